This is an optimization exercise on Yosys and OpenROAD, whose aim is small area, not a production implementation. RTL that was checked went through simulation tests only; none was proved equivalent to the original. Runs are listed by start time; runs that overlapped did not see each other's results, and the first one shown may already differ from the original design. The series may have gaps, and a smaller design here may also do less where the tests do not look. Only the layout flow was run in run 1; the RTL was not checked for function there. In runs 7 to 14 the design's own scripts or RTL, not TritonCTS, make the clock network. The flow treats the clock pin as an ideal source. Dropping or thinning the clock tree relies on that and would not hold on a real chip. No activity file was given, so power comes from the tool's default toggle rates.

File: design/flow/run.sh
#!/bin/bash
# synth_recipe.tcl (not shown) runs the flow's synth.tcl, then flattens the netlist and writes it again
# the make line also repeats each setting of config.mk as NAME=value (left out here)
make -C /OpenROAD-flow-scripts/flow DESIGN_CONFIG=/design/flow/config.mk WORK_HOME=/design/flow/orfs CLKGATE_MAP_FILE= SYNTH_SCRIPT=/design/flow/synth_recipe.tcl finish
File: design/flow/config.mk
export PLATFORM = sky130hd
export DESIGN_NAME = uart_bt_8digit
export DESIGN_NICKNAME = uart_bt_8digit
export VERILOG_FILES = /design/flow/design.v
export SDC_FILE = /design/flow/constraint.sdc
export NUM_CORES = 4
export LEC_CHECK = 0
export CAP_MARGIN = 20
export CORE_MARGIN = 2
export CORE_UTILIZATION = 40
export SLEW_MARGIN = 20
File: design/flow/constraint.sdc
create_clock -name core_clock -period 10.0 [get_ports {clk}]
set_input_delay 2.0000 -clock core_clock [delete_from_list [all_inputs] [get_ports {clk}]]
set_output_delay 2.0000 -clock core_clock [all_outputs]
set_load 0.01 [all_outputs]
File: design/flow/design.v
module uart_bt_8digit(
    input  wire       clk,
    input  wire       rst_n,
    input  wire       rx,
    output wire       tx,
    output wire [7:0] seg_dec,
    output wire [3:0] an_dec,
    output wire [7:0] seg_hex,
    output wire [3:0] an_hex,
    output wire [7:0] leds
);
    localparam [3:0] R_IDLE = 4'd0, R_RCVD = 4'd1, R_START = 4'd2,
                     R_D0 = 4'd3, R_D7 = 4'd10, R_STOP = 4'd11;
    reg [3:0] rph;
    reg [9:0] rtk;
    reg [7:0] rsh;
    reg [7:0] rdat;      
    wire rT = (rtk == 10'd0);
    wire ridle = (rph == R_IDLE) || (rph == R_RCVD);
    always @(posedge clk or negedge rst_n) begin
        if (!rst_n) rph <= R_IDLE;
        else if (ridle) rph <= rx ? R_IDLE : R_START;
        else if (rT) rph <= (rph == R_STOP) ? R_RCVD : rph + 4'd1;
    end
    always @(posedge clk) begin
        if (ridle) rtk <= 10'd434;
        else if (rT) rtk <= 10'd867;
        else rtk <= rtk - 10'd1;
    end
    always @(posedge clk)
        if (!ridle && rT && rph >= R_D0 && rph <= R_D7) rsh <= {rx, rsh[7:1]};
    always @(posedge clk or negedge rst_n) begin
        if (!rst_n) rdat <= 8'd0;
        else if (rph == R_RCVD) rdat <= rsh;
    end
    assign leds = (rph == R_RCVD) ? rsh : rdat;
    localparam [3:0] T_IDLE = 4'd0, T_PRE = 4'd1, T_SB = 4'd2,
                     T_B0 = 4'd3, T_B7 = 4'd10, T_STP = 4'd11;
    reg [3:0] tph;
    reg [9:0] ttk;
    wire tT = (ttk == 10'd0);
    always @(posedge clk or negedge rst_n) begin
        if (!rst_n) tph <= T_IDLE;
        else if (tph == T_IDLE) begin
            if (rph == R_RCVD) tph <= T_PRE;
        end else if (tph == T_PRE) tph <= T_SB;
        else if (tT) tph <= (tph == T_STP) ? T_IDLE : tph + 4'd1;
    end
    always @(posedge clk) begin
        if (tph == T_PRE || tT) ttk <= 10'd867;
        else ttk <= ttk - 10'd1;
    end
    wire [2:0] tidx = tph - T_B0;
    assign tx = (tph >= T_B0 && tph <= T_B7) ? rdat[tidx] : (tph != T_SB);
    reg [16:0] dcnt;
    reg [1:0]  sel;
    wire dT = (dcnt == 17'd99999);
    always @(posedge clk or negedge rst_n) begin
        if (!rst_n) begin
            dcnt <= 17'd0;
            sel  <= 2'd0;
        end else begin
            dcnt <= dT ? 17'd0 : dcnt + 17'd1;
            if (dT) sel <= sel + 2'd1;
        end
    end
    wire [3:0] an = ~(4'b0001 << sel);
    assign an_dec = an;
    assign an_hex = an;
    wire [3:0] hnib = sel[1] ? 4'd0 : (sel[0] ? leds[7:4] : leds[3:0]);
    wire [3:0] d_one = rdat % 10;
    wire [3:0] d_ten = (rdat / 10) % 10;
    wire [3:0] d_hun = rdat / 100;
    wire [3:0] dnib = sel[1] ? (sel[0] ? 4'd0 : d_hun) : (sel[0] ? d_ten : d_one);
    function [7:0] seg7;
        input [3:0] d;
        case (d)
            4'h0: seg7 = 8'b1100_0000;
            4'h1: seg7 = 8'b1111_1001;
            4'h2: seg7 = 8'b1010_0100;
            4'h3: seg7 = 8'b1011_0000;
            4'h4: seg7 = 8'b1001_1001;
            4'h5: seg7 = 8'b1001_0010;
            4'h6: seg7 = 8'b1000_0010;
            4'h7: seg7 = 8'b1111_1000;
            4'h8: seg7 = 8'b1000_0000;
            4'h9: seg7 = 8'b1001_0000;
            4'hA: seg7 = 8'b1000_1000;
            4'hB: seg7 = 8'b1000_0011;
            4'hC: seg7 = 8'b1100_0110;
            4'hD: seg7 = 8'b1010_0001;
            4'hE: seg7 = 8'b1000_0110;
            default: seg7 = 8'b1000_1110;
        endcase
    endfunction
    assign seg_hex = seg7(hnib);
    assign seg_dec = seg7(dnib);
endmodule
==> flow_metrics.env, run 1 <==
export IMPL_status="timing/DRC/antenna clean"
export IMPL_cp_arrival_ns=7.24
export IMPL_ctsHoldBuffers=0
export IMPL_synth_top_area_frac=0.157
export IMPL_cts_buffer_depth=2
export IMPL_netlist_top_cells_area="dfrtp_1, ha_1, dfxtp_1"
export IMPL_async_flop_share=0.556
export IMPL_drc_errors=0
export IMPL_worstSetupPathType="reg -> out"
export IMPL_rsz0062_at_grt="no"
export IMPL_firstDrtPassIters=5
export IMPL_synth_edf_count=8
export IMPL_grt_remaining_overflow=0
export IMPL_cts_max_level=3
export IMPL_crit_top_cell="ha_1"
export IMPL_first_global_vias=4695
export IMPL_clkSlewWorstSetupHoldPaths_ns=0.05
export IMPL_final_area_um2=6280
export IMPL_drt_wl_total_um=13400
export IMPL_cts_resized=0
export IMPL_hold_violations=0
export IMPL_hp_class="reg -> reg"
export IMPL_io_pins=36
export IMPL_ys_ff_latch=63
export IMPL_cp_top_family="compound AO/OA/AOI/OAI gates"
export IMPL_maxSlewHeadroom=0.343
export IMPL_drv_slew=0
export IMPL_postSynthAreaPerCell_um2=8.18
export IMPL_crit_buf_inv=4
export IMPL_cts_tree="built"
export IMPL_min_period_ns=9.24
export IMPL_grt_pass1_wl_um=22800
export IMPL_wl_per_cell_um=15.3
export IMPL_die_y_um=122
export IMPL_antenna_found_initial=0
export IMPL_yosysMostFrequentCell="nor2_1"
export IMPL_yosys_most_used_dff="dfrtp_1"
export IMPL_numCtsBuffers=9
export IMPL_fmax_ghz=0.108
export IMPL_dp_hpwl_um=10000
export IMPL_area_delta_synth_final_pct=12.2
export IMPL_coreArea_um2=13800
export IMPL_grt_usage=0.188
export IMPL_crit_chain="buf_4, clkinv_1, ha_1, nand2b_1, a21o_1, ha_1, nor4_4, a211oi_2, o31ai_1, a21oi_1, o2111ai_1, and2_1, inv_1, ha_1, a211o_1, a311o_1, nor3_4, o22ai_1, o21ai_0, ha_1, or4b_1, o311ai_1, clkdlybuf4s50_1"
export IMPL_yosys_top_cells_count="nor2_1, nand2_1, o21ai_0"
export IMPL_via_per_inst=5.74
export IMPL_critPathLaunchType="flip-flop"
export IMPL_final_setup_tns_ns=0
export IMPL_setup_viol=0
export IMPL_cpMaxStageDelayCell="o21ai_0"
export IMPL_end_kind="output port"
export IMPL_drt_antenna_violating_nets=0
export IMPL_clock_latency_ns=0.32
export IMPL_worstMarginPinSlew_ns=0.984
export IMPL_vias=5049
export IMPL_fin_crit_sh=0.924
export IMPL_die_area_um2=15000
export IMPL_cap_viol_max_count=0
export IMPL_initial_core_util=0.406
export IMPL_syn_area_um2=5600
export IMPL_die_x_um=122
export IMPL_cts_setup_buffers=0
export IMPL_rows=43
export IMPL_cts_root_buf="clkbuf_16"
export IMPL_drive_above_1_share=0.0873
export IMPL_yosysWarnings=1
export IMPL_synth_seq_area_share=0.271
export IMPL_grt_max_degree=36
export IMPL_fin_worst_skew_ns=0.00901
export IMPL_yosys_area_top_type="dfrtp_1"
export IMPL_globalplace_congestion=0.904
export IMPL_synth_cells=684
export IMPL_portBuffers=33
export IMPL_placed_cell_area_um2=5990
export IMPL_cts_sinks=63
export IMPL_final_nets=735
export IMPL_ys_types=98
export IMPL_first_iter_violations=307
export IMPL_cpPeakStageDelay_ns=0.58
export IMPL_cp_required_ns=8.00
export IMPL_antennaDiodeCount=0
export IMPL_path_max_fanout=21
==> worst paths after layout <==
check / startpoint / slack, ns / endpoint / cells after the start
max: rdat[3] / 0.76 / seg_dec[0] / 23
min: ttk[0] / 0.40 / ttk[0] / 1
max reg2reg: rtk[4] / 6.83 / rsh[2] / 4
min reg2reg: ttk[0] / 0.40 / ttk[0] / 1
max in group asynchronous: rst_n / 7.58 / tph[2] / 2
min in group asynchronous: rst_n / 2.09 / dcnt[12] / 2
==> routing by layer <==
metal  vias to the layer above  global-route usage  part of all wire
met5                         -                   0                 0
met4                         0              0.0445            0.0094
met3                        14              0.0288             0.036
met2                       119               0.311              0.49
met1                      2432               0.257              0.47
li1                       2484                   -                 -
==> stage by stage <==
stage | worst slack, ns | util | cells | hold WS, ns
2_1_floorplan | 2.19 | - | 685 | 0.371
6_report | 0.758 | 0.456 | 879 | 0.398
4_1_cts | 0.694 | 0.456 | 879 | 0.401
3_3_place_gp | 1.33 | 0.435 | 863 | 0.379
3_5_place_dp | 1.06 | 0.435 | 863 | 0.390
5_1_grt | 0.0703 | 0.456 | 879 | 0.428
==> cell type report <==
class,count,area [um^2]
Timing Repair Buffer,38,368
Multi-Input combinational cell,543,3740
Tap cell,180,225
Clock inverter,4,46.3
Sequential cell,63,1520
Inverter,39,146
Fill cell,1385,7500
Clock buffer,12,236
==> worst reg2reg max path: stages (launching register included) <==
cell     delay, ns
dfxtp_1       0.32
or4_1         0.60
nor4_1        0.52
nor3b_1       0.87
and3_1        0.52
==> flip-flops by register name (all words and copies together) (netlist names) <==
signal  count
rdat        8
tph         4
ttk        10
rsh         8
rtk        10
rph         4
sel         2
dcnt       17
==> logic make-up after synthesis <==
group | count (synthesis) | share of synthesized area
AND/OR/NAND/NOR | 267 | 0.243
flip-flops | 63 | 0.271
multiplexers | 20 | 0.0418
XOR/XNOR | 35 | 0.0575
other | 1 | 0.000670
buffers and inverters | 79 | 0.0619
AO/OA/AOI/OAI | 180 | 0.237
adder cells (fa/ha/maj) | 39 | 0.0868
==> cells in the final DEF, fill, tap and decap left out, types with 7 or more instances in the layout <==
cell	instances
nor4_1	9
o21ai_0	42
nor3_1	19
xnor2_1	24
dfrtp_1	35
dfxtp_1	20
a21oi_1	35
clkdlybuf4s50_1	33
nand4_1	13
o21a_1	8
edfxtp_1	8
and2_1	7
inv_1	37
clkbuf_16	9
nor2b_1	10
a31oi_1	8
a211oi_1	8
nand2_1	61
ha_1	38
nand2b_1	10
and3_1	8
nor2_1	69
xor2_1	9
mux2_2	7
mux2i_1	11
nand3_1	21
Power of run 1 is not shown: the default activity estimate is doubtful for this run.
==> run 2, diff against run 1 <==
==> design/flow/design.v (replaced) <==
module uart_bt_8digit(
    input  wire       clk,
    input  wire       rst_n,
    input  wire       rx,
    output wire       tx,
    output wire [7:0] seg_dec,
    output wire [3:0] an_dec,
    output wire [7:0] seg_hex,
    output wire [3:0] an_hex,
    output wire [7:0] leds
);
    localparam [9:0] K_T  = 10'b0001011100;
    localparam [9:0] K_P  = 10'b1000101101;
    localparam [9:0] K_Q  = 10'b1001011100;
    localparam [3:0] R_IDLE = 4'b0000, R_RCVD = 4'b0001, R_START = 4'b0010,
                     R_STOP = 4'b0011, R_D0 = 4'b1000, R_D7 = 4'b1111;
    reg [3:0] rph;
    reg [9:0] rtk;
    reg [7:0] rsh;
    reg [7:0] rdat;      
    wire rT    = (rtk == K_T);
    wire ridle = !rph[3] && !rph[1];
    wire rrcvd = (rph == R_RCVD);
    always @(posedge clk or negedge rst_n) begin
        if (!rst_n) rph <= R_IDLE;
        else if (ridle) rph <= rx ? R_IDLE : R_START;
        else if (rT) begin
            case (rph)
                R_START: rph <= R_D0;
                R_STOP:  rph <= R_RCVD;
                R_D7:    rph <= R_STOP;
                default: rph <= rph + 4'd1;
            endcase
        end
    end
    always @(posedge clk) begin
        if (ridle) rtk <= K_P;
        else rtk <= {rtk[8:0], rtk[9] ^ rtk[6] ^ rT};
    end
    always @(posedge clk)
        if (rph[3] && rT) rsh <= {rx, rsh[7:1]};
    always @(posedge clk or negedge rst_n) begin
        if (!rst_n) rdat <= 8'd0;
        else if (rrcvd) rdat <= rsh;
    end
    assign leds = rrcvd ? rsh : rdat;
    localparam [3:0] T_IDLE = 4'b0000, T_PRE = 4'b0001, T_SB = 4'b0010,
                     T_STP = 4'b0011, T_B0 = 4'b1000, T_B7 = 4'b1111;
    reg [3:0] tph;
    reg [9:0] ttk;
    wire tT    = (ttk == K_T);
    wire tidle = (tph == T_IDLE);
    always @(posedge clk or negedge rst_n) begin
        if (!rst_n) tph <= T_IDLE;
        else if (tidle) begin
            if (rrcvd) tph <= T_PRE;
        end else if (tph == T_PRE) tph <= T_SB;
        else if (tT) begin
            case (tph)
                T_SB:    tph <= T_B0;
                T_B7:    tph <= T_STP;
                T_STP:   tph <= T_IDLE;
                default: tph <= tph + 4'd1;
            endcase
        end
    end
    always @(posedge clk) begin
        if (tidle) ttk <= K_Q;
        else ttk <= {ttk[8:0], ttk[9] ^ ttk[6] ^ tT};
    end
    assign tx = tph[3] ? rdat[tph[2:0]] : (tph != T_SB);
    localparam [16:0] K_R  = 17'b10011000011010011;    
    localparam [16:0] K_DT = 17'b01001100001101001;    
    reg [16:0] dcnt;
    reg [1:0]  sel;
    wire dT = (dcnt == K_DT);
    always @(posedge clk or negedge rst_n) begin
        if (!rst_n) begin
            dcnt <= K_R;
            sel  <= 2'd0;
        end else begin
            dcnt <= {dcnt[15:0], dcnt[16] ^ dcnt[13] ^ dT};
            if (dT) sel <= sel + 2'd1;
        end
    end
    wire [3:0] an = ~(4'b0001 << sel);
    assign an_dec = an;
    assign an_hex = an;
    function [3:0] add3;
        input [3:0] x;
        case (x)
            4'd5: add3 = 4'd8;
            4'd6: add3 = 4'd9;
            4'd7: add3 = 4'd10;
            4'd8: add3 = 4'd11;
            4'd9: add3 = 4'd12;
            default: add3 = x;
        endcase
    endfunction
    wire [3:0] c1 = add3({1'b0, rdat[7:5]});
    wire [3:0] c2 = add3({c1[2:0], rdat[4]});
    wire [3:0] c3 = add3({c2[2:0], rdat[3]});
    wire [3:0] c4 = add3({c3[2:0], rdat[2]});
    wire [3:0] c5 = add3({1'b0, c1[3], c2[3], c3[3]});
    wire [3:0] c6 = add3({c4[2:0], rdat[1]});
    wire [3:0] c7 = add3({c5[2:0], c4[3]});
    wire [9:0] bcd = {c5[3], c7, c6, rdat[0]};
    wire [3:0] hnib = sel[1] ? 4'd0 : (sel[0] ? leds[7:4] : leds[3:0]);
    wire [3:0] dnib = sel[1] ? (sel[0] ? 4'd0 : {2'b00, bcd[9:8]})
                             : (sel[0] ? bcd[7:4] : bcd[3:0]);
    function [7:0] seg7;
        input [3:0] d;
        case (d)
            4'h0: seg7 = 8'b1100_0000;
            4'h1: seg7 = 8'b1111_1001;
            4'h2: seg7 = 8'b1010_0100;
            4'h3: seg7 = 8'b1011_0000;
            4'h4: seg7 = 8'b1001_1001;
            4'h5: seg7 = 8'b1001_0010;
            4'h6: seg7 = 8'b1000_0010;
            4'h7: seg7 = 8'b1111_1000;
            4'h8: seg7 = 8'b1000_0000;
            4'h9: seg7 = 8'b1001_0000;
            4'hA: seg7 = 8'b1000_1000;
            4'hB: seg7 = 8'b1000_0011;
            4'hC: seg7 = 8'b1100_0110;
            4'hD: seg7 = 8'b1010_0001;
            4'hE: seg7 = 8'b1000_0110;
            default: seg7 = 8'b1000_1110;
        endcase
    endfunction
    assign seg_hex = seg7(hnib);
    assign seg_dec = seg7(dnib);
endmodule
--- a/design/flow/config.mk
+++ b/design/flow/config.mk
@@ -7,5 +7,8 @@
 export LEC_CHECK = 0
+export ABC_AREA = 1
+export ABC_CLOCK_PERIOD_IN_PS = 10000
 export CAP_MARGIN = 20
 export CORE_MARGIN = 2
-export CORE_UTILIZATION = 40
+export CORE_UTILIZATION = 60
+export CTS_BUF_LIST = sky130_fd_sc_hd__clkbuf_2 sky130_fd_sc_hd__clkbuf_4
 export SLEW_MARGIN = 20
==> run 2 against run 1 <==
Via count is 40% lower. Fmax up 62%. Global-route usage increased by 4.5 points. Routed wire length fell by 47%. Still clean on timing, DRC and antenna. Synthesized cell count fell by 33%. Die area is 55% lower. Flip-flop and latch count did not move.
==> flow_metrics.env, run 2 <==
export IMPL_status="timing/DRC/antenna clean"
export IMPL_end_kind="output port"
export IMPL_grt_usage=0.233
export IMPL_drc_errors=0
export IMPL_timing_hold_ws_ns=0.374
export IMPL_power_total_uw=814
export IMPL_yosys_area_top_type="dfrtp_1"
export IMPL_area_delta_synth_final_pct=13.4
export IMPL_rsz0062_at_grt="no"
export IMPL_coreArea_um2=5920
export IMPL_synth_top_family_by_area="simple AND/OR/NAND/NOR gates"
export IMPL_globalplace_congestion=0.870
export IMPL_synth_edf_count=8
export IMPL_netlist_top_cells_area="dfrtp_1, dfxtp_1, nand2_1"
export IMPL_io_pins=36
export IMPL_rows=28
export IMPL_final_nets=519
export IMPL_min_period_ns=5.70
export IMPL_setup_viol=0
export IMPL_fin_cells=573
export IMPL_drv_slew=0
export IMPL_reg_largest_list="dcnt x17, rtk x10, ttk x10"
export IMPL_die_area_um2=6790
export IMPL_cts_sinks=63
export IMPL_grt_max_degree=36
export IMPL_cts_setup_buffers=0
export IMPL_synth_cells=459
export IMPL_drt_wl_total_um=7160
export IMPL_synth_compound_area_share=0.0964
export IMPL_crit_buf_inv=4
export IMPL_ys_types=45
export IMPL_largest_reg_flops=17
export IMPL_synth_top_area_frac=0.183
export IMPL_clockPowerShare=0.206
export IMPL_p_sw_frac=0.374
export IMPL_layout_commonest_cell="nand2_1"
export IMPL_portBuffers=33
export IMPL_power_frac_comb=0.374
export IMPL_firstDrtPassIters=5
export IMPL_mostFrequentLayoutCells="nand2_1, inv_1, nor2_1"
export IMPL_hp_class="reg -> reg"
export IMPL_first_global_vias=2793
export IMPL_crit_chain="inv_1, ha_1, nand2_1, inv_2, o21ai_0, nor2_1, nor3_1, inv_1, ha_1, nand2_1, nand2_1, a21oi_1, or2_1, clkdlybuf4s50_1"
export IMPL_first_iter_violations=187
export IMPL_muxShareOfSynthArea=0.00577
export IMPL_initial_core_util=0.623
export IMPL_via_per_inst=5.31
export IMPL_grt_remaining_overflow=0
export IMPL_numCtsBuffers=9
export IMPL_finish_utilization=0.706
export IMPL_synth_seq_area_share=0.414
export IMPL_cpPeakStageDelay_ns=0.55
export IMPL_cp_arrival_ns=3.70
export IMPL_final_setup_tns_ns=0
export IMPL_clock_latency_ns=0.40
export IMPL_irDropWorstVdd_mv=0.160
export IMPL_crit_top_cell="nand2_1"
export IMPL_cap_viol_max_count=0
export IMPL_powerDensity_nw_per_um2=195
export IMPL_maxSlewHeadroom=0.566
export IMPL_antennaDiodeCount=0
export IMPL_yosysMostFrequentCell="nand2_1"
export IMPL_placed_cells=557
export IMPL_critPathLaunchType="flip-flop"
export IMPL_yosysWarnings=1
export IMPL_fmax_ghz=0.175
export IMPL_cts_max_level=3
export IMPL_drive_above_1_share=0.153
export IMPL_syn_area_um2=3690
export IMPL_synth_simple_area_share=0.294
export IMPL_worstMarginPinSlew_ns=0.647
export IMPL_postSynthAreaPerCell_um2=8.03
export IMPL_ys_ff_latch=63
export IMPL_hold_violations=0
export IMPL_die_x_um=82.4
export IMPL_yosys_most_used_dff="dfrtp_1"
export IMPL_worstSetupPathType="reg -> out"
export IMPL_die_y_um=82.4
export IMPL_cp_required_ns=8.00
export IMPL_ctsHoldBuffers=0
export IMPL_fin_worst_skew_ns=0.0177
export IMPL_cts_resized=0
export IMPL_cts_buffer_depth=2
export IMPL_cp_top_family="simple AND/OR/NAND/NOR gates"
export IMPL_yosys_top_cells_count="nand2_1, inv_1, nor2_1"
export IMPL_synthAdderAreaFrac=0.0780
export IMPL_grt_pass1_wl_um=12000
export IMPL_wl_per_cell_um=12.5
export IMPL_clkSlewWorstSetupHoldPaths_ns=0.11
export IMPL_top_register="dcnt"
export IMPL_fin_crit_sh=0.570
export IMPL_cts_tree="built"
export IMPL_p_seq_frac=0.420
export IMPL_dp_hpwl_um=5540
export IMPL_leakagePower_nw=2.10
export IMPL_cpMaxStageDelayCell="nor3_1"
export IMPL_async_flop_share=0.556
export IMPL_p_switching_uw=304
export IMPL_path_max_fanout=9
export IMPL_vias=3040
export IMPL_intPower_uw=509
export IMPL_synth_xor_area_share=0.0119
export IMPL_cts_root_buf="clkbuf_4"
export IMPL_antenna_found_initial=0
export IMPL_drt_antenna_violating_nets=0
[run 2: cell types whose count changed after synthesis, sizes merged, moves of 18 or more]
cell,previous run,this run
nand2,61,104
inv,37,76
nor2,71,40
xnor2,25,1
clkbuf,21,3
[run 2: path summary, 6_finish.rpt]
check                      slack, ns  cells after the start     from    endpoint
max in group asynchronous       7.67                      2    rst_n     dcnt[1]
hold / removal                  0.37                      0  dcnt[6]     dcnt[7]
setup reg to reg                7.89                      5   rtk[5]      rsh[5]
min in group asynchronous       1.99                      2    rst_n     dcnt[9]
hold reg to reg                 0.37                      0  dcnt[6]     dcnt[7]
setup / recovery                4.30                     14   rph[1]  seg_hex[3]
[run 2: power groups by stage]
stage	Sequential [mW]	Clock, mW	Combinational (mW)
after global routing	0.349	0.182	0.349
final	0.342	0.167	0.304
after global placement	0.346	0	0.300
after CTS	0.342	0.172	0.307
after floorplan	0.334	0	0.224
after detailed placement	0.347	0	0.303
[run 2: through the flow]
step                area [um^2]  worst slack, ns
finish                     4180             4.30
CTS                        4180             4.29
floorplan                  3690             5.38
global placement           4040             4.88
global route               4180             3.85
detailed placement         4040             4.75
[run 2: area by class of cell]
type	instances	area (um^2)
flip-flops and latches	63	1530
clock buffers	10	75.1
repair buffers	34	338
well taps	75	93.8
fillers	477	1740
inverters	76	285
clock inverters	6	62.6
multi-input cells	309	1800
[run 2: kinds of logic after synthesis]
group                    Yosys count
AND/OR/NAND/NOR                  215
flip-flops                        63
XOR/XNOR                           5
AO/OA/AOI/OAI                     62
other                              1
buffers and inverters             88
multiplexers                       2
adder cells (fa/ha/maj)           23
[run 2: metal layers]
metal	vias to the layer above	wire length (um)	global-route usage
met4	0	117	0.0883
met5	-	0	0
met2	66	3540	0.398
li1	1543	-	-
met3	10	333	0.0522
met1	1421	3170	0.287
==> run 3, diff against run 2 <==
==> design/flow/flow/run.sh (new file) <==
#!/bin/bash
# Own layout flow: the standard flow (standard.sh) with
#  - synthesis: no half/full-adder extraction, ABC mapping with an area script
#  - port buffers of the smallest buffer cell (buf_1)
# Each tool's output is in orfs/logs/; make's own output goes to flow_make.log.
set -euo pipefail
WORK=$(pwd)
export AREA_ABC_SCRIPT=$WORK/flow/area.abc
export FLOW_SYNTH_TCL=$WORK/synth_recipe.tcl
export ADDER_MAP_FILE=
export BUFFER_PORTS_ARGS="-buffer_cell sky130_fd_sc_hd__buf_1"
sed "s|SYNTH_SCRIPT=[^ ]*|SYNTH_SCRIPT=$WORK/flow/synth_area.tcl|" standard.sh > own_standard.sh
grep -q "SYNTH_SCRIPT=$WORK/flow/synth_area.tcl" own_standard.sh
bash own_standard.sh finish > flow_make.log 2>&1
==> design/flow/flow/area.abc (new file) <==
strash
&get -n
&deepsyn -T 20
&put
strash
dch -f
map -a
topo
==> design/flow/flow/synth_area.tcl (new file) <==
# The standard synthesis (synth_recipe.tcl), with ABC's technology mapping
# run on an area-oriented script (flow/area.abc) and without a delay target.
proc abc {args} {
  set i [lsearch -exact $args -script]
  if { $i >= 0 } { lset args [expr {$i + 1}] $::env(AREA_ABC_SCRIPT) }
  set j [lsearch -exact $args -D]
  if { $j >= 0 } { set args [lreplace $args $j [expr {$j + 1}]] }
  yosys abc {*}$args
}
source $::env(FLOW_SYNTH_TCL)
==> design/flow/standard.sh (new file) <==
#!/bin/bash
# synth_recipe.tcl (not shown) runs the flow's synth.tcl, then flattens the netlist and writes it again
# the make line also repeats each setting of config.mk as NAME=value (left out here)
make -C /OpenROAD-flow-scripts/flow DESIGN_CONFIG=/design/flow/config.mk WORK_HOME=/design/flow/orfs CLKGATE_MAP_FILE= SYNTH_SCRIPT=/design/flow/synth_recipe.tcl "${@:-finish}"
==> design/flow/config.mk (replaced) <==
export PLATFORM = sky130hd
export DESIGN_NAME = uart_bt_8digit
export DESIGN_NICKNAME = uart_bt_8digit
export VERILOG_FILES = /design/flow/design.v
export SDC_FILE = /design/flow/constraint.sdc
export NUM_CORES = 4
export LEC_CHECK = 0
export CAP_MARGIN = 20
export CORE_MARGIN = 2
export CORE_UTILIZATION = 40
export SLEW_MARGIN = 20
removed: design/flow/run.sh
==> run 3 against run 2 <==
Still clean. Count of clock-buffer cells in the layout did not move. Routed wire length fell by 23%. Sequential power rose by 2%. Flip-flop and latch count did not move. Fmax fell by 13%. Sequential share of layout area rose by 11 points. Combinational power fell by 53%. Non-clock buffer count did not move. Largest power group unchanged. Highest routed layer unchanged.
==> flow_metrics.env, run 3 <==
export IMPL_status="timing/DRC/antenna clean"
export IMPL_cp_required_ns=8.00
export IMPL_final_setup_tns_ns=0
export IMPL_synthAdderAreaFrac=0
export IMPL_drv_slew=0
export IMPL_hold_violations=0
export IMPL_fin_ws_ns=3.46
export IMPL_cap_viol_max_count=0
export IMPL_cpPeakStageDelay_ns=0.46
export IMPL_p_sw_frac=0.312
export IMPL_cpMaxStageDelayCell="o21ai_0"
export IMPL_vias=2272
export IMPL_die_x_um=87.9
export IMPL_muxShareOfSynthArea=0
export IMPL_rsz0062_at_grt="no"
export IMPL_async_flop_share=0.556
export IMPL_rows=30
export IMPL_clock_latency_ns=0.32
export IMPL_min_period_ns=6.54
export IMPL_drt_wl_total_um=5520
export IMPL_first_iter_violations=183
export IMPL_power_frac_comb=0.214
export IMPL_syn_area_um2=2820
export IMPL_path_max_fanout=6
export IMPL_clockPowerShare=0.263
export IMPL_top_register="dcnt"
export IMPL_firstDrtPassIters=4
export IMPL_mostFrequentLayoutCells="clkinv_1, nor2_1, nand2_1"
export IMPL_powerDensity_nw_per_um2=210
export IMPL_initial_core_util=0.415
export IMPL_yosys_top_cells_count="clkinv_1, nand2_1, nor2_1"
export IMPL_irDropWorstVdd_mv=0.150
export IMPL_antennaDiodeCount=0
export IMPL_cts_buffer_depth=2
export IMPL_fin_cells=480
export IMPL_fin_worst_skew_ns=0.00695
export IMPL_synth_xor_area_share=0.0249
export IMPL_ys_ff_latch=63
export IMPL_cts_tree="built"
export IMPL_first_global_vias=2195
export IMPL_numCtsBuffers=9
export IMPL_timing_hold_ws_ns=0.366
export IMPL_drc_errors=0
export IMPL_nFillCells=668
export IMPL_via_per_inst=4.73
export IMPL_grt_max_degree=36
export IMPL_largest_reg_flops=17
export IMPL_reg_largest_list="dcnt x17, rtk x10, ttk x10"
export IMPL_leakagePower_nw=1.32
export IMPL_cts_sinks=63
export IMPL_coreArea_um2=6790
export IMPL_globalplace_congestion=0.933
export IMPL_die_area_um2=7730
export IMPL_p_switching_uw=208
export IMPL_drive_above_1_share=0.0807
export IMPL_final_area_um2=3180
export IMPL_portBuffers=33
export IMPL_crit_top_cell="nand2_1"
export IMPL_grt_usage=0.162
export IMPL_yosysMostFrequentCell="clkinv_1"
export IMPL_yosys_area_top_type="dfrtp_1"
export IMPL_synth_seq_area_share=0.542
export IMPL_ctsHoldBuffers=0
export IMPL_synth_edf_count=8
export IMPL_die_y_um=87.9
export IMPL_cts_max_level=3
export IMPL_synth_cells=339
export IMPL_final_nets=382
export IMPL_netlist_top_cells_area="dfrtp_1, dfxtp_1, edfxtp_1"
export IMPL_pre_cts_slack_ns=3.86
export IMPL_cp_arrival_ns=4.54
export IMPL_grt_remaining_overflow=0
export IMPL_synth_simple_area_share=0.198
export IMPL_end_kind="output port"
export IMPL_area_delta_synth_final_pct=13.0
export IMPL_power_total_uw=668
export IMPL_cts_root_buf="clkbuf_8"
export IMPL_critPathLaunchType="flip-flop"
export IMPL_worstSetupPathType="reg -> out"
export IMPL_antenna_found_initial=0
export IMPL_clkSlewWorstSetupHoldPaths_ns=0.07
export IMPL_yosys_most_used_dff="dfrtp_1"
export IMPL_intPower_uw=460
export IMPL_synth_compound_area_share=0.141
export IMPL_cts_resized=0
export IMPL_placed_cell_area_um2=3030
export IMPL_io_pins=36
export IMPL_layout_commonest_cell="clkinv_1"
export IMPL_hp_class="reg -> reg"
export IMPL_fin_crit_sh=0.654
export IMPL_maxSlewHeadroom=0.438
export IMPL_placed_cells=464
export IMPL_setup_viol=0
export IMPL_drt_antenna_violating_nets=0
export IMPL_grt_pass1_wl_um=9710
export IMPL_yosysWarnings=1
export IMPL_cts_setup_buffers=0
export IMPL_ys_types=27
export IMPL_p_seq_frac=0.524
export IMPL_fmax_ghz=0.153
export IMPL_postSynthAreaPerCell_um2=8.31
export IMPL_worstMarginPinSlew_ns=0.843
export IMPL_wl_per_cell_um=11.5
export IMPL_synth_top_family_by_area="simple AND/OR/NAND/NOR gates"
export IMPL_dp_hpwl_um=4120
export IMPL_finish_utilization=0.469
export IMPL_synth_top_area_frac=0.240
==> run 3: cell count changes after synthesis, moves of 5 or more <==
| cell | change |
|---|---|
| a22oi_1 | +6 |
| clkinv_1 | +58 |
| ha_1 | -23 |
| inv_1 | -64 |
| inv_2 | -12 |
| nand2_1 | -38 |
| nand2_2 | -12 |
| nand3_1 | -16 |
| nand3_2 | -8 |
| nand4_1 | -10 |
| nor2_1 | +15 |
| o21ai_0 | +5 |
==> run 3: cell type report <==
cell class | count | area, um^2 | area share
sequential | 63 | 1530 | 0.479
inverter | 58 | 218 | 0.0684
clock buffer | 10 | 128 | 0.0401
timing repair buffer | 34 | 133 | 0.0417
tap | 96 | 120 | 0.0377
multi-input combinational | 213 | 1030 | 0.324
clock inverter | 6 | 27.5 | 0.00864
==> run 3: kinds of logic after synthesis <==
kind of cell / Yosys count
other cells: 1
flops: 63
xor+xnor: 8
buf+inv: 64
compound gates: 70
simple gates: 133
==> run 3: layer usage <==
metal	GRT usage	routed length (um)
met1	0.226	2770
met3	0.0386	273
met4	0.0685	72
met5	0	0
met2	0.242	2410
==> run 3: path summary, 6_finish.rpt <==
path / start / end / slack, ns / cells past startpoint
min reg2reg: dcnt[12] / dcnt[13] / 0.37 / 0
max: rdat[7] / seg_dec[6] / 3.46 / 28
max reg2reg: rph[3] / tph[3] / 7.28 / 9
max in group asynchronous: rst_n / tph[0] / 7.69 / 1
min: dcnt[12] / dcnt[13] / 0.37 / 0
min in group asynchronous: rst_n / dcnt[10] / 1.77 / 1
==> run 3: power by group through the flow <==
| stage | Combinational, mW | Sequential, mW | Clock, mW |
|---|---|---|---|
| 2_1_floorplan | 0.115 | 0.347 | 0 |
| 3_3_place_gp | 0.141 | 0.355 | 0 |
| 3_5_place_dp | 0.145 | 0.355 | 0 |
| 4_1_cts | 0.145 | 0.351 | 0.184 |
| 5_1_grt | 0.171 | 0.357 | 0.193 |
| 6_report | 0.143 | 0.350 | 0.175 |
==> run 3: worst max-delay path: cells and delay by family (launching register included) <==
kind            cells  cell delay, ns
buf+inv             4            0.47
simple gates       15            1.48
flops               1            0.38
compound gates      7            1.56
xor+xnor            2            0.31
==> run 4, diff against run 3 <==
--- a/design/flow/config.mk
+++ b/design/flow/config.mk
@@ -9,3 +9,6 @@
 export CORE_MARGIN = 2
-export CORE_UTILIZATION = 40
+export CORE_UTILIZATION = 60
+export CTS_BUF_LIST = sky130_fd_sc_hd__clkbuf_2 sky130_fd_sc_hd__clkbuf_4
+export CTS_CLUSTER_DIAMETER = 80
+export CTS_CLUSTER_SIZE = 40
 export SLEW_MARGIN = 20
==> run 4 against run 3 <==
Non-clock buffer count unchanged. Largest cell class unchanged. Cell count decreased by 9.2%. Die area decreased by 32%. Critical path type unchanged. Highest routed layer unchanged. Design area decreased by 3.1%. Utilization increased by 23 points. Still clean on timing, DRC and antenna. Largest power group unchanged.
==> flow_metrics.env, run 4 <==
export IMPL_status="timing/DRC/antenna clean"
export IMPL_layout_commonest_cell="clkinv_1"
export IMPL_vias=2344
export IMPL_dp_hpwl_um=3970
export IMPL_worstSetupPathType="reg -> out"
export IMPL_grt_usage=0.230
export IMPL_fin_worst_skew_ns=0.0159
export IMPL_cts_sinks=63
export IMPL_die_area_um2=5260
export IMPL_endpoint="seg_dec[6]"
export IMPL_hp_class="reg -> reg"
export IMPL_yosys_most_used_dff="dfrtp_1"
export IMPL_antennaDiodeCount=0
export IMPL_drt_wl_total_um=5390
export IMPL_worstMarginPinSlew_ns=0.850
export IMPL_grt_pass1_wl_um=9320
export IMPL_drive_above_1_share=0.0859
export IMPL_fin_crit_sh=0.663
export IMPL_drc_errors=0
export IMPL_antenna_found_initial=0
export IMPL_die_x_um=72.5
export IMPL_cts_resized=0
export IMPL_maxSlewHeadroom=0.433
export IMPL_finish_utilization=0.694
export IMPL_r2r_slack_ns=7.32
export IMPL_syn_area_um2=2820
export IMPL_r2r_end="tph[3]"
export IMPL_area_delta_synth_final_pct=9.50
export IMPL_yosys_top_cells_count="clkinv_1, nand2_1, nor2_1"
export IMPL_initial_core_util=0.634
export IMPL_reg_largest_list="dcnt x17, rtk x10, ttk x10"
export IMPL_firstDrtPassIters=5
export IMPL_synth_cells=339
export IMPL_postSynthAreaPerCell_um2=8.31
export IMPL_drt_antenna_violating_nets=0
export IMPL_cpMaxStageDelayCell="o21ai_0"
export IMPL_io_pins=36
export IMPL_irDropWorstVdd_mv=0.153
export IMPL_yosysWarnings=1
export IMPL_r2r_start="rph[3]"
export IMPL_ys_types=27
export IMPL_wl_per_cell_um=12.4
export IMPL_powerDensity_nw_per_um2=205
export IMPL_cts_buffer_depth=2
export IMPL_cts_root_buf="clkbuf_4"
export IMPL_globalplace_congestion=0.934
export IMPL_rsz0062_at_grt="no"
export IMPL_cts_setup_buffers=0
export IMPL_cp_arrival_ns=4.63
export IMPL_path_max_fanout=6
export IMPL_async_flop_share=0.556
export IMPL_hold_depth=0
export IMPL_ys_ff_latch=63
export IMPL_via_per_inst=5.38
export IMPL_ctsHoldBuffers=0
export IMPL_power_total_uw=633
export IMPL_first_global_vias=2184
export IMPL_yosys_area_top_type="dfrtp_1"
export IMPL_cp_top_family="compound AO/OA/AOI/OAI gates"
export IMPL_synth_top_area_frac=0.240
export IMPL_first_iter_violations=112
export IMPL_min_period_ns=6.63
export IMPL_die_y_um=72.5
export IMPL_cap_viol_max_count=0
export IMPL_mostFrequentLayoutCells="clkinv_1, nor2_1, nand2_1"
export IMPL_reg2reg_depth=9
export IMPL_leakagePower_nw=1.30
export IMPL_portBuffers=33
export IMPL_netlist_top_cells_area="dfrtp_1, dfxtp_1, edfxtp_1"
export IMPL_cp_required_ns=8.00
export IMPL_crit_buf_inv=4
export IMPL_crit_top_cell="nand2_1"
export IMPL_hold_violations=0
export IMPL_cpPeakStageDelay_ns=0.44
export IMPL_fmax_ghz=0.151
export IMPL_yosysMostFrequentCell="clkinv_1"
export IMPL_final_setup_tns_ns=0
export IMPL_grt_max_degree=36
export IMPL_cts_max_level=3
export IMPL_rows=24
export IMPL_final_nets=382
export IMPL_synth_edf_count=8
export IMPL_clock_latency_ns=0.39
export IMPL_coreArea_um2=4440
export IMPL_numCtsBuffers=9
export IMPL_critPathLaunchType="flip-flop"
export IMPL_top_register="dcnt"
export IMPL_setup_viol=0
export IMPL_end_kind="output port"
export IMPL_synth_seq_area_share=0.542
export IMPL_clkSlewWorstSetupHoldPaths_ns=0.10
export IMPL_grt_remaining_overflow=0
export IMPL_cts_tree="built"
export IMPL_cp_num_cells=28
export IMPL_cp_startpoint="rdat[7]"
export IMPL_drv_slew=0
export IMPL_largest_reg_flops=17
run 4: cell counts after synthesis:
Identical to the previous run, type by type.
run 4: worst min-delay path by stage:
stage                         end  slack, ns  startpoint
after detailed placement  dcnt[7]       0.36     dcnt[6]
final                     dcnt[7]       0.37     dcnt[6]
after global placement    dcnt[7]       0.36     dcnt[6]
after floorplan           dcnt[7]       0.35     dcnt[6]
after global routing      dcnt[7]       0.37     dcnt[6]
after CTS                 dcnt[7]       0.37     dcnt[6]
run 4: power by group:
| group | switching, mW | internal (mW) | leakage, nW |
|---|---|---|---|
| combinational | 0.0831 | 0.0583 | 0.547 |
| sequential | 0.0352 | 0.315 | 0.686 |
| clock | 0.0895 | 0.0528 | 0.0641 |
run 4: kinds of logic (layout without fill, tap and decap cells):
family | after synthesis | after routing | share of synthesized area
and+or+nand+nor | 133 | 133 | 0.198
other | 1 | 2 | 0.00133
AOI/OAI and AO/OA | 70 | 70 | 0.141
DFF | 63 | 63 | 0.542
xor gates and xnor gates | 8 | 8 | 0.0249
buffers and inverters | 64 | 108 | 0.0932
run 4: stage by stage:
stage	instance area (um^2)	std cells	hold slack, ns	setup slack [ns]
global route	3090	436	0.370	2.60
finish	3090	436	0.369	3.37
global placement	2970	420	0.356	4.06
CTS	3090	436	0.367	3.42
detailed placement	2970	420	0.358	3.90
floorplan	2820	340	0.354	4.38
run 4: area by class of cell:
| class | count | area, um^2 |
|---|---|---|
| flip-flops and latches | 63 | 1530 |
| fillers | 407 | 1360 |
| multi-input cells | 213 | 1030 |
| inverters | 58 | 218 |
| repair buffers | 34 | 133 |
| clock buffers | 10 | 75.1 |
| well taps | 52 | 65.1 |
| clock inverters | 6 | 36.3 |
run 4: layer usage:
layer	part of all wire	vias up	global-route usage	wire length, um
li1	-	1192	-	-
met1	0.46	1065	0.304	2480
met2	0.47	79	0.365	2530
met3	0.059	8	0.0583	319
met4	0.011	0	0.0947	61
met5	0	-	0	0
==> run 5, diff against run 4 <==
--- a/design/flow/design.v
+++ b/design/flow/design.v
@@ -14,2 +14,3 @@
     localparam [9:0] K_Q  = 10'b1001011100;
+    localparam [9:0] POL  = 10'b0101010101;
     localparam [3:0] R_IDLE = 4'b0000, R_RCVD = 4'b0001, R_START = 4'b0010,
@@ -17,3 +18,4 @@
     reg [3:0] rph;
-    reg [9:0] rtk;
+    reg [9:0] rtz;
+    wire [9:0] rtk = rtz ^ POL;
     reg [7:0] rsh;
@@ -36,4 +38,4 @@
     always @(posedge clk) begin
-        if (ridle) rtk <= K_P;
-        else rtk <= {rtk[8:0], rtk[9] ^ rtk[6] ^ rT};
+        if (ridle) rtz <= K_P ^ POL;
+        else rtz <= {rtk[8:0], rtk[9] ^ rtk[6] ^ rT} ^ POL;
     end
@@ -49,3 +51,4 @@
     reg [3:0] tph;
-    reg [9:0] ttk;
+    reg [9:0] ttz;
+    wire [9:0] ttk = ttz ^ POL;
     wire tT    = (ttk == K_T);
@@ -67,4 +70,4 @@
     always @(posedge clk) begin
-        if (tidle) ttk <= K_Q;
-        else ttk <= {ttk[8:0], ttk[9] ^ ttk[6] ^ tT};
+        if (tidle) ttz <= K_Q ^ POL;
+        else ttz <= {ttk[8:0], ttk[9] ^ ttk[6] ^ tT} ^ POL;
     end
--- a/design/flow/config.mk
+++ b/design/flow/config.mk
@@ -10,5 +10,5 @@
 export CORE_UTILIZATION = 60
-export CTS_BUF_LIST = sky130_fd_sc_hd__clkbuf_2 sky130_fd_sc_hd__clkbuf_4
-export CTS_CLUSTER_DIAMETER = 80
-export CTS_CLUSTER_SIZE = 40
+export CTS_BUF_LIST = sky130_fd_sc_hd__clkbuf_16
+export CTS_CLUSTER_DIAMETER = 300
+export CTS_CLUSTER_SIZE = 64
 export SLEW_MARGIN = 20
==> run 5 against run 4 <==
Synthesized cell count grew 0.59%. Setup slack improved by 0.93 ns. First-iteration DRC count increased by 25%. Count of clock-buffer cells in the layout did not move. Synthesized area is 0.44% higher. Register-to-register slack improved by 0.83 ns.
==> flow_metrics.env, run 5 <==
export IMPL_path_max_fanout=4
export IMPL_yosysMostFrequentCell="nor2_1"
export IMPL_rsz0062_at_grt="no"
export IMPL_fin_crit_sh=0.570
export IMPL_die_area_um2=5280
export IMPL_final_area_um2=3260
export IMPL_synth_xor_area_share=0.0155
export IMPL_drt_wl_total_um=5950
export IMPL_synth_simple_area_share=0.235
export IMPL_critPathLaunchType="flip-flop"
export IMPL_ys_ff_latch=63
export IMPL_coreArea_um2=4440
export IMPL_muxShareOfSynthArea=0.00398
export IMPL_cp_required_ns=8.00
export IMPL_cp_arrival_ns=3.70
export IMPL_synthAdderAreaFrac=0
export IMPL_postSynthAreaPerCell_um2=8.30
export IMPL_antenna_found_initial=0
export IMPL_worstMarginPinSlew_ns=0.827
export IMPL_top_register="dcnt"
export IMPL_netlist_top_cells_area="dfrtp_1, dfxtp_1, nor2_1"
export IMPL_drt_antenna_violating_nets=0
export IMPL_hp_start="dcnt[12]"
export IMPL_clkSlewWorstSetupHoldPaths_ns=0.05
export IMPL_placed_cells=421
export IMPL_placed_cell_area_um2=2980
export IMPL_grt_pass1_wl_um=10200
export IMPL_dp_hpwl_um=4270
export IMPL_via_per_inst=5.51
export IMPL_area_delta_synth_final_pct=15.1
export IMPL_synth_cells=341
export IMPL_layout_commonest_cell="nor2_1"
export IMPL_synth_seq_area_share=0.539
export IMPL_reg2reg_depth=7
export IMPL_first_iter_violations=140
export IMPL_yosys_most_used_dff="dfrtp_1"
export IMPL_cts_setup_buffers=0
export IMPL_globalplace_congestion=0.904
export IMPL_synth_top_area_frac=0.239
export IMPL_portBuffers=33
export IMPL_yosysWarnings=1
export IMPL_maxSlewHeadroom=0.449
export IMPL_fin_worst_skew_ns=0.00538
export IMPL_die_y_um=72.7
export IMPL_vias=2406
export IMPL_cts_max_level=3
export IMPL_first_global_vias=2205
export IMPL_status="timing/DRC/antenna clean"
export IMPL_drc_errors=0
export IMPL_grt_usage=0.257
export IMPL_wl_per_cell_um=13.6
export IMPL_io_pins=36
export IMPL_firstDrtPassIters=4
export IMPL_timing_hold_ws_ns=0.368
export IMPL_grt_max_degree=36
export IMPL_yosys_area_top_type="dfrtp_1"
export IMPL_cts_buffer_depth=2
export IMPL_synth_compound_area_share=0.126
export IMPL_synth_edf_count=8
export IMPL_cts_sinks=63
export IMPL_clock_latency_ns=0.33
export IMPL_numCtsBuffers=9
export IMPL_r2r_end="tph[0]"
export IMPL_yosys_top_cells_count="nor2_1, nand2_1, clkinv_1"
export IMPL_final_nets=383
export IMPL_r2r_slack_ns=8.15
export IMPL_syn_area_um2=2830
export IMPL_largest_reg_flops=17
export IMPL_drv_slew=0
export IMPL_setup_viol=0
export IMPL_synth_top_family_by_area="simple AND/OR/NAND/NOR gates"
export IMPL_worstSetupPathType="reg -> out"
export IMPL_mostFrequentLayoutCells="nor2_1, nand2_1, clkinv_1"
export IMPL_cap_viol_max_count=0
export IMPL_rows=24
export IMPL_ctsHoldBuffers=0
export IMPL_reg_largest_list="dcnt x17, rtz x10, ttz x10"
export IMPL_antennaDiodeCount=0
export IMPL_cts_root_buf="clkbuf_16"
export IMPL_min_period_ns=5.70
export IMPL_end_kind="output port"
export IMPL_final_setup_tns_ns=0
export IMPL_drive_above_1_share=0.0597
export IMPL_initial_core_util=0.637
export IMPL_die_x_um=72.7
export IMPL_fmax_ghz=0.176
export IMPL_ys_types=34
export IMPL_hold_violations=0
export IMPL_fin_cells=437
export IMPL_hold_depth=0
export IMPL_r2r_start="tph[3]"
export IMPL_async_flop_share=0.556
export IMPL_whs_endpoint="dcnt[13]"
export IMPL_cts_tree="built"
export IMPL_hp_class="reg -> reg"
export IMPL_cts_resized=0
export IMPL_grt_remaining_overflow=0
==> run 5: per-stage QoR <==
| stage | utilization | worst slack [ns] |
|---|---|---|
| 6_report | 0.733 | 4.30 |
| 3_3_place_gp | 0.670 | 4.70 |
| 2_1_floorplan | - | 5.18 |
| 4_1_cts | 0.733 | 4.33 |
| 5_1_grt | 0.733 | 3.81 |
| 3_5_place_dp | 0.670 | 4.69 |
==> run 5: worst max-delay path, stage by stage (launching register included) <==
cell and delay (ns):
dfrtp_1 0.41, clkinv_1 0.14, nor2_1 0.18, clkinv_1 0.13
a21oi_1 0.27, clkinv_1 0.16, nor2_1 0.11, clkinv_1 0.08
nor2_1 0.08, o21ai_0 0.07, nand2_1 0.12, nand2_1 0.06
nand2_1 0.08, clkinv_1 0.11, nor2_1 0.12, o21ai_0 0.09
o221ai_1 0.14, a31oi_1 0.11, nor2_1 0.13, clkinv_1 0.12
nor2_1 0.15, nor2_1 0.05, nor2_1 0.10, clkinv_1 0.08
a21oi_1 0.11, buf_1 0.16
==> run 5: layout make-up <==
cell class / instances / area, um^2
Clock inverter: 6 / 27.5
Fill cell: 339 / 1190
Multi-Input combinational cell: 226 / 1090
Clock buffer: 10 / 250
Tap cell: 52 / 65.1
Sequential cell: 63 / 1530
Inverter: 47 / 176
Timing Repair Buffer: 33 / 125
==> run 5: cells by family (layout without fill, tap and decap cells) <==
family,after synthesis,count (layout)
mux,1,1
xor+xnor,5,5
other cells,1,2
compound gates,58,58
flops,63,63
buf+inv,53,96
simple gates,160,160
==> run 5: how the worst max path moves through the flow <==
stage / start / endpoint / slack [ns] / cells after the start
CTS: rdat[6] / seg_dec[5] / 4.33 / 25
global route: rdat[6] / seg_dec[5] / 3.81 / 25
detailed placement: rdat[6] / seg_dec[5] / 4.69 / 25
floorplan: rph[3] / seg_hex[3] / 5.18 / 15
global placement: rdat[6] / seg_dec[5] / 4.70 / 25
finish: rdat[6] / seg_dec[5] / 4.30 / 25
==> run 5: per-layer routing <==
metal  GRT usage  part of all wire
met2       0.415              0.50
met4       0.117             0.012
met3      0.0552             0.044
met5           0                 0
met1       0.332              0.44
Power of run 5 is not shown: the default activity estimate is doubtful for this run.
==> run 6, diff against run 5 <==
--- a/design/flow/config.mk
+++ b/design/flow/config.mk
@@ -10,3 +10,3 @@
 export CORE_UTILIZATION = 60
-export CTS_BUF_LIST = sky130_fd_sc_hd__clkbuf_16
+export CTS_BUF_LIST = sky130_fd_sc_hd__clkbuf_8
 export CTS_CLUSTER_DIAMETER = 300
==> run 6 against run 5 <==
Utilization decreased by 1.5 points. Non-clock buffer count is the same. Routed wire length is 4.8% lower.
==> flow_metrics.env, run 6 <==
export IMPL_maxSlewHeadroom=0.429
export IMPL_synth_compound_area_share=0.126
export IMPL_fmax_ghz=0.176
export IMPL_cts_sinks=63
export IMPL_firstDrtPassIters=4
export IMPL_end_kind="output port"
export IMPL_yosysWarnings=1
export IMPL_path_max_fanout=4
export IMPL_status="timing/DRC/antenna clean"
export IMPL_ys_types=34
export IMPL_setup_viol=0
export IMPL_cts_root_buf="clkbuf_8"
export IMPL_rsz0062_at_grt="no"
export IMPL_critPathLaunchType="flip-flop"
export IMPL_wl_per_cell_um=13.0
export IMPL_synth_edf_count=8
export IMPL_async_flop_share=0.556
export IMPL_synth_top_family_by_area="simple AND/OR/NAND/NOR gates"
export IMPL_fin_worst_skew_ns=0.00780
export IMPL_drt_wl_total_um=5660
export IMPL_syn_area_um2=2830
export IMPL_netlist_top_cells_area="dfrtp_1, dfxtp_1, nor2_1"
export IMPL_cp_arrival_ns=3.67
export IMPL_dp_hpwl_um=4270
export IMPL_synth_top_area_frac=0.239
export IMPL_layout_commonest_cell="nor2_1"
export IMPL_hp_class="reg -> reg"
export IMPL_cp_startpoint="rdat[6]"
export IMPL_wl_met1_um=2670
export IMPL_yosysMostFrequentCell="nor2_1"
export IMPL_muxShareOfSynthArea=0.00398
export IMPL_antennaDiodeCount=0
export IMPL_antenna_found_initial=0
export IMPL_reg_largest_list="dcnt x17, rtz x10, ttz x10"
export IMPL_grt_pass1_wl_um=9870
export IMPL_via_per_inst=5.41
export IMPL_cpMaxStageDelayCell="dfrtp_1"
export IMPL_drv_slew=0
export IMPL_final_setup_tns_ns=0
export IMPL_met3WireLength_um=192
export IMPL_r2r_start="tph[3]"
export IMPL_hold_violations=0
export IMPL_numCtsBuffers=9
export IMPL_mostFrequentLayoutCells="nor2_1, nand2_1, clkinv_1"
export IMPL_worstMarginPinSlew_ns=0.856
export IMPL_r2r_end="tph[0]"
export IMPL_initial_core_util=0.637
export IMPL_io_pins=36
export IMPL_ctsHoldBuffers=0
export IMPL_postSynthAreaPerCell_um2=8.30
export IMPL_first_iter_violations=159
export IMPL_synthAdderAreaFrac=0
export IMPL_fin_ws_ns=4.33
export IMPL_met2_length_um=2730
export IMPL_crit_top_cell="nor2_1"
export IMPL_rows=24
export IMPL_final_nets=383
export IMPL_reg2reg_depth=7
export IMPL_clkSlewWorstSetupHoldPaths_ns=0.06
export IMPL_synth_xor_area_share=0.0155
export IMPL_vias=2364
export IMPL_cp_required_ns=8.00
export IMPL_globalplace_congestion=0.904
export IMPL_drive_above_1_share=0.0675
export IMPL_die_area_um2=5280
export IMPL_cts_buffer_depth=2
export IMPL_yosys_top_cells_count="nor2_1, nand2_1, clkinv_1"
export IMPL_endpoint="seg_dec[6]"
export IMPL_synth_simple_area_share=0.235
export IMPL_die_x_um=72.7
export IMPL_highest_layer="met4"
export IMPL_ys_ff_latch=63
export IMPL_pre_cts_slack_ns=4.69
export IMPL_min_period_ns=5.67
export IMPL_drt_antenna_violating_nets=0
export IMPL_cap_viol_max_count=0
export IMPL_cts_setup_buffers=0
export IMPL_portBuffers=33
export IMPL_clock_latency_ns=0.32
export IMPL_top_register="dcnt"
export IMPL_synth_seq_area_share=0.539
export IMPL_cts_tree="built"
export IMPL_cts_resized=0
export IMPL_grt_usage=0.247
export IMPL_largest_reg_flops=17
export IMPL_synth_cells=341
export IMPL_fin_crit_sh=0.567
export IMPL_die_y_um=72.7
export IMPL_grt_remaining_overflow=0
export IMPL_area_delta_synth_final_pct=12.7
export IMPL_first_global_vias=2186
export IMPL_drc_errors=0
export IMPL_worstSetupPathType="reg -> out"
export IMPL_yosys_area_top_type="dfrtp_1"
export IMPL_grt_max_degree=36
export IMPL_coreArea_um2=4440
export IMPL_yosys_most_used_dff="dfrtp_1"
export IMPL_finish_utilization=0.718
export IMPL_r2r_slack_ns=8.17
export IMPL_cpPeakStageDelay_ns=0.41
export IMPL_cts_max_level=3
run 6: how the worst min path moves through the flow:
| stage | startpoint | cells past startpoint | slack [ns] | end |
|---|---|---|---|---|
| 2_1_floorplan | dcnt[9] | 0 | 0.35 | dcnt[10] |
| 3_3_place_gp | dcnt[9] | 0 | 0.36 | dcnt[10] |
| 3_5_place_dp | dcnt[12] | 0 | 0.36 | dcnt[13] |
| 4_1_cts | dcnt[6] | 0 | 0.37 | dcnt[7] |
| 5_1_grt | dcnt[12] | 0 | 0.37 | dcnt[13] |
| 6_report | dcnt[12] | 0 | 0.37 | dcnt[13] |
run 6: layout make-up:
type	instances	area, um^2
clock buffers	12	165
repair buffers	33	125
flip-flops and latches	63	1530
clock inverters	4	46.3
inverters	47	176
fillers	357	1250
multi-input cells	226	1090
well taps	52	65.1
run 6: per-stage QoR:
stage / cells / area [um^2] / hold WS, ns
after floorplan: 342 / 2830 / 0.345
after global placement: 421 / 2980 / 0.357
after detailed placement: 421 / 2980 / 0.358
after CTS: 437 / 3190 / 0.371
after global routing: 437 / 3190 / 0.373
final: 437 / 3190 / 0.371
run 6: metal layers:
| layer | vias to the layer above | GRT usage |
|---|---|---|
| met5 | - | 0 |
| met4 | 0 | 0.0988 |
| met3 | 7 | 0.0497 |
| met2 | 54 | 0.399 |
| met1 | 1084 | 0.328 |
| li1 | 1219 | - |
run 6: worst max-delay path, delay by kind of cell (launching register included):
kind / cells / cell delay (ns)
compound gates: 6 / 0.80
simple gates: 11 / 1.17
buf+inv: 8 / 0.98
flops: 1 / 0.41
run 6: cell families after synthesis:
group | Yosys count
flip-flops | 63
multiplexers | 1
AND/OR/NAND/NOR | 160
XOR/XNOR | 5
buffers and inverters | 53
other | 1
AO/OA/AOI/OAI | 58
Power of run 6 is not shown: the default activity estimate is doubtful for this run.
==> run 7, diff against run 6 <==
--- a/design/flow/flow/run.sh
+++ b/design/flow/flow/run.sh
@@ -2,4 +2,7 @@
 # Own layout flow: the standard flow (standard.sh) with
-#  - synthesis: no half/full-adder extraction, ABC mapping with an area script
+#  - synthesis: no half/full-adder extraction, ABC mapping with an area
+#    script (flow/area.abc, via flow/synth_area.tcl)
 #  - port buffers of the smallest buffer cell (buf_1)
+#  - clock tree: CLKBUF_COUNT buffers on the clock port, each driving a group
+#    of nearby flip-flops (flow/cts_pre.tcl), instead of an H-tree
 # Each tool's output is in orfs/logs/; make's own output goes to flow_make.log.
@@ -11,2 +14,5 @@
 export BUFFER_PORTS_ARGS="-buffer_cell sky130_fd_sc_hd__buf_1"
+export PRE_CTS_TCL=$WORK/flow/cts_pre.tcl
+export CLKBUF_CELL=sky130_fd_sc_hd__clkbuf_16
+export CLKBUF_COUNT=2
 sed "s|SYNTH_SCRIPT=[^ ]*|SYNTH_SCRIPT=$WORK/flow/synth_area.tcl|" standard.sh > own_standard.sh
==> design/flow/flow/cts_pre.tcl (new file) <==
# PRE_CTS_TCL hook: the clock port drives CLKBUF_COUNT clock buffers
# (CLKBUF_CELL) directly; each drives the flip-flop clock pins of one group
# of nearby flip-flops (k-means on the placed positions). The H-tree that
# clock_tree_synthesis would build is skipped.
set block [ord::get_db_block]
set master [[ord::get_db] findMaster $::env(CLKBUF_CELL)]
set k $::env(CLKBUF_COUNT)
set clknet [[$block findBTerm clk] getNet]
set sinks {}
foreach it [$clknet getITerms] {
  set box [[$it getInst] getBBox]
  lappend sinks [list $it [expr {([$box xMin] + [$box xMax]) / 2.0}] [expr {([$box yMin] + [$box yMax]) / 2.0}]]
}
set n [llength $sinks]
# initial centres: sinks spread along x
set sorted [lsort -real -index 1 $sinks]
set cx {}; set cy {}
for {set j 0} {$j < $k} {incr j} {
  set s [lindex $sorted [expr {int(($j + 0.5) * $n / $k)}]]
  lappend cx [lindex $s 1]; lappend cy [lindex $s 2]
}
# balanced k-means: each group takes at most ceil(n/k) sinks
set cap [expr {($n + $k - 1) / $k}]
for {set iter 0} {$iter < 30} {incr iter} {
  set pairs {}
  foreach s $sinks {
    for {set j 0} {$j < $k} {incr j} {
      set d [expr {abs([lindex $s 1] - [lindex $cx $j]) + abs([lindex $s 2] - [lindex $cy $j])}]
      lappend pairs [list $d [lindex $s 0] $j [lindex $s 1] [lindex $s 2]]
    }
  }
  set pairs [lsort -real -index 0 $pairs]
  array unset grp; array unset cnt
  for {set j 0} {$j < $k} {incr j} { set cnt($j) 0; set sxs($j) 0.0; set sys($j) 0.0 }
  foreach p $pairs {
    lassign $p d it j x y
    if {[info exists grp($it)] || $cnt($j) >= $cap} continue
    set grp($it) $j; incr cnt($j)
    set sxs($j) [expr {$sxs($j) + $x}]; set sys($j) [expr {$sys($j) + $y}]
  }
  set cx {}; set cy {}
  for {set j 0} {$j < $k} {incr j} {
    lappend cx [expr {$sxs($j) / max(1, $cnt($j))}]; lappend cy [expr {$sys($j) / max(1, $cnt($j))}]
  }
}
for {set j 0} {$j < $k} {incr j} {
  set inst($j) [odb::dbInst_create $block $master clkbuf_root_$j]
  set net($j) [odb::dbNet_create $block clk_root_$j]
  $net($j) setSigType CLOCK
  [$inst($j) findITerm A] connect $clknet
  [$inst($j) findITerm X] connect $net($j)
  $inst($j) setLocation [expr {int([lindex $cx $j])}] [expr {int([lindex $cy $j])}]
  $inst($j) setPlacementStatus PLACED
}
foreach s $sinks {
  set it [lindex $s 0]
  $it disconnect
  $it connect $net($grp($it))
}
puts "PRE_CTS_TCL: $k clock buffers ($::env(CLKBUF_CELL)) drive $n clock sinks"
proc clock_tree_synthesis {args} { puts "clock_tree_synthesis skipped: clock buffers inserted by PRE_CTS_TCL" }
--- a/design/flow/config.mk
+++ b/design/flow/config.mk
@@ -10,5 +10,2 @@
 export CORE_UTILIZATION = 60
-export CTS_BUF_LIST = sky130_fd_sc_hd__clkbuf_8
-export CTS_CLUSTER_DIAMETER = 300
-export CTS_CLUSTER_SIZE = 64
 export SLEW_MARGIN = 20
==> run 7 against run 6 <==
Register-to-register slack about the same. Flip-flop and latch count unchanged. Critical path depth did not move. Synthesized area did not move. Sequential share of layout area grew 2.5 points. Worst hold slack improved by 0.0031 ns. Highest routed layer unchanged. Fmax up 2.3%. Critical path type unchanged. Setup slack improved by 0.13 ns.
==> flow_metrics.env, run 7 <==
export IMPL_status="timing/DRC/antenna clean"
export IMPL_antennaDiodeCount=0
export IMPL_fin_crit_sh=0.555
export IMPL_fin_cells=423
export IMPL_netlist_top_cells_area="dfrtp_1, dfxtp_1, nor2_1"
export IMPL_fin_worst_skew_ns=0.00924
export IMPL_hold_depth=0
export IMPL_mostFrequentLayoutCells="nor2_1, nand2_1, clkinv_1"
export IMPL_syn_area_um2=2830
export IMPL_portBuffers=33
export IMPL_grt_max_degree=36
export IMPL_muxShareOfSynthArea=0.00398
export IMPL_yosys_area_top_type="dfrtp_1"
export IMPL_synth_cells=341
export IMPL_reg_largest_list="dcnt x17, rtz x10, ttz x10"
export IMPL_synth_top_family_by_area="simple AND/OR/NAND/NOR gates"
export IMPL_first_global_vias=2118
export IMPL_path_max_fanout=4
export IMPL_clock_latency_ns=0.17
export IMPL_placed_cells=421
export IMPL_first_iter_violations=117
export IMPL_initial_core_util=0.637
export IMPL_top_register="dcnt"
export IMPL_drv_slew=0
export IMPL_die_x_um=72.7
export IMPL_firstDrtPassIters=4
export IMPL_area_delta_synth_final_pct=7.03
export IMPL_synth_edf_count=8
export IMPL_ctsHoldBuffers=0
export IMPL_hp_start="dcnt[6]"
export IMPL_end_kind="output port"
export IMPL_yosysWarnings=1
export IMPL_cp_required_ns=8.00
export IMPL_grt_pass1_wl_um=9500
export IMPL_final_nets=376
export IMPL_hp_class="reg -> reg"
export IMPL_die_y_um=72.7
export IMPL_ys_ff_latch=63
export IMPL_yosys_most_used_dff="dfrtp_1"
export IMPL_rsz0062_at_grt="no"
export IMPL_drc_errors=0
export IMPL_drt_antenna_violating_nets=0
export IMPL_antenna_found_initial=0
export IMPL_setup_viol=0
export IMPL_cp_arrival_ns=3.55
export IMPL_min_period_ns=5.55
export IMPL_hold_violations=0
export IMPL_placed_cell_area_um2=2980
export IMPL_synth_simple_area_share=0.235
export IMPL_rows=24
export IMPL_maxSlewHeadroom=0.436
export IMPL_worstMarginPinSlew_ns=0.846
export IMPL_via_per_inst=5.37
export IMPL_final_setup_tns_ns=0
export IMPL_fmax_ghz=0.180
export IMPL_clkSlewWorstSetupHoldPaths_ns=0.11
export IMPL_ys_types=34
export IMPL_wl_per_cell_um=12.8
export IMPL_r2r_slack_ns=8.17
export IMPL_grt_usage=0.220
export IMPL_largest_reg_flops=17
export IMPL_synth_top_area_frac=0.239
export IMPL_grt_remaining_overflow=0
export IMPL_vias=2273
export IMPL_coreArea_um2=4440
export IMPL_timing_hold_ws_ns=0.374
export IMPL_cap_viol_max_count=0
export IMPL_globalplace_congestion=0.904
export IMPL_async_flop_share=0.556
export IMPL_yosysMostFrequentCell="nor2_1"
export IMPL_drt_wl_total_um=5400
export IMPL_r2r_end="tph[0]"
export IMPL_r2r_start="tph[3]"
export IMPL_cts_setup_buffers=0
export IMPL_postSynthAreaPerCell_um2=8.30
export IMPL_synth_compound_area_share=0.126
export IMPL_dp_hpwl_um=4270
export IMPL_worstSetupPathType="reg -> out"
export IMPL_io_pins=36
export IMPL_die_area_um2=5280
export IMPL_synth_seq_area_share=0.539
export IMPL_layout_commonest_cell="nor2_1"
export IMPL_nFillCells=382
export IMPL_synthAdderAreaFrac=0
export IMPL_cts_resized=0
export IMPL_synth_xor_area_share=0.0155
export IMPL_final_area_um2=3030
export IMPL_whs_endpoint="dcnt[7]"
export IMPL_reg2reg_depth=7
export IMPL_yosys_top_cells_count="nor2_1, nand2_1, clkinv_1"
export IMPL_drive_above_1_share=0.0377
export IMPL_critPathLaunchType="flip-flop"
-- run 7: cell types whose count changed in the layout (fill, tap and decap cells not counted), sizes merged --
cell and change:
clkinv -1, inv -2, clkbuf -10, bufinv -1
-- run 7: cells by family after synthesis --
group                     Yosys count
xor gates and xnor gates            5
buffers and inverters              53
other                               1
DFF                                63
AOI/OAI and AO/OA                  58
and+or+nand+nor                   160
muxes                               1
-- run 7: per-stage QoR --
stage / utilization / worst slack, ns
after floorplan: - / 5.18
after global placement: 0.670 / 4.70
after detailed placement: 0.670 / 4.69
after CTS: 0.682 / 4.67
after global routing: 0.682 / 3.93
final: 0.682 / 4.45
-- run 7: worst max-delay path: stages (launching register included) --
cell and delay (ns):
dfrtp_1 0.43, clkinv_1 0.14, nor2_1 0.16, clkinv_1 0.12, a21oi_1 0.27, clkinv_1 0.16
nor2_1 0.11, clkinv_1 0.08, nor2_1 0.08, o21ai_0 0.07, nand2_1 0.11, nand2_1 0.06
nand2_1 0.08, clkinv_1 0.11, nor2_1 0.13, o21ai_0 0.10, o221ai_1 0.15, a31oi_1 0.11
nor2_1 0.13, clkinv_1 0.12, nor2_1 0.15, nor2_1 0.05, nor2_1 0.10, clkinv_1 0.08
a21oi_1 0.11, buf_1 0.16
-- run 7: area by class of cell --
class	count	area, um^2	area share
plain buffers	2	50.0	0.0165
well taps	52	65.1	0.0215
multi-input cells	226	1090	0.359
flip-flops and latches	63	1530	0.504
repair buffers	33	125	0.0413
inverters	47	176	0.0582
-- run 7: metal layers --
layer,track usage,wire [um]
met1,0.320,2590
met2,0.384,2650
met3,0.00829,124
met4,0.0247,34
met5,0,0
-- run 7: how the worst max path moves through the flow --
stage          startpoint  cells past startpoint  slack [ns]          to
2_1_floorplan      rph[3]                     15        5.18  seg_hex[3]
3_3_place_gp      rdat[6]                     25        4.70  seg_dec[5]
3_5_place_dp      rdat[6]                     25        4.69  seg_dec[5]
4_1_cts           rdat[6]                     25        4.67  seg_dec[5]
5_1_grt           rdat[6]                     25        3.93  seg_dec[5]
6_report          rdat[6]                     25        4.45  seg_dec[5]
Power of run 7 is not shown: the default activity estimate is doubtful for this run.
==> run 8, diff against run 7 <==
--- a/design/flow/flow/run.sh
+++ b/design/flow/flow/run.sh
@@ -15,4 +15,4 @@
 export PRE_CTS_TCL=$WORK/flow/cts_pre.tcl
-export CLKBUF_CELL=sky130_fd_sc_hd__clkbuf_16
-export CLKBUF_COUNT=2
+export CLKBUF_CELL=sky130_fd_sc_hd__clkbuf_8
+export CLKBUF_COUNT=3
 sed "s|SYNTH_SCRIPT=[^ ]*|SYNTH_SCRIPT=$WORK/flow/synth_area.tcl|" standard.sh > own_standard.sh
==> run 8 against run 7 <==
Critical path depth unchanged. Clock skew is 0.0063 ns higher. Setup slack improved by 0.023 ns. Flip-flop and latch count unchanged. Sequential share of layout area up 0.15 points. Design area shrank 0.29%. Synthesized cell count is the same. Routed wire length grew 0.68%. Critical path type unchanged. Largest cell class unchanged.
==> flow_metrics.env, run 8 <==
export IMPL_synth_edf_count=8
export IMPL_cp_startpoint="rdat[6]"
export IMPL_grt_max_degree=36
export IMPL_coreArea_um2=4440
export IMPL_ys_ff_latch=63
export IMPL_drive_above_1_share=0.0403
export IMPL_hold_violations=0
export IMPL_yosys_area_top_type="dfrtp_1"
export IMPL_multi_input_comb_area_um2=1090
export IMPL_first_iter_violations=123
export IMPL_worstSetupPathType="reg -> out"
export IMPL_drv_slew=0
export IMPL_setup_viol=0
export IMPL_antenna_found_initial=0
export IMPL_rows=24
export IMPL_r2r_start="rtz[6]"
export IMPL_layout_commonest_cell="nor2_1"
export IMPL_portBuffers=33
export IMPL_firstDrtPassIters=5
export IMPL_final_nets=377
export IMPL_placed_cell_area_um2=2980
export IMPL_drt_wl_total_um=5440
export IMPL_endpoint="seg_dec[6]"
export IMPL_drt_antenna_violating_nets=0
export IMPL_die_y_um=72.7
export IMPL_rsz0062_at_grt="no"
export IMPL_placed_cells=421
export IMPL_yosys_most_used_dff="dfrtp_1"
export IMPL_min_period_ns=5.52
export IMPL_cp_required_ns=8.00
export IMPL_critPathLaunchType="flip-flop"
export IMPL_vias=2308
export IMPL_nFillCells=380
export IMPL_end_kind="output port"
export IMPL_via_per_inst=5.44
export IMPL_synth_seq_area_share=0.539
export IMPL_hp_class="reg -> reg"
export IMPL_dp_hpwl_um=4270
export IMPL_drc_errors=0
export IMPL_grt_busiest_layer="met2"
export IMPL_die_x_um=72.7
export IMPL_maxSlewHeadroom=0.418
export IMPL_top_register="dcnt"
export IMPL_reg2reg_depth=3
export IMPL_fin_crit_sh=0.552
export IMPL_mostFrequentLayoutCells="nor2_1, nand2_1, clkinv_1"
export IMPL_yosys_top_cells_count="nor2_1, nand2_1, clkinv_1"
export IMPL_cap_viol_max_count=0
export IMPL_r2r_slack_ns=8.15
export IMPL_cp_arrival_ns=3.52
export IMPL_final_setup_tns_ns=0
export IMPL_yosysMostFrequentCell="nor2_1"
export IMPL_fmax_ghz=0.181
export IMPL_initial_core_util=0.637
export IMPL_synth_top_area_frac=0.239
export IMPL_r2r_end="rsh[5]"
export IMPL_clkSlewWorstSetupHoldPaths_ns=0.12
export IMPL_cts_setup_buffers=0
export IMPL_clock_latency_ns=0.17
export IMPL_antennaDiodeCount=0
export IMPL_grtUsageMet3=0.00967
export IMPL_status="timing/DRC/antenna clean"
export IMPL_ctsHoldBuffers=0
export IMPL_yosysWarnings=1
export IMPL_die_area_um2=5280
export IMPL_final_seq_area_um2=1530
export IMPL_io_pins=36
export IMPL_ys_types=34
export IMPL_largest_reg_flops=17
export IMPL_netlist_top_cells_area="dfrtp_1, dfxtp_1, nor2_1"
export IMPL_reg_largest_list="dcnt x17, rtz x10, ttz x10"
export IMPL_final_area_um2=3020
export IMPL_postSynthAreaPerCell_um2=8.30
export IMPL_cts_resized=0
export IMPL_fin_worst_skew_ns=0.0155
export IMPL_syn_area_um2=2830
export IMPL_grt_usage=0.221
export IMPL_path_max_fanout=4
export IMPL_grt_remaining_overflow=0
export IMPL_first_global_vias=2145
export IMPL_fin_cells=424
export IMPL_grt_pass1_wl_um=9540
export IMPL_worstMarginPinSlew_ns=0.873
export IMPL_grt_use_met1=0.314
export IMPL_wl_per_cell_um=12.8
export IMPL_async_flop_share=0.556
export IMPL_area_delta_synth_final_pct=6.72
export IMPL_globalplace_congestion=0.904
export IMPL_globalRouteMet2Util=0.388
export IMPL_synth_cells=341
run 8: worst min path at each step:
stage	from	end	cells past startpoint
floorplan	dcnt[9]	dcnt[10]	0
global placement	dcnt[9]	dcnt[10]	0
detailed placement	dcnt[12]	dcnt[13]	0
CTS	dcnt[6]	dcnt[7]	0
global route	dcnt[12]	dcnt[13]	0
finish	dcnt[6]	dcnt[7]	0
run 8: critical path, cell delays in order (launching register included):
cell and delay, ns:
dfrtp_1 0.43, clkinv_1 0.14, nor2_1 0.16, clkinv_1 0.12, a21oi_1 0.26, clkinv_1 0.15, nor2_1 0.11, clkinv_1 0.08
nor2_1 0.08, o21ai_0 0.07, nand2_1 0.11, nand2_1 0.06, nand2_1 0.09, clkinv_1 0.11, nor2_1 0.13, o21ai_0 0.10
o221ai_1 0.14, a31oi_1 0.11, nor2_1 0.13, clkinv_1 0.12, nor2_1 0.15, nor2_1 0.05, nor2_1 0.10, clkinv_1 0.08
a21oi_1 0.11, buf_1 0.16
run 8: logic make-up after synthesis:
| family | count (synthesis) | share of synthesized area |
|---|---|---|
| buf+inv | 53 | 0.0782 |
| xor+xnor | 5 | 0.0155 |
| flops | 63 | 0.539 |
| simple gates | 160 | 0.235 |
| mux | 1 | 0.00398 |
| other cells | 1 | 0.00132 |
| compound gates | 58 | 0.126 |
run 8: per-layer routing:
| metal | vias up | routed length (um) |
|---|---|---|
| met5 | - | 0 |
| met4 | 0 | 78 |
| met3 | 6 | 222 |
| met2 | 52 | 2610 |
| met1 | 1051 | 2530 |
| li1 | 1199 | - |
run 8: cell type report:
cell class	instances	share of cell area
multi-input combinational	226	0.360
tap	52	0.0215
inverter	47	0.0584
buffer	3	0.0137
sequential	63	0.505
timing repair buffer	33	0.0414
run 8: stage by stage:
step	hold WS, ns	util	worst slack, ns
2_1_floorplan	0.345	-	5.18
3_3_place_gp	0.357	0.670	4.70
3_5_place_dp	0.358	0.670	4.69
4_1_cts	0.361	0.680	4.67
5_1_grt	0.381	0.680	3.93
6_report	0.374	0.680	4.48
Power of run 8 is not shown: the default activity estimate is doubtful for this run.
==> run 9, diff against run 8 <==
--- a/design/flow/flow/run.sh
+++ b/design/flow/flow/run.sh
@@ -2,4 +2,5 @@
 # Own layout flow: the standard flow (standard.sh) with
-#  - synthesis: no half/full-adder extraction, ABC mapping with an area
-#    script (flow/area.abc, via flow/synth_area.tcl)
+#  - synthesis: no half/full-adder extraction; ABC maps the logic with each
+#    area script flow/a*.abc and the smallest result is kept
+#    (flow/synth_area.tcl wraps synth_recipe.tcl)
 #  - port buffers of the smallest buffer cell (buf_1)
@@ -10,3 +11,3 @@
 WORK=$(pwd)
-export AREA_ABC_SCRIPT=$WORK/flow/area.abc
+export AREA_ABC_SCRIPTS="$(ls $WORK/flow/a*.abc | tr '\n' ' ')"
 export FLOW_SYNTH_TCL=$WORK/synth_recipe.tcl
@@ -15,4 +16,4 @@
 export PRE_CTS_TCL=$WORK/flow/cts_pre.tcl
-export CLKBUF_CELL=sky130_fd_sc_hd__clkbuf_8
-export CLKBUF_COUNT=3
+export CLKBUF_CELL=sky130_fd_sc_hd__clkbuf_16
+export CLKBUF_COUNT=2
 sed "s|SYNTH_SCRIPT=[^ ]*|SYNTH_SCRIPT=$WORK/flow/synth_area.tcl|" standard.sh > own_standard.sh
==> design/flow/flow/a1_deep_map.abc (new file) <==
strash
&get -n
&deepsyn -T 20
&put
strash
dch -f
map -a
topo
==> design/flow/flow/a2_deep_amap.abc (new file) <==
strash
&get -n
&deepsyn -T 20
&put
strash
dch -f
amap
topo
==> design/flow/flow/a3_deep_amapm.abc (new file) <==
strash
&get -n
&deepsyn -T 20
&put
strash
dch -f
amap -m
topo
==> design/flow/flow/a4_deep_dc2_amap.abc (new file) <==
strash
&get -n
&deepsyn -T 20
&put
strash
dc2
dch -f
amap
topo
==> design/flow/flow/synth_area.tcl (replaced) <==
# The standard synthesis (synth_recipe.tcl), with ABC's technology mapping
# run on area-oriented scripts (AREA_ABC_SCRIPTS) and without a delay target:
# every script is tried on the same logic and the smallest result is kept.
proc abc {args} {
  set i [lsearch -exact $args -script]
  set j [lsearch -exact $args -D]
  if { $j >= 0 } { set args [lreplace $args $j [expr {$j + 1}]] }
  set lib [lindex $args [expr {[lsearch -exact $args -liberty] + 1}]]
  design -save before_area_abc
  set best ""
  set best_area 1e18
  foreach s $::env(AREA_ABC_SCRIPTS) {
    design -load before_area_abc
    set a $args
    lset a [expr {$i + 1}] $s
    yosys abc {*}$a
    set rpt $::env(OBJECTS_DIR)/area_abc_stat.txt
    tee -q -o $rpt stat -liberty $lib
    set f [open $rpt r]; set txt [read $f]; close $f
    regexp {Chip area for module[^:]*:\s*([0-9.]+)} $txt -> area
    puts "AREA_ABC: $s -> $area"
    if { $area < $best_area } { set best_area $area; set best $s }
  }
  design -load before_area_abc
  set a $args
  lset a [expr {$i + 1}] $best
  puts "AREA_ABC: using $best ($best_area)"
  yosys abc {*}$a
}
source $::env(FLOW_SYNTH_TCL)
removed: design/flow/flow/area.abc
==> run 9 against run 8 <==
Worst hold slack about the same. Setup slack got worse by 0.38 ns. Fmax decreased by 6.5%. First-iteration DRC count increased by 72%. Still clean on timing, DRC and antenna.
==> flow_metrics.env, run 9 <==
export IMPL_status="timing/DRC/antenna clean"
export IMPL_worstMarginPinSlew_ns=0.843
export IMPL_area_delta_synth_final_pct=7.24
export IMPL_ys_ff_latch=63
export IMPL_synth_top_area_frac=0.246
export IMPL_r2r_slack_ns=7.05
export IMPL_yosys_most_used_dff="dfrtp_1"
export IMPL_first_global_vias=1996
export IMPL_yosys_area_top_type="dfrtp_1"
export IMPL_cts_resized=0
export IMPL_synth_edf_count=8
export IMPL_nFillCells=355
export IMPL_clkSlewWorstSetupHoldPaths_ns=0.11
export IMPL_grt_remaining_overflow=0
export IMPL_async_flop_share=0.556
export IMPL_postSynthAreaPerCell_um2=9.07
export IMPL_yosys_top_cells_count="nor2_1, clkinv_1, nand2_1"
export IMPL_critPathLaunchType="flip-flop"
export IMPL_synth_seq_area_share=0.555
export IMPL_drv_slew=0
export IMPL_antenna_found_initial=0
export IMPL_drt_antenna_violating_nets=0
export IMPL_grt_max_degree=36
export IMPL_netlist_top_cells_area="dfrtp_1, dfxtp_1, edfxtp_1"
export IMPL_drive_above_1_share=0.0330
export IMPL_hold_violations=0
export IMPL_mostFrequentLayoutCells="nor2_1, clkinv_1, nand2_1, buf_1, dfrtp_1"
export IMPL_final_nets=338
export IMPL_syn_area_um2=2750
export IMPL_wl_per_cell_um=13.6
export IMPL_hp_class="reg -> reg"
export IMPL_portBuffers=33
export IMPL_cap_viol_max_count=0
export IMPL_clock_latency_ns=0.17
export IMPL_ys_types=46
export IMPL_vias=2255
export IMPL_grt_pass1_wl_um=9000
export IMPL_globalplace_congestion=0.998
export IMPL_multi_input_comb_area_um2=1050
export IMPL_finish_utilization=0.672
export IMPL_drt_wl_total_um=5230
export IMPL_rows=24
export IMPL_rsz0062_at_grt="no"
export IMPL_path_max_fanout=5
export IMPL_cp_arrival_ns=3.91
export IMPL_initial_core_util=0.627
export IMPL_yosysWarnings=1
export IMPL_top_register="dcnt"
export IMPL_end_kind="output port"
export IMPL_yosysMostFrequentCell="nor2_1"
export IMPL_fmax_ghz=0.169
export IMPL_fin_crit_sh=0.591
export IMPL_via_per_inst=5.86
export IMPL_maxSlewHeadroom=0.438
export IMPL_coreArea_um2=4380
export IMPL_ctsHoldBuffers=0
export IMPL_final_setup_tns_ns=0
export IMPL_min_period_ns=5.91
export IMPL_fin_worst_skew_ns=0.00691
export IMPL_hold_depth=0
export IMPL_reg_largest_list="dcnt x17, rtz x10, ttz x10"
export IMPL_io_pins=36
export IMPL_die_y_um=71.7
export IMPL_worstSetupPathType="reg -> out"
export IMPL_die_x_um=71.7
export IMPL_setup_viol=0
export IMPL_synth_cells=303
export IMPL_firstDrtPassIters=5
export IMPL_dp_hpwl_um=3940
export IMPL_reg2reg_depth=7
export IMPL_drc_errors=0
export IMPL_cp_required_ns=8.00
export IMPL_cts_setup_buffers=0
export IMPL_grt_usage=0.211
export IMPL_die_area_um2=5140
export IMPL_largest_reg_flops=17
export IMPL_first_iter_violations=212
export IMPL_layout_commonest_cell="nor2_1"
export IMPL_antennaDiodeCount=0
export IMPL_final_seq_area_um2=1530
==> run 9: cell count changes in the layout (fill, tap and decap cells not counted), sizes merged, moves of 6 or more <==
cell / previous run / this run
a21oi: 18 / 12
nor2: 76 / 57
clkinv: 47 / 36
nand3: 10 / 2
nand2: 53 / 32
o22ai: 4 / 14
==> run 9: metal layers <==
layer | GRT usage | up-vias | part of all wire
li1 | - | 1120 | -
met1 | 0.331 | 1051 | 0.48
met2 | 0.336 | 75 | 0.45
met3 | 0.00563 | 9 | 0.050
met4 | 0.0356 | 0 | 0.016
met5 | 0 | - | 0
==> run 9: worst max-delay path, stage by stage, from the launching register on <==
cell and delay [ns]:
dfrtp_1 0.40, clkinv_1 0.16, nor2_1 0.16, clkinv_1 0.12
a21oi_1 0.29, clkinv_1 0.14, nor2_1 0.14, a211o_1 0.13
nand2_1 0.09, o21ai_0 0.35, a21oi_1 0.11, a21oi_1 0.12
o21ai_0 0.16, a222oi_1 0.57, nor2_1 0.13, nor2_1 0.19
clkinv_1 0.10, nor2_1 0.12, or2_0 0.11, buf_1 0.14
==> run 9: cells by family after synthesis <==
family / count (synthesis) / synth area share
XOR/XNOR: 1 / 0.00319
flip-flops: 63 / 0.555
buffers and inverters: 42 / 0.0655
other: 1 / 0.00136
AND/OR/NAND/NOR: 127 / 0.210
AO/OA/AOI/OAI: 69 / 0.164
==> run 9: worst paths after layout <==
path	end	start
worst max-delay path	seg_dec[3]	rdat[6]
worst min-delay path	dcnt[7]	dcnt[6]
worst max register to register	rph[0]	rtz[1]
worst min register to register	dcnt[7]	dcnt[6]
max in group asynchronous	dcnt[10]	rst_n
min in group asynchronous	rph[0]	rst_n
==> run 9: layout make-up <==
| type | instances | area share |
|---|---|---|
| Tap cell | 52 | 0.0221 |
| Sequential cell | 63 | 0.518 |
| Multi-Input combinational cell | 199 | 0.355 |
| Inverter | 36 | 0.0458 |
| Buffer | 2 | 0.0170 |
| Timing Repair Buffer | 33 | 0.0424 |
==> run 9: per-stage QoR <==
step	cells	area (um^2)	hold WS, ns	setup slack (ns)
floorplan	304	2750	0.345	4.81
global placement	383	2900	0.354	4.57
detailed placement	383	2900	0.359	4.36
CTS	385	2950	0.356	4.34
global route	385	2950	0.382	3.50
finish	385	2950	0.374	4.09
Power of run 9 is not shown: the default activity estimate is doubtful for this run.
==> run 10, diff against run 9 <==
--- a/design/flow/design.v
+++ b/design/flow/design.v
@@ -15,11 +15,11 @@
     localparam [9:0] POL  = 10'b0101010101;
-    localparam [3:0] R_IDLE = 4'b0000, R_RCVD = 4'b0001, R_START = 4'b0010,
-                     R_STOP = 4'b0011, R_D0 = 4'b1000, R_D7 = 4'b1111;
-    reg [3:0] rph;
+    localparam [2:0] R_IDLE = 3'd0, R_RCVD = 3'd1, R_START = 3'd2,
+                     R_STOP = 3'd3, R_DATA = 3'd4;
+    reg [2:0] rph;
     reg [9:0] rtz;
     wire [9:0] rtk = rtz ^ POL;
-    reg [7:0] rsh;
+    reg [7:0] rsh;       
     reg [7:0] rdat;      
     wire rT    = (rtk == K_T);
-    wire ridle = !rph[3] && !rph[1];
+    wire ridle = !rph[2] && !rph[1];
     wire rrcvd = (rph == R_RCVD);
@@ -30,6 +30,6 @@
             case (rph)
-                R_START: rph <= R_D0;
+                R_START: rph <= R_DATA;
+                R_DATA:  if (rsh[0]) rph <= R_STOP;
                 R_STOP:  rph <= R_RCVD;
-                R_D7:    rph <= R_STOP;
-                default: rph <= rph + 4'd1;
+                default: rph <= R_IDLE;
             endcase
@@ -42,3 +42,6 @@
     always @(posedge clk)
-        if (rph[3] && rT) rsh <= {rx, rsh[7:1]};
+        if (rT) begin
+            if (rph == R_START) rsh <= 8'b1000_0000;
+            else if (rph == R_DATA) rsh <= {rx, rsh[7:1]};
+        end
     always @(posedge clk or negedge rst_n) begin
==> run 10 against run 9 <==
Worst hold slack got worse by 0.0012 ns. Flip-flop and latch count fell by 1. Synthesized area fell by 0.64%. Global-route usage fell by 0.28 points. Die area fell by 0.60%. Synthesized cell count fell by 0.66%. Critical path depth rose by 7. Via count fell by 4.6%. Cell count fell by 0.52%. Critical path type unchanged. Largest cell class unchanged. Highest routed layer unchanged.
==> flow_metrics.env, run 10 <==
export IMPL_syn_area_um2=2730
export IMPL_antenna_found_initial=0
export IMPL_clock_latency_ns=0.17
export IMPL_yosysWarnings=1
export IMPL_io_pins=36
export IMPL_die_y_um=71.5
export IMPL_final_seq_area_um2=1500
export IMPL_final_area_um2=2930
export IMPL_reg_largest_list="dcnt x17, rtz x10, ttz x10"
export IMPL_area_delta_synth_final_pct=7.28
export IMPL_critPathLaunchType="flip-flop"
export IMPL_drive_above_1_share=0.0332
export IMPL_min_period_ns=6.96
export IMPL_initial_core_util=0.623
export IMPL_hold_violations=0
export IMPL_grt_usage=0.208
export IMPL_cts_resized=0
export IMPL_yosys_top_cells_count="nor2_1, clkinv_1, dfrtp_1, nand2_1"
export IMPL_top_register="dcnt"
export IMPL_grt_pass1_wl_um=8820
export IMPL_async_flop_share=0.548
export IMPL_die_x_um=71.5
export IMPL_netlist_top_cells_area="dfrtp_1, dfxtp_1, edfxtp_1"
export IMPL_ctsHoldBuffers=0
export IMPL_fin_crit_sh=0.696
export IMPL_synth_cells=301
export IMPL_placed_cell_area_um2=2880
export IMPL_cts_setup_buffers=0
export IMPL_synth_top_area_frac=0.238
export IMPL_first_global_vias=1973
export IMPL_die_area_um2=5110
export IMPL_fin_worst_skew_ns=0.00520
export IMPL_drc_errors=0
export IMPL_mostFrequentLayoutCells="nor2_1, clkinv_1, buf_1"
export IMPL_final_nets=336
export IMPL_worstSetupPathType="reg -> out"
export IMPL_rsz0062_at_grt="no"
export IMPL_wl_per_cell_um=13.2
export IMPL_cp_required_ns=8.00
export IMPL_synth_edf_count=8
export IMPL_grt_remaining_overflow=0
export IMPL_rows=24
export IMPL_drt_wl_total_um=5060
export IMPL_nFillCells=358
export IMPL_postSynthAreaPerCell_um2=9.07
export IMPL_coreArea_um2=4380
export IMPL_yosysMostFrequentCell="nor2_1"
export IMPL_path_max_fanout=6
export IMPL_portBuffers=33
export IMPL_via_per_inst=5.62
export IMPL_dp_hpwl_um=3920
export IMPL_setup_viol=0
export IMPL_maxSlewHeadroom=0.328
export IMPL_status="timing/DRC/antenna clean"
export IMPL_layout_commonest_cell="nor2_1"
export IMPL_drv_slew=0
export IMPL_yosys_most_used_dff="dfrtp_1"
export IMPL_hp_class="reg -> reg"
export IMPL_cp_arrival_ns=4.96
export IMPL_worstMarginPinSlew_ns=1.00
export IMPL_firstDrtPassIters=4
export IMPL_final_setup_tns_ns=0
export IMPL_fmax_ghz=0.144
export IMPL_first_iter_violations=71
export IMPL_clkSlewWorstSetupHoldPaths_ns=0.10
export IMPL_vias=2151
export IMPL_fin_ws_ns=3.04
export IMPL_timing_hold_ws_ns=0.373
export IMPL_pre_cts_slack_ns=3.30
export IMPL_cap_viol_max_count=0
export IMPL_ys_types=41
export IMPL_synth_seq_area_share=0.550
export IMPL_yosys_area_top_type="dfrtp_1"
export IMPL_drt_antenna_violating_nets=0
export IMPL_end_kind="output port"
export IMPL_multi_input_comb_area_um2=1050
export IMPL_grt_max_degree=35
export IMPL_ys_ff_latch=62
export IMPL_globalplace_congestion=0.875
export IMPL_antennaDiodeCount=0
export IMPL_largest_reg_flops=17
run 10: cell types whose count changed after synthesis, sizes merged, moves of 3 or more:
cell,previous run,this run
nor2b,2,9
nand2,32,26
o21a,1,7
o22ai,14,20
a22oi,0,5
nor2,57,54
or3,4,1
or4,5,2
run 10: cell families (layout without fill, tap and decap cells):
family	count (synthesis)	count (layout)	share of synthesized area
other	1	2	0.00137
buffers and inverters	44	73	0.0687
and+or+nand+nor	116	116	0.194
DFF	62	62	0.550
AOI/OAI and AO/OA	77	77	0.183
xor gates and xnor gates	1	1	0.00321
run 10: routing by layer:
metal / track usage / wire length [um] / vias to the layer above / part of all wire
li1: - / - / 1106 / -
met1: 0.317 / 2510 / 1011 / 0.50
met2: 0.348 / 2350 / 27 / 0.46
met3: 0.00563 / 116 / 7 / 0.023
met4: 0.0252 / 79 / 0 / 0.016
met5: 0 / 0 / - / 0
run 10: per-stage QoR:
step                      cells  utilization
after global placement      381        0.657
after floorplan             302            -
final                       383        0.668
after global routing        383        0.668
after CTS                   383        0.668
after detailed placement    381        0.657
run 10: cell type report:
class                   instances  share of cell area
plain buffers                   2              0.0171
inverters                      38              0.0487
multi-input cells             196               0.357
flip-flops and latches         62               0.512
well taps                      52              0.0222
repair buffers                 33              0.0427
run 10: worst paths after layout:
check	cells past startpoint	startpoint	endpoint	slack, ns
max	26	rdat[7]	seg_dec[3]	3.04
min	0	dcnt[12]	dcnt[13]	0.37
max reg2reg	6	rph[2]	rdat[7]	7.23
min reg2reg	0	dcnt[12]	dcnt[13]	0.37
max in group asynchronous	1	rst_n	dcnt[3]	7.56
min in group asynchronous	1	rst_n	rdat[1]	1.91
run 10: critical path: stages (launching register included):
cell and delay [ns]:
dfrtp_1 0.42, clkinv_1 0.10, nor2_1 0.18, clkinv_1 0.13, o211ai_1 0.13, o21ai_0 0.18, o21ai_0 0.24, a21oi_1 0.10
nor2_1 0.17, clkinv_1 0.10, o21ai_0 0.21, nor2_1 0.06, o21ai_0 0.50, clkinv_1 0.23, a22oi_1 0.24, nand2_1 0.12
clkinv_1 0.06, o21a_1 0.14, nor2_1 0.06, o22a_1 0.21, o32ai_1 0.25, clkinv_1 0.24, nor2_1 0.23, o21bai_1 0.11
nor2_1 0.15, a21o_1 0.10, buf_1 0.14
Power of run 10 is not shown: the default activity estimate is doubtful for this run.
==> run 11, diff against run 10 <==
--- a/design/flow/design.v
+++ b/design/flow/design.v
@@ -13,3 +13,2 @@
     localparam [9:0] K_P  = 10'b1000101101;
-    localparam [9:0] K_Q  = 10'b1001011100;
     localparam [9:0] POL  = 10'b0101010101;
@@ -51,4 +50,4 @@
     assign leds = rrcvd ? rsh : rdat;
-    localparam [3:0] T_IDLE = 4'b0000, T_PRE = 4'b0001, T_SB = 4'b0010,
-                     T_STP = 4'b0011, T_B0 = 4'b1000, T_B7 = 4'b1111;
+    localparam [3:0] T_IDLE = 4'b0101, T_PRE = 4'b0110, T_SB = 4'b0111,
+                     T_STP = 4'b0000, T_B0 = 4'b1000, T_B7 = 4'b1111;
     reg [3:0] tph;
@@ -58,14 +57,7 @@
     wire tidle = (tph == T_IDLE);
+    wire tadv = tidle ? rrcvd : tT;
     always @(posedge clk or negedge rst_n) begin
         if (!rst_n) tph <= T_IDLE;
-        else if (tidle) begin
-            if (rrcvd) tph <= T_PRE;
-        end else if (tph == T_PRE) tph <= T_SB;
-        else if (tT) begin
-            case (tph)
-                T_SB:    tph <= T_B0;
-                T_B7:    tph <= T_STP;
-                T_STP:   tph <= T_IDLE;
-                default: tph <= tph + 4'd1;
-            endcase
+        else if (tadv) begin
+            tph <= (tph == T_STP) ? T_IDLE : tph + 4'd1;
         end
@@ -73,3 +65,3 @@
     always @(posedge clk) begin
-        if (tidle) ttz <= K_Q ^ POL;
+        if (tidle) ttz <= K_T ^ POL;
         else ttz <= {ttk[8:0], ttk[9] ^ ttk[6] ^ tT} ^ POL;
==> design/flow/flow/a5_deep2_amap.abc (new file) <==
strash
&get -n
&deepsyn -T 10
&put
strash
dch -f
amap
strash
&get -n
&deepsyn -T 10
&put
strash
dch -f
amap
topo
==> run 11 against run 10 <==
Fmax increased by 24%. Clock skew increased by 0.010 ns. Design area decreased by 1.1%. Setup slack improved by 1.3 ns. Synthesized area decreased by 1.4%. Critical path depth decreased by 10. Cell count unchanged. Synthesized cell count unchanged. Utilization decreased by 0.29 points. Register-to-register slack improved by 0.44 ns. Via count decreased by 1.0%.
==> flow_metrics.env, run 11 <==
export IMPL_via_per_inst=5.56
export IMPL_dp_hpwl_um=3890
export IMPL_first_global_vias=1868
export IMPL_syn_area_um2=2690
export IMPL_cp_arrival_ns=3.61
export IMPL_r2r_slack_ns=7.67
export IMPL_first_iter_violations=118
export IMPL_drt_antenna_violating_nets=0
export IMPL_async_flop_share=0.548
export IMPL_layout_commonest_cell="nor2_1"
export IMPL_netlist_top_cells_area="dfrtp_1, dfxtp_1, dfstp_2"
export IMPL_die_x_um=71.0
export IMPL_largest_reg_flops=17
export IMPL_reg_largest_list="dcnt x17, rtz x10, ttz x10"
export IMPL_crit_buf_inv=2
export IMPL_antennaDiodeCount=0
export IMPL_status="timing/DRC/antenna clean"
export IMPL_r2r_end="rsh[1]"
export IMPL_synth_top_area_frac=0.223
export IMPL_r2r_start="rtz[1]"
export IMPL_firstDrtPassIters=4
export IMPL_cp_required_ns=8.00
export IMPL_coreArea_um2=4350
export IMPL_die_y_um=71.0
export IMPL_fin_worst_skew_ns=0.0153
export IMPL_ys_types=38
export IMPL_cts_resized=0
export IMPL_yosysMostFrequentCell="nor2_1"
export IMPL_clock_latency_ns=0.17
export IMPL_setup_viol=0
export IMPL_cpMaxStageDelayCell="dfrtp_1"
export IMPL_yosysWarnings=1
export IMPL_synth_seq_area_share=0.558
export IMPL_hp_class="reg -> reg"
export IMPL_cts_setup_buffers=0
export IMPL_fin_cells=383
export IMPL_initial_core_util=0.619
export IMPL_placed_cells=381
export IMPL_rows=24
export IMPL_portBuffers=33
export IMPL_maxSlewHeadroom=0.456
export IMPL_hold_depth=0
export IMPL_fmax_ghz=0.178
export IMPL_area_delta_synth_final_pct=7.57
export IMPL_drt_wl_total_um=5150
export IMPL_grt_pass1_wl_um=8590
export IMPL_die_area_um2=5040
export IMPL_ys_ff_latch=62
export IMPL_drc_errors=0
export IMPL_fin_crit_sh=0.561
export IMPL_hp_start="dcnt[0]"
export IMPL_path_max_fanout=8
export IMPL_synth_cells=301
export IMPL_cpPeakStageDelay_ns=0.47
export IMPL_crit_chain="o21ai_0, nand2_1, nand2_1, nor3_1, a311oi_1, clkinv_1, or3_1, nand2_1, o21ai_0, a32oi_1, o21ai_0, nand2_1, o21ai_0, or2_0, o22ai_1, buf_1"
export IMPL_mostFrequentLayoutCells="nor2_1, clkinv_1, buf_1"
export IMPL_final_nets=336
export IMPL_cap_viol_max_count=0
export IMPL_io_pins=36
export IMPL_end_kind="output port"
export IMPL_yosys_area_top_type="dfrtp_1"
export IMPL_antenna_found_initial=0
export IMPL_finish_utilization=0.666
export IMPL_hold_violations=0
export IMPL_clkSlewWorstSetupHoldPaths_ns=0.11
export IMPL_grt_remaining_overflow=0
export IMPL_worstSetupPathType="reg -> out"
export IMPL_grt_usage=0.204
export IMPL_reg2reg_depth=5
export IMPL_globalplace_congestion=0.957
export IMPL_min_period_ns=5.61
export IMPL_critPathLaunchType="flip-flop"
export IMPL_postSynthAreaPerCell_um2=8.95
export IMPL_drive_above_1_share=0.0423
export IMPL_yosys_most_used_dff="dfrtp_1"
export IMPL_nFillCells=366
export IMPL_cp_top_family="compound AO/OA/AOI/OAI gates"
export IMPL_multi_input_comb_area_um2=1000
export IMPL_final_setup_tns_ns=0
export IMPL_rsz0062_at_grt="no"
export IMPL_yosys_top_cells_count="nor2_1, clkinv_1, dfrtp_1"
export IMPL_grt_max_degree=35
export IMPL_whs_endpoint="dcnt[1]"
export IMPL_wl_per_cell_um=13.5
export IMPL_top_register="dcnt"
export IMPL_drv_slew=0
export IMPL_ctsHoldBuffers=0
export IMPL_synth_edf_count=8
export IMPL_timing_hold_ws_ns=0.359
export IMPL_vias=2129
export IMPL_final_seq_area_um2=1500
export IMPL_worstMarginPinSlew_ns=0.816
run 11: cell count changes after synthesis, sizes merged, moves of 3 or more:
| cell | previous run | this run |
|---|---|---|
| nor2 | 54 | 66 |
| nor4 | 1 | 4 |
| nor2b | 9 | 4 |
| nand2 | 26 | 18 |
| nor3 | 9 | 14 |
| nand3 | 4 | 0 |
| o21a | 7 | 2 |
| or2 | 2 | 6 |
run 11: layout make-up:
class / count / area share
flip-flops and latches: 62 / 0.519
plain buffers: 2 / 0.0173
multi-input cells: 194 / 0.346
inverters: 40 / 0.0518
well taps: 52 / 0.0225
repair buffers: 33 / 0.0432
run 11: cells by family (layout without fill, tap and decap cells):
family,after synthesis,after routing,share of synthesized area
other,1,2,0.00139
AOI/OAI and AO/OA,65,65,0.151
xor gates and xnor gates,1,1,0.00325
DFF,62,62,0.558
and+or+nand+nor,126,126,0.214
buffers and inverters,46,75,0.0725
run 11: layer usage:
| metal | track usage | vias to the layer above | share of wire |
|---|---|---|---|
| met5 | 0 | - | 0 |
| met4 | 0.0210 | 0 | 0.015 |
| met3 | 0.00855 | 8 | 0.041 |
| met2 | 0.364 | 46 | 0.48 |
| met1 | 0.290 | 983 | 0.47 |
| li1 | - | 1092 | - |
run 11: metrics by stage:
stage               setup slack, ns  cell area, um^2
global route                   3.96             2900
finish                         4.39             2900
CTS                            4.66             2890
detailed placement             4.66             2840
floorplan                      5.12             2700
global placement               4.82             2840
run 11: worst max path at each step:
stage | startpoint | endpoint | slack, ns | cells past startpoint
3_5_place_dp | rdat[7] | seg_dec[6] | 4.66 | 16
2_1_floorplan | rdat[7] | seg_dec[6] | 5.12 | 16
5_1_grt | rdat[7] | seg_dec[6] | 3.96 | 16
4_1_cts | rdat[7] | seg_dec[6] | 4.66 | 16
6_report | rdat[7] | seg_dec[6] | 4.39 | 16
3_3_place_gp | rdat[7] | seg_dec[6] | 4.82 | 12
Power of run 11 is not shown: the default activity estimate is doubtful for this run.
==> run 12, diff against run 11 <==
--- a/design/flow/design.v
+++ b/design/flow/design.v
@@ -14,4 +14,4 @@
     localparam [9:0] POL  = 10'b0101010101;
-    localparam [2:0] R_IDLE = 3'd0, R_RCVD = 3'd1, R_START = 3'd2,
-                     R_STOP = 3'd3, R_DATA = 3'd4;
+    localparam [2:0] R_IDLE = 3'd0, R_RCVD = 3'd2, R_START = 3'd3,
+                     R_STOP = 3'd4, R_DATA = 3'd5;
     reg [2:0] rph;
@@ -19,6 +19,6 @@
     wire [9:0] rtk = rtz ^ POL;
-    reg [7:0] rsh;       
+    reg [7:0] rsh;
     reg [7:0] rdat;      
     wire rT    = (rtk == K_T);
-    wire ridle = !rph[2] && !rph[1];
+    wire ridle = (rph == R_IDLE) || (rph == R_RCVD);
     wire rrcvd = (rph == R_RCVD);
@@ -41,6 +41,4 @@
     always @(posedge clk)
-        if (rT) begin
-            if (rph == R_START) rsh <= 8'b1000_0000;
-            else if (rph == R_DATA) rsh <= {rx, rsh[7:1]};
-        end
+        if (ridle) rsh <= 8'b1000_0000;
+        else if (rT && rph == R_DATA) rsh <= {rx, rsh[7:1]};
     always @(posedge clk or negedge rst_n) begin
==> run 12 against run 11 <==
Still clean. Design area down 2.0%. Setup slack worse by 0.35 ns. Flip-flop and latch count unchanged. Die area down 1.9%. Register-to-register slack worse by 0.41 ns. Fmax down 5.9%. Synthesized cell count up 1.0%. Sequential share of layout area down 1.7 points. Clock skew down 0.0036 ns. Global-route usage about the same. Utilization down 0.44 points. Critical endpoint is now seg_hex[2].
==> flow_metrics.env, run 12 <==
export IMPL_grt_max_degree=35
export IMPL_first_global_vias=1975
export IMPL_crit_chain="nor2_1, clkinv_1, nor2_1, clkinv_1, o22ai_1, a32oi_1, nand2_1, o21ai_0, nor3_1, a21oi_1, o21ai_0, clkinv_1, o22ai_1, buf_1"
export IMPL_ctsHoldBuffers=0
export IMPL_ys_types=40
export IMPL_setup_viol=0
export IMPL_mostFrequentLayoutCells="nor2_1, clkinv_1, buf_1"
export IMPL_initial_core_util=0.615
export IMPL_grt_remaining_overflow=0
export IMPL_first_iter_violations=80
export IMPL_yosysMostFrequentCell="nor2_1"
export IMPL_cpMaxStageDelayCell="nor2_1"
export IMPL_io_pins=36
export IMPL_worstSetupPathType="reg -> out"
export IMPL_cp_arrival_ns=3.96
export IMPL_coreArea_um2=4290
export IMPL_fin_worst_skew_ns=0.0117
export IMPL_clkSlewWorstSetupHoldPaths_ns=0.10
export IMPL_synth_cells=304
export IMPL_yosys_top_cells_count="nor2_1, clkinv_1, dfxtp_1"
export IMPL_hold_depth=0
export IMPL_drv_slew=0
export IMPL_largest_reg_flops=17
export IMPL_drive_above_1_share=0.0389
export IMPL_critPathLaunchType="flip-flop"
export IMPL_synth_seq_area_share=0.539
export IMPL_clock_latency_ns=0.17
export IMPL_cp_required_ns=8.00
export IMPL_globalplace_congestion=0.993
export IMPL_wl_per_cell_um=12.9
export IMPL_final_setup_tns_ns=0
export IMPL_path_max_fanout=10
export IMPL_yosys_area_top_type="dfrtp_1"
export IMPL_reg_largest_list="dcnt x17, rtz x10, ttz x10"
export IMPL_antenna_found_initial=0
export IMPL_ys_ff_latch=62
export IMPL_via_per_inst=5.64
export IMPL_vias=2178
export IMPL_postSynthAreaPerCell_um2=8.68
export IMPL_hold_violations=0
export IMPL_drt_wl_total_um=4970
export IMPL_rsz0062_at_grt="no"
export IMPL_dp_hpwl_um=3890
export IMPL_antennaDiodeCount=0
export IMPL_rows=24
export IMPL_cts_resized=0
export IMPL_die_y_um=70.3
export IMPL_synth_edf_count=0
export IMPL_layout_commonest_cell="nor2_1"
export IMPL_drc_errors=0
export IMPL_fmax_ghz=0.168
export IMPL_yosysWarnings=1
export IMPL_async_flop_share=0.548
export IMPL_portBuffers=33
export IMPL_yosys_most_used_dff="dfxtp_1"
export IMPL_synth_top_area_frac=0.227
export IMPL_syn_area_um2=2640
export IMPL_maxSlewHeadroom=0.293
export IMPL_fin_crit_sh=0.596
export IMPL_final_nets=339
export IMPL_die_area_um2=4950
export IMPL_worstMarginPinSlew_ns=1.05
export IMPL_cpPeakStageDelay_ns=0.58
export IMPL_finish_utilization=0.661
export IMPL_end_kind="output port"
export IMPL_grt_usage=0.204
export IMPL_hp_class="reg -> reg"
export IMPL_die_x_um=70.3
export IMPL_top_register="dcnt"
export IMPL_min_period_ns=5.96
export IMPL_firstDrtPassIters=4
export IMPL_area_delta_synth_final_pct=7.54
export IMPL_grt_pass1_wl_um=8600
export IMPL_reg2reg_depth=9
export IMPL_status="timing/DRC/antenna clean"
export IMPL_cap_viol_max_count=0
export IMPL_netlist_top_cells_area="dfrtp_1, dfxtp_1, dfstp_2"
export IMPL_cts_setup_buffers=0
export IMPL_crit_top_cell="clkinv_1"
export IMPL_drt_antenna_violating_nets=0
[run 12: path summary, 6_finish.rpt]
check                                   to    start  slack (ns)
worst max-delay path            seg_hex[2]   rph[0]        4.04
worst min-delay path               dcnt[7]  dcnt[6]        0.37
worst max register to register      tph[3]   rph[0]        7.26
worst min register to register     dcnt[7]  dcnt[6]        0.37
max in group asynchronous           sel[1]    rst_n        7.59
min in group asynchronous          rdat[3]    rst_n        1.91
[run 12: cell type report]
| cell class | instances | area, um^2 |
|---|---|---|
| multi-input combinational | 192 | 1010 |
| timing repair buffer | 33 | 125 |
| inverter | 45 | 169 |
| buffer | 2 | 50.0 |
| fill | 363 | 1460 |
| sequential | 62 | 1420 |
| tap | 52 | 65.1 |
[run 12: stage by stage]
step / setup WS (ns) / hold slack (ns) / instance area, um^2 / cells
floorplan: 4.75 / 0.345 / 2640 / 305
global placement: 4.22 / 0.348 / 2790 / 384
detailed placement: 4.28 / 0.357 / 2790 / 384
CTS: 4.26 / 0.352 / 2840 / 386
global route: 3.51 / 0.378 / 2840 / 386
finish: 4.04 / 0.372 / 2840 / 386
[run 12: layer usage]
metal,vias to the layer above,global-route usage,wire (um)
met5,-,0,0
met4,0,0.0321,55
met3,6,0.00866,158
met2,44,0.352,2400
met1,1014,0.292,2360
li1,1114,-,-
[run 12: critical path: cells and delay by family, from the launching register on]
kind            cells  cell delay, ns
flops               1            0.44
compound gates      6            1.14
buf+inv             4            0.99
simple gates        4            1.23
[run 12: cell families (layout without fill, tap and decap cells)]
family	count (synthesis)	count (layout)	synth area share
AO/OA/AOI/OAI	83	83	0.195
other	1	2	0.00142
XOR/XNOR	1	1	0.00332
flip-flops	62	62	0.539
buffers and inverters	51	80	0.0810
AND/OR/NAND/NOR	106	106	0.180
Power of run 12 is not shown: the default activity estimate is doubtful for this run.
==> run 13, diff against run 12 <==
--- a/design/flow/design.v
+++ b/design/flow/design.v
@@ -78,6 +78,7 @@
             dcnt <= {dcnt[15:0], dcnt[16] ^ dcnt[13] ^ dT};
-            if (dT) sel <= sel + 2'd1;
+            if (dT) sel <= {sel[0], ~sel[1]};    
         end
     end
-    wire [3:0] an = ~(4'b0001 << sel);
+    wire [1:0] dig = {sel[1], sel[1] ^ sel[0]};    
+    wire [3:0] an = ~(4'b0001 << dig);
     assign an_dec = an;
@@ -103,5 +104,5 @@
     wire [9:0] bcd = {c5[3], c7, c6, rdat[0]};
-    wire [3:0] hnib = sel[1] ? 4'd0 : (sel[0] ? leds[7:4] : leds[3:0]);
-    wire [3:0] dnib = sel[1] ? (sel[0] ? 4'd0 : {2'b00, bcd[9:8]})
-                             : (sel[0] ? bcd[7:4] : bcd[3:0]);
+    wire [3:0] hnib = dig[1] ? 4'd0 : (dig[0] ? leds[7:4] : leds[3:0]);
+    wire [3:0] dnib = dig[1] ? (dig[0] ? 4'd0 : {2'b00, bcd[9:8]})
+                             : (dig[0] ? bcd[7:4] : bcd[3:0]);
     function [7:0] seg7;
==> design/flow/flow/a6_deep_s5_amap.abc (new file) <==
strash
&get -n
&deepsyn -T 20 -S 5
&put
strash
dch -f
amap
topo
==> design/flow/flow/a7_deep40_amapm.abc (new file) <==
strash
&get -n
&deepsyn -T 40
&put
strash
dch -f
amap -m
topo
==> design/flow/flow/a8_deep2_amapm.abc (new file) <==
strash
&get -n
&deepsyn -T 10
&put
strash
dch -f
amap -m
strash
&get -n
&deepsyn -T 10
&put
strash
dch -f
amap -m
topo
==> run 13 against run 12 <==
Still clean on timing, DRC and antenna. Via count is 0.55% higher. Fmax fell by 9.7%. Design area rose by 1.2%. Setup slack lost 0.64 ns. Sequential share of layout area is 0.61 points lower. Synthesized cell count decreased by 1.6%. Flip-flop and latch count is the same. Global-route usage increased by 0.57 points. Synthesized area rose by 1.3%. Cell count shrank 1.3%. Die area rose by 1.3%.
==> flow_metrics.env, run 13 <==
export IMPL_maxSlewHeadroom=0.399
export IMPL_firstDrtPassIters=5
export IMPL_fin_worst_skew_ns=0.0159
export IMPL_cp_startpoint="rdat[5]"
export IMPL_final_nets=334
export IMPL_nFillCells=363
export IMPL_met3WireLength_um=189
export IMPL_first_global_vias=2014
export IMPL_dp_hpwl_um=3860
export IMPL_portBuffers=33
export IMPL_drc_errors=0
export IMPL_grt_usage=0.210
export IMPL_reg2reg_depth=6
export IMPL_rows=24
export IMPL_fin_ws_ns=3.40
export IMPL_antennaDiodeCount=0
export IMPL_r2r_end="rdat[4]"
export IMPL_cap_viol_max_count=0
export IMPL_vias=2190
export IMPL_finish_utilization=0.665
export IMPL_syn_area_um2=2680
export IMPL_drive_above_1_share=0.0395
export IMPL_drt_antenna_violating_nets=0
export IMPL_fmax_ghz=0.151
export IMPL_hp_class="reg -> reg"
export IMPL_grt_remaining_overflow=0
export IMPL_wl_per_cell_um=13.5
export IMPL_fin_cells=381
export IMPL_path_max_fanout=6
export IMPL_min_period_ns=6.60
export IMPL_grt_max_degree=35
export IMPL_coreArea_um2=4320
export IMPL_hp_start="dcnt[10]"
export IMPL_ctsHoldBuffers=0
export IMPL_netlist_top_cells_area="dfrtp_1, dfxtp_1, dfstp_2"
export IMPL_yosysMostFrequentCell="nor2_1"
export IMPL_hold_depth=0
export IMPL_cts_setup_buffers=0
export IMPL_cp_arrival_ns=4.60
export IMPL_status="timing/DRC/antenna clean"
export IMPL_met2_length_um=2420
export IMPL_globalplace_congestion=0.876
export IMPL_synth_top_area_frac=0.225
export IMPL_reg_largest_list="dcnt x17, rtz x10, ttz x10"
export IMPL_rsz0062_at_grt="no"
export IMPL_synth_seq_area_share=0.532
export IMPL_worstMarginPinSlew_ns=0.894
export IMPL_yosys_most_used_dff="dfxtp_1"
export IMPL_end_kind="output port"
export IMPL_yosysWarnings=1
export IMPL_layout_commonest_cell="nor2_1"
export IMPL_via_per_inst=5.75
export IMPL_ys_ff_latch=62
export IMPL_initial_core_util=0.619
export IMPL_highest_layer="met4"
export IMPL_placed_cells=379
export IMPL_yosys_top_cells_count="nor2_1, clkinv_1, dfxtp_1"
export IMPL_worstSetupPathType="reg -> out"
export IMPL_pre_cts_slack_ns=3.70
export IMPL_multi_input_comb_area_um2=1060
export IMPL_die_area_um2=5010
export IMPL_ys_types=39
export IMPL_clock_latency_ns=0.17
export IMPL_whs_endpoint="dcnt[11]"
export IMPL_top_register="dcnt"
export IMPL_r2r_start="rph[0]"
export IMPL_cts_resized=0
export IMPL_first_iter_violations=101
export IMPL_async_flop_share=0.548
export IMPL_die_x_um=70.8
export IMPL_die_y_um=70.8
export IMPL_postSynthAreaPerCell_um2=8.95
export IMPL_wl_met1_um=2470
export IMPL_hold_violations=0
export IMPL_clkSlewWorstSetupHoldPaths_ns=0.11
export IMPL_final_setup_tns_ns=0
export IMPL_drt_wl_total_um=5130
export IMPL_cp_required_ns=8.00
export IMPL_area_delta_synth_final_pct=7.44
export IMPL_synth_cells=299
export IMPL_yosys_area_top_type="dfrtp_1"
export IMPL_mostFrequentLayoutCells="nor2_1, clkinv_1, buf_1"
export IMPL_antenna_found_initial=0
export IMPL_fin_crit_sh=0.660
export IMPL_critPathLaunchType="flip-flop"
export IMPL_final_seq_area_um2=1420
export IMPL_grt_pass1_wl_um=8910
export IMPL_largest_reg_flops=17
export IMPL_synth_edf_count=0
export IMPL_setup_viol=0
export IMPL_io_pins=36
export IMPL_r2r_slack_ns=7.19
export IMPL_drv_slew=0
-- run 13: cell count changes after synthesis, moves of 3 or more --
cell	change
nand2b_1	-3
o21ai_0	-4
o22ai_1	-4
o21a_1	+5
a32oi_1	-3
o32a_1	+3
o221a_1	+7
clkinv_1	-4
-- run 13: final cells by class --
| type | instances | area share |
|---|---|---|
| Buffer | 2 | 0.0174 |
| Timing Repair Buffer | 33 | 0.0435 |
| Sequential cell | 62 | 0.495 |
| Inverter | 41 | 0.0535 |
| Tap cell | 52 | 0.0226 |
| Multi-Input combinational cell | 191 | 0.367 |
-- run 13: cell families after synthesis --
kind of cell	share of synthesized area
buf+inv	0.0744
compound gates	0.209
simple gates	0.180
flops	0.532
xor+xnor	0.00327
other cells	0.00140
-- run 13: how the worst max path moves through the flow --
stage / end / slack (ns) / cells after the start
floorplan: seg_dec[3] / 4.10 / 22
global placement: seg_dec[3] / 3.84 / 23
detailed placement: seg_dec[3] / 3.70 / 23
CTS: seg_dec[3] / 3.68 / 23
global route: seg_dec[3] / 2.83 / 24
finish: seg_dec[3] / 3.40 / 23
-- run 13: metrics by stage --
stage	instance area [um^2]	hold WS, ns
6_report	2870	0.367
5_1_grt	2870	0.382
4_1_cts	2870	0.359
3_5_place_dp	2820	0.354
3_3_place_gp	2820	0.350
2_1_floorplan	2680	0.346
-- run 13: per-layer routing --
metal	vias to the layer above	global-route usage
met5	-	0
met4	0	0.0252
met3	4	0.0128
met2	43	0.358
met1	1037	0.308
li1	1106	-
-- run 13: worst max-delay path: stages, from the launching register on --
cell and delay (ns):
dfrtp_1 0.43, clkinv_1 0.08, nor2_1 0.06, o21a_1 0.20
nor2_1 0.22, nor2_1 0.09, a21oi_1 0.18, nor2_1 0.08
o22ai_1 0.37, clkinv_1 0.17, o22ai_1 0.23, a21oi_1 0.09
nor2_1 0.24, clkinv_1 0.18, a22oi_1 0.25, o31a_1 0.17
o21a_1 0.14, a21oi_1 0.07, a21oi_1 0.12, o21ai_0 0.20
nor2b_1 0.24, nor4_1 0.36, a21o_1 0.12, buf_1 0.14
Power of run 13 is not shown: the default activity estimate is doubtful for this run.
==> run 14, diff against run 13 <==
--- a/design/flow/design.v
+++ b/design/flow/design.v
@@ -78,7 +78,6 @@
             dcnt <= {dcnt[15:0], dcnt[16] ^ dcnt[13] ^ dT};
-            if (dT) sel <= {sel[0], ~sel[1]};    
+            if (dT) sel <= sel + 2'd1;
         end
     end
-    wire [1:0] dig = {sel[1], sel[1] ^ sel[0]};    
-    wire [3:0] an = ~(4'b0001 << dig);
+    wire [3:0] an = ~(4'b0001 << sel);
     assign an_dec = an;
@@ -104,5 +103,5 @@
     wire [9:0] bcd = {c5[3], c7, c6, rdat[0]};
-    wire [3:0] hnib = dig[1] ? 4'd0 : (dig[0] ? leds[7:4] : leds[3:0]);
-    wire [3:0] dnib = dig[1] ? (dig[0] ? 4'd0 : {2'b00, bcd[9:8]})
-                             : (dig[0] ? bcd[7:4] : bcd[3:0]);
+    wire [3:0] hnib = sel[1] ? 4'd0 : (sel[0] ? leds[7:4] : leds[3:0]);
+    wire [3:0] dnib = sel[1] ? (sel[0] ? 4'd0 : {2'b00, bcd[9:8]})
+                             : (sel[0] ? bcd[7:4] : bcd[3:0]);
     function [7:0] seg7;
==> run 14 against run 13 <==
Worst hold slack improved by 0.0070 ns. Synthesized area shrank 1.3%. Largest cell class unchanged. First-iteration DRC count shrank 9.9%. Critical path depth decreased by 9. Highest routed layer unchanged. Global-route usage rose by 0.70 points. Setup slack improved by 0.59 ns.
==> flow_metrics.env, run 14 <==
export IMPL_postSynthAreaPerCell_um2=8.68
export IMPL_hold_depth=0
export IMPL_synth_top_area_frac=0.227
export IMPL_rows=24
export IMPL_end_kind="output port"
export IMPL_drt_antenna_violating_nets=0
export IMPL_fmax_ghz=0.166
export IMPL_coreArea_um2=4290
export IMPL_ys_types=40
export IMPL_ys_ff_latch=62
export IMPL_cts_setup_buffers=0
export IMPL_reg_largest_list="dcnt x17, rtz x10, ttz x10"
export IMPL_grt_remaining_overflow=0
export IMPL_drt_wl_total_um=5110
export IMPL_grt_max_degree=35
export IMPL_initial_core_util=0.615
export IMPL_critPathLaunchType="flip-flop"
export IMPL_portBuffers=33
export IMPL_mostFrequentLayoutCells="nor2_1, clkinv_1, buf_1"
export IMPL_area_delta_synth_final_pct=7.54
export IMPL_wl_per_cell_um=13.2
export IMPL_drive_above_1_share=0.0389
export IMPL_grt_pass1_wl_um=9090
export IMPL_min_period_ns=6.01
export IMPL_clock_latency_ns=0.17
export IMPL_yosys_most_used_dff="dfxtp_1"
export IMPL_final_nets=339
export IMPL_setup_viol=0
export IMPL_r2r_end="tph[3]"
export IMPL_path_max_fanout=10
export IMPL_hold_violations=0
export IMPL_r2r_slack_ns=7.27
export IMPL_cap_viol_max_count=0
export IMPL_hp_class="reg -> reg"
export IMPL_synth_cells=304
export IMPL_syn_area_um2=2640
export IMPL_final_setup_tns_ns=0
export IMPL_first_global_vias=2062
export IMPL_netlist_top_cells_area="dfrtp_1, dfxtp_1, dfstp_2"
export IMPL_cp_arrival_ns=4.01
export IMPL_globalplace_congestion=0.988
export IMPL_yosys_top_cells_count="nor2_1, clkinv_1, dfxtp_1"
export IMPL_worstMarginPinSlew_ns=1.06
export IMPL_grt_usage=0.217
export IMPL_via_per_inst=5.59
export IMPL_first_iter_violations=91
export IMPL_worstSetupPathType="reg -> out"
export IMPL_antenna_found_initial=0
export IMPL_fin_worst_skew_ns=0.00322
export IMPL_clkSlewWorstSetupHoldPaths_ns=0.11
export IMPL_status="timing/DRC/antenna clean"
export IMPL_ctsHoldBuffers=0
export IMPL_r2r_start="rph[0]"
export IMPL_fin_crit_sh=0.601
export IMPL_die_y_um=70.3
export IMPL_layout_commonest_cell="nor2_1"
export IMPL_yosysMostFrequentCell="nor2_1"
export IMPL_vias=2159
export IMPL_largest_reg_flops=17
export IMPL_top_register="dcnt"
export IMPL_dp_hpwl_um=3930
export IMPL_yosys_area_top_type="dfrtp_1"
export IMPL_yosysWarnings=1
export IMPL_drv_slew=0
export IMPL_async_flop_share=0.548
export IMPL_drc_errors=0
export IMPL_cp_startpoint="rph[0]"
export IMPL_synth_seq_area_share=0.539
export IMPL_cts_resized=0
export IMPL_antennaDiodeCount=0
export IMPL_firstDrtPassIters=4
export IMPL_reg2reg_depth=9
export IMPL_cp_required_ns=8.00
export IMPL_io_pins=36
export IMPL_maxSlewHeadroom=0.285
export IMPL_die_area_um2=4950
export IMPL_synth_edf_count=0
export IMPL_endpoint="seg_hex[2]"
export IMPL_die_x_um=70.3
export IMPL_rsz0062_at_grt="no"
run 14: worst min path at each step:
stage	start	endpoint	slack (ns)
global route	dcnt[12]	dcnt[13]	0.38
floorplan	dcnt[14]	dcnt[15]	0.35
finish	dcnt[6]	dcnt[7]	0.37
global placement	dcnt[14]	dcnt[15]	0.35
CTS	dcnt[14]	dcnt[15]	0.35
detailed placement	dcnt[14]	dcnt[15]	0.35
run 14: cell type report:
class	count	area (um^2)
multi-input combinational	192	1010
timing repair buffer	33	125
tap	52	65.1
sequential	62	1420
buffer	2	50.0
fill	374	1460
inverter	45	169
run 14: layer usage:
layer | vias up | global-route usage | wire [um]
met2 | 38 | 0.365 | 2400
met3 | 9 | 0.00866 | 134
met1 | 994 | 0.316 | 2490
met5 | - | 0 | 0
met4 | 0 | 0.0406 | 81
li1 | 1118 | - | -
run 14: critical path, stage by stage (launching register included):
cell and delay, ns:
dfrtp_1 0.44, nor2_1 0.27, clkinv_1 0.29, nor2_1 0.59
clkinv_1 0.39, o22ai_1 0.39, a32oi_1 0.21, nand2_1 0.17
o21ai_0 0.13, nor3_1 0.23, a21oi_1 0.13, o21ai_0 0.15
clkinv_1 0.15, o22ai_1 0.16, buf_1 0.16
run 14: cells by family (layout without fill, tap and decap cells):
logic type / after synthesis / count (layout) / synth area share
other: 1 / 2 / 0.00142
buffers and inverters: 51 / 80 / 0.0810
XOR/XNOR: 1 / 1 / 0.00332
flip-flops: 62 / 62 / 0.539
AO/OA/AOI/OAI: 83 / 83 / 0.195
AND/OR/NAND/NOR: 106 / 106 / 0.180
run 14: metrics by stage:
step	cell area [um^2]	setup slack (ns)	hold WS (ns)	util	instances
after floorplan	2640	4.75	0.345	-	305
after global placement	2790	4.20	0.348	0.649	384
after detailed placement	2790	4.22	0.351	0.649	384
after CTS	2840	4.21	0.351	0.661	386
after global routing	2840	3.48	0.380	0.661	386
final	2840	3.99	0.374	0.661	386
Power of run 14 is not shown: the default activity estimate is doubtful for this run.

## what the ideal ports hide
The flow's constraints put no driver on any port. The routed layouts listed below were extracted and timed again, unchanged, in two steps.
Step 1 assumes that a clkbuf_16 drives the clock port and a buf_2 every other input.
Step 2 adds t to the input delays and takes it off the output delays; t is the mean of the earliest and latest rising clock arrival at the registers after step 1. Input paths then give back, and output paths get back, about the clock's delay inside the block.
a / b / c = ideal / step 1 / step 2; a / b = the first two.
| run | shift t [ns] | slack for setup (ns) | slew at the worst register clock pin (ns) | worst slew at a driven data input, ns | cell pins on the clock port's net |
|---|---|---|---|---|---|
| run 1 | 0.351 | 0.758 / 0.725 / 1.076 | 0.05 / 0.05 | 0.03 | 1 |
| run 2 | 0.423 | 4.298 / 4.269 / 4.692 | 0.11 / 0.11 | 0.03 | 1 |
| run 3 | 0.347 | 3.455 / 3.427 / 3.775 | 0.07 / 0.07 | 0.03 | 1 |
| run 4 | 0.407 | 3.370 / 3.348 / 3.755 | 0.11 / 0.11 | 0.03 | 1 |
| run 5 | 0.356 | 4.302 / 4.268 / 4.624 | 0.05 / 0.05 | 0.03 | 1 |
| run 6 | 0.348 | 4.325 / 4.296 / 4.645 | 0.07 / 0.07 | 0.03 | 1 |
| run 7 | 0.207 | 4.455 / 4.413 / 4.619 | 0.11 / 0.11 | 0.03 | 2 |
| run 8 | 0.211 | 4.477 / 4.430 / 4.641 | 0.12 / 0.12 | 0.03 | 3 |
| run 9 | 0.211 | 4.092 / 4.047 / 4.258 | 0.11 / 0.11 | 0.03 | 2 |
| run 10 | 0.206 | 3.045 / 3.002 / 3.209 | 0.11 / 0.11 | 0.03 | 2 |
| run 11 | 0.211 | 4.393 / 4.348 / 4.559 | 0.11 / 0.11 | 0.03 | 2 |
| run 12 | 0.204 | 4.040 / 3.997 / 4.201 | 0.11 / 0.11 | 0.03 | 2 |
| run 13 | 0.212 | 3.397 / 3.350 / 3.563 | 0.11 / 0.11 | 0.03 | 2 |
| run 14 | 0.212 | 3.988 / 3.942 / 4.154 | 0.11 / 0.11 | 0.03 | 2 |
After both steps setup and hold are still met in every run listed.
